This design comes from an exercise in tuning for a short achievable clock period and few clock cycles on the open sky130 flow, not from production work. Where RTL was checked, it was by simulation tests only, not by an equivalence proof against the original. The runs stand in the order in which they began. Some may have run side by side, so a run need not build on the results above it, and the first need not be the original design. Not every run is shown, and edits may drop behaviour that the tests do not exercise. Function not checked in runs 2 and 3: the RTL went through the layout flow alone. No activity file was given, so power comes from the tool's default toggle rates.

==> design.v <==
`timescale 1ns / 1ps
`timescale 1ns / 1ps
module ALU(
    input [31:0] ReadData1,          
    input [31:0] ReadData2,          
    input [31:0] imm32,              
    input ALUSrc,                    
    input [1:0] ALUOp,               
    input [2:0] funct3,              
    input [6:0] funct7,              
    input [3:0] Ftype,               
    output reg [31:0] ALUResult,     
    output reg zero                      
    );
reg [3:0] ALUControl;
wire [31:0] operand1 = ReadData1;
wire [31:0] operand2 = (ALUSrc==1) ? imm32 : ReadData2;
wire [31:0] fadd_result, product_result;
wire [11:0] com_funct = {1'b0, funct3, 1'b0, funct7};
always @(*) begin
    case(ALUOp)
        2'b00:begin  
            ALUControl = 4'b0100;
        end
        2'b01:begin  
            if (funct3 == 3'h6 || funct3 == 3'h7)
                ALUControl = 4'b1100;
            else
                ALUControl = 4'b0110;
        end
        2'b10:begin  
            if (com_funct == 12'h0_00)
                ALUControl = 4'b0100;
            else if (com_funct == 12'h0_20)
                ALUControl = 4'b0110;
            else if (com_funct == 12'h4_00)
                ALUControl = 4'b1001;
            else if (com_funct == 12'h6_00)
                ALUControl = 4'b1000;
            else if (com_funct == 12'h7_00)
                ALUControl = 4'b0111;
            else if (com_funct == 12'h1_00)
                ALUControl = 4'b0001;
            else if (com_funct == 12'h5_00)
                ALUControl = 4'b0010;
            else if (com_funct == 12'h5_20)
                ALUControl = 4'b0011;
            else if (com_funct == 12'h2_00)
                ALUControl = 4'b1011;
            else if (com_funct == 12'h3_00)
                ALUControl = 4'b1010;
            else if (com_funct == 12'h0_01)
                ALUControl = 4'b1110; 
            else
                ALUControl = 4'b0000;
        end 
        2'b11:begin  
            if (funct3 == 3'h0)
                ALUControl = 4'b0100;
            else if (funct3 == 3'h4)
                ALUControl = 4'b1001;
            else if (funct3 == 3'h6)
                ALUControl = 4'b1000;
            else if (Ftype == 4'b0001)
                ALUControl = 4'b1101;
            else if (funct3 == 3'h7)
                ALUControl = 4'b0111;
            else if (com_funct == 12'h1_00)
                ALUControl = 4'b0001;
            else if (com_funct == 12'h5_00)
                ALUControl = 4'b0010;
            else if (com_funct == 12'h5_20)
                ALUControl = 4'b0011;
            else if (funct3 == 3'h2)
                ALUControl = 4'b1011;
            else if (funct3 == 3'h3)
                ALUControl = 4'b1010;
            else
                ALUControl = 4'b0000;
        end
    endcase
end
always @(*) begin
    case (ALUControl)
        4'b0000:              ALUResult = 0;
        4'b0001:            ALUResult = operand1 << operand2[4:0];
        4'b0010:            ALUResult = operand1 >> operand2[4:0];
        4'b0011:      ALUResult = $signed(operand1) >>> operand2[4:0];
        4'b0100:               ALUResult = $signed(operand1) + $signed(operand2);
        4'b0110:               ALUResult = $signed(operand1) - $signed(operand2);
        4'b0111:               ALUResult = operand1 & operand2;
        4'b1000:                ALUResult = operand1 | operand2;
        4'b1001:               ALUResult = operand1 ^ operand2;
        4'b1010:ALUResult = {31'b0, $unsigned(operand1) < $unsigned(operand2)};
        4'b1011:  ALUResult = {31'b0, $signed(operand1) < $signed(operand2)};
        4'b1100:      ALUResult = $unsigned(operand1) - $unsigned(operand2);
        4'b1101:              ALUResult = fadd_result;
        4'b1110:           ALUResult = product_result;
        default: 
            ALUResult = 0;
    endcase
end
always @(*) begin
    if (ALUOp == 2'b01) begin
        case (funct3)
            3'h0:          zero = (ALUResult == 0);
            3'h1:          zero = (ALUResult != 0);
            3'h4:          zero = ($signed(ALUResult) < 0);
            3'h5:          zero = ($signed(ALUResult) >= 0);
            3'h6:         zero = ($unsigned(operand1) < $unsigned(operand2));
            3'h7:         zero = ($unsigned(operand1) >= $unsigned(operand2));
            default: 
                zero = (ALUResult == 0);
        endcase
    end
    else 
        zero = (ALUResult == 0);
end
Float_Addition fadd(
    .operand1(operand1),
    .operand2(operand2),
    .addition_result(fadd_result)
);
MUL mul(
    .operand1(operand1[15:0]),
    .operand2(operand2[15:0]),
    .product_result(product_result)
);
endmodule
module Float_Addition(
    input [31:0]operand1,
    input [31:0]operand2,
    output reg [31:0]addition_result
);
wire [11:0] float1 = {operand1[7:0], 4'b0};  
wire [11:0] float2 = {operand2[7:0], 4'b0};  
reg  sign1, sign2, final_sign;       
reg  [2:0] exp1, exp2;       
reg  [15:0] m_align1, m_align2;
reg  [15:0] sum_m;        
always @(*) begin
    sign1 = float1[11];
    exp1  = float1[10:8];
    sign2 = float2[11];
    exp2  = float2[10:8];
    m_align1 = {7'b0, 1'b1, float1[7:0]};
    m_align2 = {7'b0, 1'b1, float2[7:0]};
    if (exp1 < 3) begin
        m_align1 = m_align1 >> (3 - exp1);
    end else if (exp1 > 3) begin
        m_align1 = m_align1 << (exp1 - 3);
    end
    if (exp2 < 3) begin
        m_align2 = m_align2 >> (3 - exp2);
    end else if (exp2 > 3) begin
        m_align2 = m_align2 << (exp2 - 3);
    end
    if(sign1 == sign2) begin
        sum_m = m_align1 + m_align2;
        final_sign = sign1;
    end else begin
        if(m_align1 >= m_align2) begin
            sum_m = m_align1 - m_align2;
            final_sign = sign1;
        end else begin
            sum_m = m_align2 - m_align1;
            final_sign = sign2;
        end
    end
    if (final_sign == 1) begin
        addition_result[31:24] = 8'hFF;
    end else begin
        addition_result[31:24] = 8'h00;
    end
    addition_result[23:0] = {16'b0, sum_m[15:8]};
end
endmodule
module MUL(
    input [15:0]operand1,
    input [15:0]operand2,
    output reg [31:0]product_result
);
    wire sign = operand1[15] ^ operand2[15];
    wire [16:0] abs_op1 = operand1[15] ? {1'b0, ~operand1} + 1'b1 : {1'b0, operand1};
    wire [16:0] abs_op2 = operand2[15] ? {1'b0, ~operand2} + 1'b1 : {1'b0, operand2};
    wire [31:0] unsigned_product = abs_op1 * abs_op2;
    always @(*) begin
        product_result = sign ? (~unsigned_product + 1) : unsigned_product;
    end
endmodule
`timescale 1ns / 1ps
module ImmGen(
    input [31:0] inst,
    output reg[31:0] imm32
    );
wire [6:0] opcode;
wire sign;
assign opcode = inst[6:0];
assign sign = inst[31];
always @(*) begin
    case (opcode)
        7'b0110011: imm32 = {32'b0};
        7'b0010011, 7'b0000011, 7'b1100111: imm32 = {{20{sign}},inst[31:20]};
        7'b0100011: imm32 = {{20{sign}}, inst[31:25], inst[11:7]};
        7'b1100011: imm32 = {{19{sign}}, inst[31], inst[7], inst[30:25], inst[11:8], 1'b0};
        7'b0110111, 7'b0010111: imm32 = {inst[31:12], 12'b0};
        7'b1101111: imm32 = {{12{sign}}, inst[31], inst[19:12], inst[20], inst[30:21], 1'b0};
        default:
            imm32 = 0;
    endcase
end
endmodule
`timescale 1ns / 1ps
module RegisterFile(
    input clk,
    input rstn,
    input en,
    input [4:0] raddr1,
    input [4:0] raddr2,
    input [4:0] waddr,
    input [31:0] wdata,
    input regWrite,
    output [31:0] rdata1,
    output [31:0] rdata2
    );
reg [31:0] registers [31:1];
assign rdata1 = (raddr1 == 5'd0) ? 32'b0 : registers[raddr1];
assign rdata2 = (raddr2 == 5'd0) ? 32'b0 : registers[raddr2];
integer i;
always @(posedge clk or negedge rstn) begin
    if (~rstn) begin
        for (i = 1; i < 32; i = i + 1) begin
            registers[i] <= 32'b0;
        end
    end
    else if (en && regWrite && waddr != 5'b0)
        registers[waddr] <= wdata;
end
endmodule
`timescale 1ns / 1ps
module Decoder(
    input clk,
    input rstn,
    input en,
    input [31:0] ALUResult,
    input [31:0] MemData,
    input [31:0] pc4_i,
    input [31:0] pc_i,
    input regWrite,
    input MemtoReg,
    input [31:0] inst,
    output [31:0] rdata1,
    output [31:0] rdata2,
    output [31:0] imm32
    );
wire [6:0] opcode = inst[6:0];
wire [4:0] raddr1 = inst[19:15];
wire [4:0] raddr2 = inst[24:20];
wire [4:0] rd_v = inst[11:7];
wire [2:0] funct3 = inst[14:12];
reg [31:0] wdata;
always @(*) begin
    if (opcode == 7'b1101111 || opcode == 7'b1100111)
        wdata = pc_i + 32'h4;
    else if (opcode == 7'b0110111)
        wdata = imm32;
    else if (opcode == 7'b0010111)
        wdata = pc4_i + imm32 + 32'h003FFFF8;
    else if (MemtoReg == 1) begin
            case (funct3)
            3'h0:
                wdata = {{24{MemData[7]}}, MemData[7:0]};
            3'h1:
                wdata = {{16{MemData[16]}}, MemData[15:0]};
            3'h2:
                wdata = MemData;
            3'h4:
                wdata = {24'b0, MemData[7:0]};
            3'h5:
                wdata = {16'b0, MemData[15:0]};
            default:
                wdata = 0;
            endcase
        end
    else
        wdata = ALUResult;
end
RegisterFile uRegisterFile(
    .clk(clk),
    .rstn(rstn),
    .en(en),
    .raddr1(raddr1),
    .raddr2(raddr2),
    .waddr(rd_v),
    .wdata(wdata),
    .regWrite(regWrite),
    .rdata1(rdata1),
    .rdata2(rdata2)
);
ImmGen uImmGen(
    .inst(inst),
    .imm32(imm32)
);
endmodule
`timescale 1ns / 1ps
module Controller(
    input [31:0] inst,
    input zero,
    output Branch,
    output Jump,
    output Jalr,
    output [3:0] Ftype,
    output [1:0] ALUOp,
    output ALUSrc,
    output MemRead,
    output MemWrite,
    output MemtoReg,
    output RegWrite,
    output eBreak
    );
wire [6:0] opcode = inst[6:0];
wire [11:0] imm12 = inst [31:20];
assign Branch = (opcode == 7'b1100011) && (zero == 1);
assign Jump = (opcode == 7'b1101111);
assign Jalr = (opcode == 7'b1100111);
assign Ftype = {3'b0, opcode == 7'b1010011};
assign ALUOp = {
            {(opcode != 7'b0000011) && (opcode != 7'b0100011) && (opcode != 7'b1100011)},
            {(opcode != 7'b0000011) && (opcode != 7'b0100011) && (opcode != 7'b0110011)}
        };
assign ALUSrc = (opcode == 7'b0010011) || (opcode == 7'b0000011) || (opcode == 7'b0100011) || (opcode == 7'b0110111) ||
            (opcode == 7'b0010111);
assign MemRead = opcode == 7'b0000011;
assign MemWrite = (opcode == 7'b0100011);
assign MemtoReg = (opcode == 7'b0000011);
assign RegWrite = (opcode == 7'b0110011) || (opcode == 7'b0010011) || (opcode == 7'b0000011) || (opcode == 7'b0110111) ||
            (opcode == 7'b0010111) || (opcode == 7'b1101111) || (opcode == 7'b1100111) ||  (opcode == 7'b1010011);
assign eBreak = ( (opcode == 7'b1110011) && (imm12 == 12'h1) );
endmodule
`timescale 1ns / 1ps
module IFetch(
    input clk,
    input rstn,
    input en,
    input [31:0] imm32,
    input Branch,
    input Jump,
    input Jalr,
    input [31:0] ALUResult,
    input [31:0] imem_rdata,
    output [31:0] imem_addr,
    output [31:0] inst,
    output [31:0] pc4_i,
    output [31:0] pc_i
    );
reg [31:0] PC;
wire [31:0] next_PC =   (Branch || Jump) ? PC + imm32 :
                        (Jalr) ? ALUResult :
                        PC + 32'h4;
assign pc_i = PC;
always @(posedge clk or negedge rstn) begin
    if (~rstn) begin
        PC <= 0;
        end
    else if (en) begin
        PC <= next_PC;
        end
end
assign pc4_i = PC + 32'h4;
assign imem_addr = PC;
assign inst = imem_rdata;
endmodule
`timescale 1ns / 1ps
module naive_cpu(
    input         clk,
    input         rst_n,
    output [31:0] imem_addr,
    input  [31:0] imem_rdata,
    output [31:0] dmem_addr,
    output [31:0] dmem_wdata,
    output        dmem_we,
    input  [31:0] dmem_rdata,
    output        halt
);
    wire [31:0] inst;
    wire [31:0] ReadData1, ReadData2;
    wire [31:0] ALUResult;
    wire [31:0] imm32;
    wire zero;
    wire Branch, Jump, Jalr, ALUSrc, MemRead, MemWrite, MemtoReg, RegWrite;
    wire [3:0] Ftype;
    wire eBreak;
    wire [1:0] ALUOp;
    wire [2:0] funct3;
    wire [6:0] funct7;
    wire [31:0] pc4_i;
    wire [31:0] pc_i;
    reg halted;
    always @(posedge clk or negedge rst_n) begin
        if (~rst_n)
            halted <= 1'b0;
        else if (eBreak)
            halted <= 1'b1;
    end
    wire en = ~halted & ~eBreak;
    IFetch ifetch(
        .clk(clk),
        .rstn(rst_n),
        .en(en),
        .imm32(imm32),
        .Branch(Branch),
        .Jump(Jump),
        .Jalr(Jalr),
        .ALUResult(ALUResult),
        .imem_rdata(imem_rdata),
        .imem_addr(imem_addr),
        .inst(inst),
        .pc4_i(pc4_i),
        .pc_i(pc_i)
    );
    Controller controller(
        .inst(inst),
        .zero(zero),
        .Branch(Branch),
        .Jump(Jump),
        .Jalr(Jalr),
        .Ftype(Ftype),
        .ALUOp(ALUOp),
        .ALUSrc(ALUSrc),
        .MemRead(MemRead),
        .MemWrite(MemWrite),
        .MemtoReg(MemtoReg),
        .RegWrite(RegWrite),
        .eBreak(eBreak)
    );
    ALU alu(
        .ReadData1(ReadData1),
        .ReadData2(ReadData2),
        .imm32(imm32),
        .ALUSrc(ALUSrc),
        .ALUOp(ALUOp),
        .funct3(funct3),
        .funct7(funct7),
        .Ftype(Ftype),
        .ALUResult(ALUResult),
        .zero(zero)
    );
    Decoder decoder(
        .clk(clk),
        .rstn(rst_n),
        .en(en),
        .ALUResult(ALUResult),
        .MemData(dmem_rdata),
        .pc4_i(pc4_i),
        .pc_i(pc_i),
        .regWrite(RegWrite),
        .MemtoReg(MemtoReg),
        .inst(inst),
        .rdata1(ReadData1),
        .rdata2(ReadData2),
        .imm32(imm32)
    );
    assign funct3 = inst[14:12];
    assign funct7 = inst[31:25];
    assign dmem_addr  = ALUResult;
    assign dmem_wdata = ReadData2;
    assign dmem_we    = MemWrite & en;
    assign halt       = halted;
endmodule
==> run.sh <==
#!/bin/bash
# synth_recipe.tcl (not shown) runs the flow's synth.tcl, then flattens the netlist and writes it again
# the make line also repeats each setting of config.mk as NAME=value (left out here)
make -C /OpenROAD-flow-scripts/flow DESIGN_CONFIG=/design/flow/config.mk WORK_HOME=/design/flow/orfs CLKGATE_MAP_FILE= SYNTH_SCRIPT=/design/flow/synth_recipe.tcl finish
==> config.mk <==
export PLATFORM = sky130hd
export DESIGN_NAME = naive_cpu
export DESIGN_NICKNAME = naive_cpu
export VERILOG_FILES = /design/flow/design.v
export SDC_FILE = /design/flow/constraint.sdc
export NUM_CORES = 4
export LEC_CHECK = 0
export CAP_MARGIN = 20
export CORE_MARGIN = 2
export CORE_UTILIZATION = 30
export PLACE_DENSITY = 0.5
export SETUP_SLACK_MARGIN = 4
export SLEW_MARGIN = 20
==> constraint.sdc <==
create_clock -name core_clock -period 18.0 [get_ports {clk}]
set_input_delay 3.6000 -clock core_clock [delete_from_list [all_inputs] [get_ports {clk}]]
set_output_delay 3.6000 -clock core_clock [all_outputs]
set_load 0.01 [all_outputs]
==> results of run 1 <==
## sequential cells by signal (all words and copies together), names as in the netlist
register / flops
ifetch.PC: 32
decoder.uRegisterFile.registers: 992
halted: 1
## worst register-to-register path: cells and delay by family, from the launching register on
family	cells	cell delay [ns]
and+or+nand+nor	15	3.66
adders and majority gates	7	3.35
AOI/OAI and AO/OA	8	2.21
buffers and inverters	13	1.50
DFF	1	0.48
xor gates and xnor gates	1	0.21
muxes	1	0.16
## metal layers
metal / global-route usage / share of wire
met3: 0.105 / 0.10
met2: 0.589 / 0.43
met5: 0 / 0.00025
met4: 0.288 / 0.094
met1: 0.471 / 0.37
## power breakdown
| part | switching [W] | internal, W |
|---|---|---|
| registers | 0.000174 | 0.00242 |
| clock network | 0.00113 | 0.00140 |
| logic | 0.00177 | 0.00109 |
## through the flow
step,worst slack [ns],cells,hold WS (ns),setup TNS (ns)
floorplan,2.07,10100,0.450,0
global route,0.968,14500,0.530,0
CTS,1.28,14400,0.507,0
finish,1.13,14500,0.508,0
global placement,-0.0940,13900,0.469,-0.195
detailed placement,0.0711,13900,0.485,0
## placed cells by master (no fill, tap or decap), types with 37 or more instances in the layout
cell type        synthesis  layout
a211oi_1                54      43
a21o_1                  66      62
a21oi_1                556     490
a21oi_2                  1      52
a22o_1                  47      47
a22oi_1                429     417
a31oi_1                 74      55
and2_1                  72      61
and3_1                 172     154
buf_12                   0     103
buf_4                   20     974
buf_6                   16     140
clkbuf_16                0     117
clkdlybuf4s50_1          0     119
dfrtp_1               1025    1025
fa_1                   228     205
ha_1                   340     313
inv_1                  522     478
inv_2                    5      37
mux2_2                  87      85
mux2i_1                104     100
nand2_1               1453    1392
nand2_2                  4      50
nand2b_1                63      56
nand3_1                700     689
nand4_1                208     208
nor2_1                 579     503
nor2_2                   4      39
nor2_4                   0      42
nor2b_1                 64      51
nor3_1                 168     129
nor4_1                  73      47
o211ai_1               104     104
o21ai_0               1050     997
o21ai_1                 13      49
o22ai_1                 53      53
xnor2_1                131     102
xor2_1                  59      47
## path summary, 6_finish.rpt
| kind | start | endpoint | slack, ns | cells after the start |
|---|---|---|---|---|
| min in group asynchronous | rst_n | decoder.uRegisterFile.registers[19][20]$_DFFE_PN0P_ | 2.90 | 1 |
| worst max register to register | decoder.uRegisterFile.registers[23][1]$_DFFE_PN0P_ | ifetch.PC[4]$_DFFE_PN0P_ | 6.29 | 45 |
| worst min-delay path | decoder.uRegisterFile.registers[12][11]$_DFFE_PN0P_ | decoder.uRegisterFile.registers[12][11]$_DFFE_PN0P_ | 0.51 | 2 |
| worst max-delay path | imem_rdata[23] | dmem_addr[31] | 1.13 | 46 |
| max in group asynchronous | rst_n | decoder.uRegisterFile.registers[13][2]$_DFFE_PN0P_ | 11.81 | 4 |
| worst min register to register | decoder.uRegisterFile.registers[12][11]$_DFFE_PN0P_ | decoder.uRegisterFile.registers[12][11]$_DFFE_PN0P_ | 0.51 | 2 |
## area by class of cell
cell class	instances	area (um2)	share of cell area
multi-input cells	7744	53800	0.522
diodes	26	65.1	0.000632
clock inverters	66	761	0.00738
repair buffers	1392	13200	0.128
well taps	3552	4440	0.0431
flip-flops and latches	1025	25600	0.249
inverters	534	2050	0.0199
clock buffers	138	3090	0.0300
## repair_timing
item	in CTS	in global routing
endpoints found under the setup margin	678	498
resized for setup	703	290
buffers inserted	224	81
hold buffers	0	0
pin swaps	198	158
gates cloned	19	4
## logic make-up after synthesis
| logic type | after synthesis | share of synthesized area |
|---|---|---|
| AND/OR/NAND/NOR | 3799 | 0.224 |
| AO/OA/AOI/OAI | 2945 | 0.233 |
| buffers and inverters | 1362 | 0.0682 |
| flip-flops | 1025 | 0.319 |
| adder cells (fa/ha/maj) | 568 | 0.110 |
| multiplexers | 195 | 0.0259 |
| XOR/XNOR | 191 | 0.0209 |
| other | 2 | 0.0000933 |
==> summary.md, run 1 <==
| Metric | Value |
|---|---|
| Wire length per cell | `37.8 um` |
| CP Capture Type | `output port` |
| Die H | `522 um` |
| Status | `timing/DRC/antenna clean` |
| Total track usage | `0.388` |
| Syn Area/Cell | `7.98 um2` |
| Post-route ant nets | `0` |
| Root Buffer Master | `clkbuf_16` |
| GPL Wtd Cong | `1.04` |
| Tot Pwr | `0.00798 W` |
| Clock Latency Late Sink | `0.78 ns` |
| Fin. max-slew vios | `0` |
| Worst clock skew | `0.0371 ns` |
| #FFs+latches synth | `1025` |
| Final HPWL DP | `388000 um` |
| Final min period | `16.87 ns` |
| Syn Inst Count | `10100` |
| Cell area power density | `77.5 nW/um2` |
| Highest Clock Rate | `59.3 MHz` |
| Largest net degree at the start of global routing | `146` |
| Residual DRC | `0` |
| Final Hold Fails | `0` |
| Worst slew pin tran | `1.32 ns` |
| CTS H-tree lvls | `3` |
| Post-DP Area | `92200 um2` |
| Sequential area share after synthesis | `0.319` |
| Post-synthesis cell type count | `117` |
| Share of the synthesized area in the top cell type | `0.319` |
| Data required time of the critical path | `14.40 ns` |
| Final net count | `11400` |
| Buf/Inv on CP | `15` |
| Initial Utilization | `0.301` |
| Layout cell share with drive strength beyond 1 | `0.212` |
| Leakage power | `45.3 nW` |
| CP top delay family | `adder cells` |
| Syn. warnings | `9` |
| First-pass iteration count of the detailed router | `8` |
| Top post-synthesis cells by area | `dfrtp_1, nand2_1, o21ai_0` |
| Initial antenna violation count | `34` |
| Clock tree buffer depth | `3` |
| DR iter-0 viols | `12400` |
| Worst-path maximum fanout | `16` |
| IO Port Bufs | `163` |
| Fin crit share | `0.937` |
| Crit start category | `input port` |
| Area growth syn-to-layout | `27.9%` |
| Finished Cell Area | `103000 um2` |
| Filler cells | `27500` |
| Post-layout util | `0.385` |
| # Max-Cap Violations | `0` |
| Die area | `273000 um2` |
| Final wirelength | `548000 um` |
| WS Path Type | `input port to output port` |
| HP Class | `flop to flop` |
| Peak VDD IR | `0.0000789 V` |
| Synth async-reset ratio | `1.00` |
| TritonCTS Buffers | `112` |
| Crit-path slowest cell | `or4_4` |
| CP peak stage delay | `0.60 ns` |
| Synth cell count leaders | `nand2_1, o21ai_0, dfrtp_1` |
| Via-to-Cell Ratio | `6.33` |
| DR vias | `91700` |
| Die Width | `522 um` |
| Grt total ovfl | `0` |
| Cell with the most instances on the worst path | `fa_1` |
| Most frequent cell after synthesis | `nand2_1` |
| Clock transition at the registers of the reported paths | `0.07 ns` |
| CTS tree | `yes` |
| EDFF count, synth | `0` |
| Main synth FF type | `dfrtp_1` |
| Largest area contributor in the netlist | `dfrtp_1` |
| I/O pins | `164` |
| Core ar. | `267000 um2` |
| First-pass GRT wire length | `740000 um` |
| Slew margin rel. | `0.114` |
| Cell Area, Synth | `80500 um2` |
| # setup viols final | `0` |
| Worst EP arrival | `13.27 ns` |
| Row cnt | `190` |
| Number of global-route vias before repair | `87200` |
| Sink Count | `1025` |
| RSZ-0062 raised after global routing | `true` |
Testbench counts, summed over its fixed seeds: cycles 203,025.
==> run 2: changes to the inputs <==
==> design.v (replaced) <==
`timescale 1ns / 1ps
`timescale 1ns / 1ps
module mul16_csa(
    input  [15:0] a,
    input  [15:0] b,
    output [31:0] s,
    output [31:0] c
    );
wire [31:0] r [0:15];
genvar j;
generate
    for (j = 0; j < 15; j = j + 1) begin : g_pp
        wire [15:0] row = {~(a[15] & b[j]), a[14:0] & {15{b[j]}}};
        if (j == 0)
            assign r[j] = {1'b1, 14'b0, 1'b1, row};
        else
            assign r[j] = {{(16-j){1'b0}}, row, {j{1'b0}}};
    end
endgenerate
assign r[15] = {1'b0, a[15] & b[15], ~(a[14:0] & {15{b[15]}}), 15'b0};
wire [31:0] l1_0 = ((r[0]) ^ (r[1]) ^ (r[2]));
wire [31:0] l1_1 = ((((r[0]) & (r[1])) | ((r[0]) & (r[2])) | ((r[1]) & (r[2]))) << 1);
wire [31:0] l1_2 = ((r[3]) ^ (r[4]) ^ (r[5]));
wire [31:0] l1_3 = ((((r[3]) & (r[4])) | ((r[3]) & (r[5])) | ((r[4]) & (r[5]))) << 1);
wire [31:0] l1_4 = ((r[6]) ^ (r[7]) ^ (r[8]));
wire [31:0] l1_5 = ((((r[6]) & (r[7])) | ((r[6]) & (r[8])) | ((r[7]) & (r[8]))) << 1);
wire [31:0] l1_6 = ((r[9]) ^ (r[10]) ^ (r[11]));
wire [31:0] l1_7 = ((((r[9]) & (r[10])) | ((r[9]) & (r[11])) | ((r[10]) & (r[11]))) << 1);
wire [31:0] l1_8 = ((r[12]) ^ (r[13]) ^ (r[14]));
wire [31:0] l1_9 = ((((r[12]) & (r[13])) | ((r[12]) & (r[14])) | ((r[13]) & (r[14]))) << 1);
wire [31:0] l1_10 = r[15];
wire [31:0] l2_0 = ((l1_0) ^ (l1_1) ^ (l1_2));
wire [31:0] l2_1 = ((((l1_0) & (l1_1)) | ((l1_0) & (l1_2)) | ((l1_1) & (l1_2))) << 1);
wire [31:0] l2_2 = ((l1_3) ^ (l1_4) ^ (l1_5));
wire [31:0] l2_3 = ((((l1_3) & (l1_4)) | ((l1_3) & (l1_5)) | ((l1_4) & (l1_5))) << 1);
wire [31:0] l2_4 = ((l1_6) ^ (l1_7) ^ (l1_8));
wire [31:0] l2_5 = ((((l1_6) & (l1_7)) | ((l1_6) & (l1_8)) | ((l1_7) & (l1_8))) << 1);
wire [31:0] l2_6 = l1_9;
wire [31:0] l2_7 = l1_10;
wire [31:0] l3_0 = ((l2_0) ^ (l2_1) ^ (l2_2));
wire [31:0] l3_1 = ((((l2_0) & (l2_1)) | ((l2_0) & (l2_2)) | ((l2_1) & (l2_2))) << 1);
wire [31:0] l3_2 = ((l2_3) ^ (l2_4) ^ (l2_5));
wire [31:0] l3_3 = ((((l2_3) & (l2_4)) | ((l2_3) & (l2_5)) | ((l2_4) & (l2_5))) << 1);
wire [31:0] l3_4 = l2_6;
wire [31:0] l3_5 = l2_7;
wire [31:0] l4_0 = ((l3_0) ^ (l3_1) ^ (l3_2));
wire [31:0] l4_1 = ((((l3_0) & (l3_1)) | ((l3_0) & (l3_2)) | ((l3_1) & (l3_2))) << 1);
wire [31:0] l4_2 = ((l3_3) ^ (l3_4) ^ (l3_5));
wire [31:0] l4_3 = ((((l3_3) & (l3_4)) | ((l3_3) & (l3_5)) | ((l3_4) & (l3_5))) << 1);
wire [31:0] l5_0 = ((l4_0) ^ (l4_1) ^ (l4_2));
wire [31:0] l5_1 = ((((l4_0) & (l4_1)) | ((l4_0) & (l4_2)) | ((l4_1) & (l4_2))) << 1);
wire [31:0] l5_2 = l4_3;
assign s = ((l5_0) ^ (l5_1) ^ (l5_2));
assign c = ((((l5_0) & (l5_1)) | ((l5_0) & (l5_2)) | ((l5_1) & (l5_2))) << 1);
endmodule
module fadd8(
    input  [7:0]  x1,
    input  [7:0]  x2,
    output [31:0] y
    );
function [15:0] align;
    input [7:0] x;
    reg [15:0] m;
    begin
        m = {7'b0, 1'b1, x[3:0], 4'b0};
        case (x[6:4])
            3'd0: align = m >> 3;
            3'd1: align = m >> 2;
            3'd2: align = m >> 1;
            3'd3: align = m;
            3'd4: align = m << 1;
            3'd5: align = m << 2;
            3'd6: align = m << 3;
            default: align = m << 4;
        endcase
    end
endfunction
wire [15:0] m1 = align(x1);
wire [15:0] m2 = align(x2);
wire [16:0] d12 = {1'b0, m1} - {1'b0, m2};
wire [15:0] d21 = m2 - m1;
wire [15:0] sm  = m1 + m2;
wire same = (x1[7] == x2[7]);
wire ge = ~d12[16];
wire [15:0] r = same ? sm : (ge ? d12[15:0] : d21);
wire sg = (same | ge) ? x1[7] : x2[7];
assign y = {{8{sg}}, 16'b0, r[15:8]};
endmodule
`timescale 1ns / 1ps
module naive_cpu(
    input         clk,
    input         rst_n,
    output [31:0] imem_addr,
    input  [31:0] imem_rdata,
    output [31:0] dmem_addr,
    output [31:0] dmem_wdata,
    output        dmem_we,
    input  [31:0] dmem_rdata,
    output        halt
);
    reg        halted;
    reg [31:0] pc_f;
    localparam NB = 16;
    reg [NB-1:0] bv;
    reg [29:0] btag [0:NB-1];
    reg [29:0] btgt [0:NB-1];
    reg [3:0]  rr;
    reg        u_ins, u_inv;
    reg [3:0]  u_idx;
    reg [29:0] u_tag, u_tgt;
    reg        v_d;
    reg [31:0] ir_d;
    reg [31:0] pc_d;
    reg [31:0] pc4_d;
    reg [31:0] nxt_d;
    reg        bp_d;
    reg [3:0]  bi_d;
    reg        v_e;
    reg [31:0] a_e, b_e, r2_e, p_e, t_e;
    reg [4:0]  rd_e;
    reg        we_e, ld_e, st_e, mul_e, br_e, jalr_e, ebrk_e, pred_e;
    reg [2:0]  f3_e;
    reg        sub_e;
    reg        s_add, s_and, s_or, s_xor, s_sll, s_srl, s_sra, s_slt, s_sltu, s_fadd, s_pass;
    reg        fa_m, fa_w, fb_m, fb_w, fs_m, fs_w;
    reg [31:0] nxt_e;
    reg [29:0] pc_e;
    reg        bp_e, tmis_e, jal_e;
    reg [3:0]  bi_e;
    reg        v_m;
    reg [31:0] res_m, sd_m, ms_m, mc_m;
    reg [4:0]  rd_m;
    reg        we_m, ld_m, st_m, mul_m;
    reg [2:0]  f3_m;
    reg        v_w;
    reg [31:0] wb_w;
    reg [4:0]  rd_w;
    reg        we_w;
    reg [31:0] rf [1:31];
    wire [31:0] A  = fa_m ? res_m : fa_w ? wb_w : a_e;
    wire [31:0] B  = fb_m ? res_m : fb_w ? wb_w : b_e;
    wire [31:0] R2 = fs_m ? res_m : fs_w ? wb_w : r2_e;
    wire [31:0] Bx = sub_e ? ~B : B;
    wire [32:0] sum33 = {1'b0, A} + {1'b0, Bx} + {32'b0, sub_e};
    wire [31:0] sum = sum33[31:0];
    wire        cout = sum33[32];            
    wire        eq = (A == B);
    wire        lt_s = (A[31] != B[31]) ? A[31] : sum[31];
    wire        lt_u = ~cout;
    wire [31:0] sll_r = A << B[4:0];
    wire [31:0] srl_r = A >> B[4:0];
    wire [31:0] sra_r = $signed(A) >>> B[4:0];
    wire [31:0] fadd_r;
    fadd8 u_fadd(.x1(A[7:0]), .x2(B[7:0]), .y(fadd_r));
    wire [31:0] res_e =
          ({32{s_add}}  & sum)
        | ({32{s_and}}  & (A & B))
        | ({32{s_or}}   & (A | B))
        | ({32{s_xor}}  & (A ^ B))
        | ({32{s_sll}}  & sll_r)
        | ({32{s_srl}}  & srl_r)
        | ({32{s_sra}}  & sra_r)
        | ({32{s_slt}}  & {31'b0, lt_s})
        | ({32{s_sltu}} & {31'b0, lt_u})
        | ({32{s_fadd}} & fadd_r)
        | ({32{s_pass}} & p_e);
    wire [31:0] mul_s, mul_c;
    mul16_csa u_mul(.a(A[15:0]), .b(B[15:0]), .s(mul_s), .c(mul_c));
    reg cond;
    always @(*) begin
        case (f3_e)
            3'd1:    cond = ~eq;
            3'd4:    cond = sum[31];
            3'd5:    cond = ~sum[31];
            3'd6:    cond = lt_u;
            3'd7:    cond = cout;
            default: cond = eq;
        endcase
    end
    wire [31:0] jx = A ^ B ^ ~nxt_e;
    wire [31:0] jc = {(A[30:0] & B[30:0]) | ((A[30:0] | B[30:0]) & ~nxt_e[30:0]), 1'b0};
    wire        jeq = &(jx ^ jc);
    wire taken_e    = br_e & cond;
    wire redirect_e = v_e & ((br_e & ((cond ^ pred_e) | (cond & bp_e & tmis_e)))
                           | (jal_e & bp_e & tmis_e)
                           | (jalr_e & ~(bp_e & jeq))
                           | ebrk_e);
    wire [31:0] target_e = jalr_e ? sum : ((br_e & ~cond) ? p_e : t_e);
    wire ins_e = v_e & (taken_e | jal_e | jalr_e) & (~bp_e | redirect_e);
    wire inv_e = v_e & br_e & ~cond & bp_e;
    reg [NB-1:0] hv;
    reg [29:0]   ptgt;
    reg [3:0]    pidx;
    integer k;
    always @(*) begin
        ptgt = 30'b0;
        pidx = 4'b0;
        for (k = 0; k < NB; k = k + 1) begin
            hv[k] = bv[k] & (btag[k] == pc_f[31:2]);
            ptgt = ptgt | ({30{hv[k]}} & btgt[k]);
            pidx = pidx | ({4{hv[k]}} & k[3:0]);
        end
    end
    wire        phit = |hv;
    wire [31:0] pc4_f = pc_f + 32'd4;
    wire [31:0] npc_f = phit ? {ptgt, 2'b00} : pc4_f;
    wire [6:0] op_d  = ir_d[6:0];
    wire [2:0] f3_d  = ir_d[14:12];
    wire [6:0] f7_d  = ir_d[31:25];
    wire [4:0] rs1_d = ir_d[19:15];
    wire [4:0] rs2_d = ir_d[24:20];
    wire [4:0] rd_d  = ir_d[11:7];
    wire is_r    = (op_d == 7'b0110011);
    wire is_i    = (op_d == 7'b0010011);
    wire is_l    = (op_d == 7'b0000011);
    wire is_s    = (op_d == 7'b0100011);
    wire is_b    = (op_d == 7'b1100011);
    wire is_lui  = (op_d == 7'b0110111);
    wire is_aui  = (op_d == 7'b0010111);
    wire is_jal  = (op_d == 7'b1101111);
    wire is_jalr = (op_d == 7'b1100111);
    wire is_f    = (op_d == 7'b1010011);
    wire is_ebrk = (op_d == 7'b1110011) && (ir_d[31:20] == 12'h1);
    wire use1 = is_r | is_i | is_l | is_s | is_b | is_jalr | is_f;
    wire use2 = is_r | is_s | is_b | is_jalr | is_f;
    wire wr_d = (is_r | is_i | is_l | is_lui | is_aui | is_jal | is_jalr | is_f) & (rd_d != 5'd0);
    wire imm_b = is_i | is_l | is_s;         
    wire [31:0] imm_i = {{20{ir_d[31]}}, ir_d[31:20]};
    wire [31:0] imm_s = {{20{ir_d[31]}}, ir_d[31:25], ir_d[11:7]};
    wire [31:0] imm_bb = {{19{ir_d[31]}}, ir_d[31], ir_d[7], ir_d[30:25], ir_d[11:8], 1'b0};
    wire [31:0] imm_j = {{12{ir_d[31]}}, ir_d[19:12], ir_d[20], ir_d[30:21], 1'b0};
    wire [31:0] imm_u = {ir_d[31:12], 12'b0};
    wire [31:0] tgt_d = pc_d + (is_jal ? imm_j : imm_bb);
    wire [31:0] aui_d = pc4_d + imm_u + 32'h003FFFF8;
    wire r_add  = is_r & (f3_d == 3'd0) & (f7_d == 7'h00);
    wire r_sub  = is_r & (f3_d == 3'd0) & (f7_d == 7'h20);
    wire r_mul  = is_r & (f3_d == 3'd0) & (f7_d == 7'h01);
    wire r_sll  = is_r & (f3_d == 3'd1) & (f7_d == 7'h00);
    wire r_slt  = is_r & (f3_d == 3'd2) & (f7_d == 7'h00);
    wire r_sltu = is_r & (f3_d == 3'd3) & (f7_d == 7'h00);
    wire r_xor  = is_r & (f3_d == 3'd4) & (f7_d == 7'h00);
    wire r_srl  = is_r & (f3_d == 3'd5) & (f7_d == 7'h00);
    wire r_sra  = is_r & (f3_d == 3'd5) & (f7_d == 7'h20);
    wire r_or   = is_r & (f3_d == 3'd6) & (f7_d == 7'h00);
    wire r_and  = is_r & (f3_d == 3'd7) & (f7_d == 7'h00);
    wire i_add  = is_i & (f3_d == 3'd0);
    wire i_sll  = is_i & (f3_d == 3'd1) & (f7_d == 7'h00);
    wire i_slt  = is_i & (f3_d == 3'd2);
    wire i_sltu = is_i & (f3_d == 3'd3);
    wire i_xor  = is_i & (f3_d == 3'd4);
    wire i_srl  = is_i & (f3_d == 3'd5) & (f7_d == 7'h00);
    wire i_sra  = is_i & (f3_d == 3'd5) & (f7_d == 7'h20);
    wire i_or   = is_i & (f3_d == 3'd6);
    wire i_and  = is_i & (f3_d == 3'd7);
    wire f_add  = is_f & (f3_d == 3'd0);
    wire f_xor  = is_f & (f3_d == 3'd4);
    wire f_or   = is_f & (f3_d == 3'd6);
    wire f_fadd = is_f & ~f_add & ~f_xor & ~f_or;
    wire [31:0] rf1 = (rs1_d == 5'd0) ? 32'b0 : rf[rs1_d];
    wire [31:0] rf2 = (rs2_d == 5'd0) ? 32'b0 : rf[rs2_d];
    wire byp1 = v_w & we_w & (rd_w == rs1_d);
    wire byp2 = v_w & we_w & (rd_w == rs2_d);
    wire [31:0] rv1 = byp1 ? wb_w : rf1;
    wire [31:0] rv2 = byp2 ? wb_w : rf2;
    wire m1e = v_e & we_e & (rd_e == rs1_d);
    wire m2e = v_e & we_e & (rd_e == rs2_d);
    wire m1m = v_m & we_m & (rd_m == rs1_d);
    wire m2m = v_m & we_m & (rd_m == rs2_d);
    wire stall_d = v_d & (ld_e | mul_e) & ((use1 & m1e) | (use2 & m2e));
    wire is_ctl = is_b | is_jal | is_jalr;
    wire pred_d = is_b & (bp_d | ir_d[31]);
    wire rd_seq = bp_d & ~is_ctl;            
    wire rd_tgt = ~bp_d & (is_jal | (is_b & ir_d[31]));
    wire redirect_d = v_d & ~stall_d & (rd_seq | rd_tgt);
    wire [31:0] rtgt_d = rd_seq ? pc4_d : tgt_d;
    always @(posedge clk or negedge rst_n) begin
        if (~rst_n) begin
            halted <= 1'b0;
            pc_f   <= 32'b0;
            v_d    <= 1'b0;
            v_e    <= 1'b0;
            v_m    <= 1'b0;
            v_w    <= 1'b0;
        end else begin
            if (v_e & ebrk_e)
                halted <= 1'b1;
            if (halted)
                pc_f <= pc_f;
            else if (redirect_e)
                pc_f <= target_e;
            else if (stall_d)
                pc_f <= pc_f;
            else if (redirect_d)
                pc_f <= rtgt_d;
            else
                pc_f <= npc_f;
            if (halted | redirect_e | redirect_d)
                v_d <= 1'b0;
            else if (~stall_d)
                v_d <= 1'b1;
            v_e <= v_d & ~stall_d & ~redirect_e & ~halted;
            v_m <= v_e;
            v_w <= v_m;
        end
    end
    always @(posedge clk) begin
        if (~stall_d) begin
            ir_d  <= imem_rdata;
            pc_d  <= pc_f;
            pc4_d <= pc4_f;
            nxt_d <= npc_f;
            bp_d  <= phit;
            bi_d  <= pidx;
        end
    end
    always @(posedge clk) begin
        a_e    <= rv1;
        b_e    <= imm_b ? (is_s ? imm_s : imm_i) : rv2;
        r2_e   <= rv2;
        p_e    <= is_lui ? imm_u : is_aui ? aui_d : pc4_d;
        t_e    <= tgt_d;
        rd_e   <= rd_d;
        we_e   <= wr_d;
        ld_e   <= is_l;
        st_e   <= is_s;
        mul_e  <= r_mul;
        br_e   <= is_b;
        jalr_e <= is_jalr;
        ebrk_e <= is_ebrk;
        pred_e <= pred_d;
        f3_e   <= f3_d;
        sub_e  <= r_sub | r_slt | r_sltu | i_slt | i_sltu | is_b;
        s_add  <= r_add | r_sub | i_add | f_add | is_l | is_s;
        s_and  <= r_and | i_and;
        s_or   <= r_or | i_or | f_or;
        s_xor  <= r_xor | i_xor | f_xor;
        s_sll  <= r_sll | i_sll;
        s_srl  <= r_srl | i_srl;
        s_sra  <= r_sra | i_sra;
        s_slt  <= r_slt | i_slt;
        s_sltu <= r_sltu | i_sltu;
        s_fadd <= f_fadd;
        s_pass <= is_lui | is_aui | is_jal | is_jalr;
        fa_m   <= m1e;
        fa_w   <= ~m1e & m1m;
        fb_m   <= ~imm_b & m2e;
        fb_w   <= ~imm_b & ~m2e & m2m;
        fs_m   <= m2e;
        fs_w   <= ~m2e & m2m;
        nxt_e  <= nxt_d;
        pc_e   <= pc_d[31:2];
        bp_e   <= bp_d;
        bi_e   <= bi_d;
        jal_e  <= is_jal;
        tmis_e <= (tgt_d != nxt_d);
    end
    always @(posedge clk or negedge rst_n) begin
        if (~rst_n) begin
            bv    <= {NB{1'b0}};
            rr    <= 4'b0;
            u_ins <= 1'b0;
            u_inv <= 1'b0;
        end else begin
            u_ins <= ins_e;
            u_inv <= inv_e;
            if (u_ins) begin
                bv[u_idx] <= 1'b1;
            end else if (u_inv) begin
                bv[u_idx] <= 1'b0;
            end
            if (ins_e & ~bp_e)
                rr <= rr + 4'd1;
        end
    end
    always @(posedge clk) begin
        u_idx <= bp_e ? bi_e : rr;
        u_tag <= pc_e;
        u_tgt <= target_e[31:2];
        if (u_ins) begin
            btag[u_idx] <= u_tag;
            btgt[u_idx] <= u_tgt;
        end
    end
    always @(posedge clk) begin
        res_m <= res_e;
        sd_m  <= R2;
        ms_m  <= mul_s;
        mc_m  <= mul_c;
        rd_m  <= rd_e;
        we_m  <= we_e;
        ld_m  <= ld_e;
        st_m  <= st_e;
        mul_m <= mul_e;
        f3_m  <= f3_e;
    end
    reg [31:0] ld_val;
    always @(*) begin
        case (f3_m)
            3'd0:    ld_val = {{24{dmem_rdata[7]}}, dmem_rdata[7:0]};
            3'd1:    ld_val = {{16{dmem_rdata[16]}}, dmem_rdata[15:0]};
            3'd2:    ld_val = dmem_rdata;
            3'd4:    ld_val = {24'b0, dmem_rdata[7:0]};
            3'd5:    ld_val = {16'b0, dmem_rdata[15:0]};
            default: ld_val = 32'b0;
        endcase
    end
    wire [31:0] mul_r = ms_m + mc_m;
    always @(posedge clk) begin
        wb_w <= ld_m ? ld_val : mul_m ? mul_r : res_m;
        rd_w <= rd_m;
        we_w <= we_m;
    end
    integer i;
    always @(posedge clk or negedge rst_n) begin
        if (~rst_n) begin
            for (i = 1; i < 32; i = i + 1)
                rf[i] <= 32'b0;
        end else if (v_w & we_w) begin
            rf[rd_w] <= wb_w;
        end
    end
    assign imem_addr  = pc_f;
    assign dmem_addr  = res_m;
    assign dmem_wdata = sd_m;
    assign dmem_we    = v_m & st_m;
    assign halt       = halted;
endmodule
==> flow/run.sh (new file) <==
#!/bin/bash
# Standard ORFS layout (standard.sh) with a larger setup repair
# margin so that repair_timing works on paths well below the 18 ns period.
set -euo pipefail
bash standard.sh SETUP_SLACK_MARGIN=13 finish > flow_make.log 2>&1
==> standard.sh (new file) <==
#!/bin/bash
# synth_recipe.tcl (not shown) runs the flow's synth.tcl, then flattens the netlist and writes it again
# the make line also repeats each setting of config.mk as NAME=value (left out here)
make -C /OpenROAD-flow-scripts/flow DESIGN_CONFIG=/design/flow/config.mk WORK_HOME=/design/flow/orfs CLKGATE_MAP_FILE= SYNTH_SCRIPT=/design/flow/synth_recipe.tcl "${@:-finish}"
removed: run.sh
==> run 2 against run 1 <==
  * Synthesized cell count grew 11%
  * Sequential cell count rose by 1614
  * Clock power grew 150%
  * Final cell count grew 20%
  * Critical endpoint is now imem_addr[28]
  * Total power rose by 140%
  * Via count is 15% higher
  * Die area grew 63%
  * Utilization down 2.9 points
  * Synthesized area rose by 63%
  * Global-route usage fell by 11 points
  * Sequential share of layout area up 19 points
  * First-iteration DRC count is 34% higher
  * Still clean
==> summary.md, run 2 <==
| Metric | Value |
|---|---|
| # Max-Cap Violations | `0` |
| Data required time of the critical path | `14.40 ns` |
| First-pass GRT wire length | `860000 um` |
| Final Hold Fails | `0` |
| Final wirelength | `641000 um` |
| HP Class | `flop to flop` |
| Leakage power | `62.0 nW` |
| Post-Synth XOR/XNOR Area | `0.0500` |
| Final HPWL DP | `378000 um` |
| Largest family of logic cells by synthesized area | `compound AO/OA/AOI/OAI gates` |
| Commonest non-fill, non-tap cell in the layout | `edfxtp_1` |
| Clock transition at the registers of the reported paths | `0.06 ns` |
| Die area | `444000 um2` |
| EDFF count, synth | `1091` |
| Most frequent cell after synthesis | `edfxtp_1` |
| I/O pins | `164` |
| Multi-input logic area | `59300 um2` |
| Status | `timing/DRC/antenna clean` |
| Clock Latency Late Sink | `0.98 ns` |
| Clock tree buffer depth | `4` |
| IO Port Bufs | `163` |
| Synth async-reset ratio | `0.398` |
| Post-layout util | `0.357` |
| Residual DRC | `0` |
| Final net count | `12000` |
| Via-to-Cell Ratio | `6.03` |
| Worst-path maximum fanout | `2` |
| Slew margin rel. | `0.0797` |
| Initial Utilization | `0.301` |
| Sequential area share after synthesis | `0.525` |
| Core ar. | `437000 um2` |
| Crit start category | `flop` |
| TritonCTS Buffers | `301` |
| Row cnt | `243` |
| Syn Area/Cell | `11.8 um2` |
| Die Width | `666 um` |
| Largest area contributor in the netlist | `edfxtp_1` |
| Largest net degree at the start of global routing | `86` |
| First-pass iteration count of the detailed router | `8` |
| Top post-synthesis cells by area | `edfxtp_1, dfrtp_1, mux2_2` |
| Top Registers | `rf (992), btag (480), btgt (480)` |
| Peak VDD IR | `0.000100 V` |
| Fin. max-slew vios | `0` |
| Syn. warnings | `4` |
| Layout cell share with drive strength beyond 1 | `0.236` |
| Wire length per cell | `36.7 um` |
| # setup viols final | `0` |
| CTS tree | `yes` |
| Cell Area, Synth | `131000 um2` |
| Main synth FF type | `edfxtp_1` |
| DR iter-0 viols | `16600` |
| GPL Wtd Cong | `0.981` |
| Area growth syn-to-layout | `18.6%` |
| Highest Clock Rate | `184 MHz` |
| Simple-Gate Fraction of Synth Area | `0.0773` |
| Syn Inst Count | `11200` |
| Synth Area in Adders | `0.0633` |
| Hold WS | `0.314 ns` |
| Worst clock skew | `0.0774 ns` |
| Share of the synthesized area in the top cell type | `0.249` |
| Largest register FFs | `992` |
| Number of global-route vias before repair | `99300` |
| Tot Pwr | `0.0188 W` |
| Mux share of post-synthesis cell area | `0.103` |
| Filler cells | `43000` |
| #FFs+latches synth | `2639` |
| Most frequent cells in the layout | `edfxtp_1, mux2_2, dfrtp_1` |
| WS Path Type | `flop to output port` |
| Reg area | `69200 um2` |
| Setup tns final | `0 ns` |
| Final min period | `5.43 ns` |
| Sink Count | `2639` |
| CP Capture Type | `output port` |
| Synth cell count leaders | `edfxtp_1, mux2_2, dfrtp_1` |
| RSZ-0062 raised after global routing | `true` |
| CTS H-tree lvls | `5` |
| Worst slew pin tran | `1.38 ns` |
| Worst EP arrival | `1.83 ns` |
| Die H | `666 um` |
| Root Buffer Master | `clkbuf_16` |
| Fin crit share | `0.301` |
| Grt total ovfl | `0` |
| Initial antenna violation count | `86` |
| Largest Register | `rf` |
| Post-synthesis cell type count | `109` |
| Total track usage | `0.278` |
| Post-route ant nets | `0` |
| DR vias | `105000` |
| Synth Area in Compound Gates | `0.142` |
| Cell area power density | `121 nW/um2` |
## run 2: through the flow
step / setup slack (ns) / instances / area (um2)
after floorplan: 13.00 / 11200 / 132000
after global placement: 11.17 / 16600 / 141000
after detailed placement: 11.15 / 16600 / 141000
after CTS: 12.54 / 17300 / 154000
after global routing: 12.57 / 17400 / 156000
final: 12.57 / 17400 / 156000
## run 2: path summary, 6_finish.rpt
check	startpoint	end	slack, ns	depth (start not counted)
setup / recovery	pc_f[28]$_DFFE_PN0P_	imem_addr[28]	12.57	2
hold reg to reg	pc_e[4]$_DFF_P_	u_tag[4]$_DFF_P_	0.31	0
setup reg to reg	ir_d[4]$_DFFE_PN_	tmis_e$_DFF_P_	12.96	19
hold / removal	pc_e[4]$_DFF_P_	u_tag[4]$_DFF_P_	0.31	0
max in group asynchronous	rst_n	rf[25][31]$_DFFE_PN0P_	13.33	4
min in group asynchronous	rst_n	rf[18][23]$_DFFE_PN0P_	2.67	1
## run 2: kinds of logic (layout without fill, tap and decap cells)
logic type      count (synthesis)  in the layout
buf+inv                      1344           1831
xor+xnor                      739            739
simple gates                 2135           2136
flops                        2639           2639
other cells                     0             33
compound gates               2556           2564
fa+ha+maj                     524            524
mux                          1217           1217
## run 2: worst max-delay path: stages (launching register included)
cell     delay (ns)
dfrtp_2        0.52
buf_12         0.19
buf_6          0.12
## run 2: timing repair
item	in CTS	in global routing
setup buffers	165	68
gates cloned	29	13
pin swaps	26	29
setup endpoints to repair	555	555
resized for setup	902	213
hold buffers	0	0
## run 2: area by class of cell
class	instances	share of cell area
clock inverters	133	0.00868
repair inverters	3	0.000112
diodes	33	0.000529
repair buffers	796	0.0533
well taps	5757	0.0462
multi-input cells	7180	0.380
inverters	484	0.0122
clock buffers	415	0.0548
flip-flops and latches	2639	0.444
## run 2: per-layer routing
layer / track usage / vias to the layer above / share of wire / wire length, um
li1: - / 42000 / - / -
met4: 0.166 / 48 / 0.075 / 47900
met3: 0.0811 / 2025 / 0.11 / 72000
met2: 0.419 / 7335 / 0.43 / 277000
met1: 0.352 / 53700 / 0.38 / 244000
met5: 0 / - / 0.00048 / 307
## run 2: power by group
part	total (W)	internal, W	switching (W)
logic	0.00468	0.00169	0.00298
clock network	0.00628	0.00357	0.00271
registers	0.00785	0.00705	0.000797
total	0.0188	0.0123	0.00649
==> run 3: changes to the inputs <==
--- a/design.v
+++ b/design.v
@@ -4,6 +4,8 @@
     input  [15:0] a,
     input  [15:0] b,
-    output [31:0] s,
-    output [31:0] c
+    output [31:0] r0,
+    output [31:0] r1,
+    output [31:0] r2,
+    output [31:0] r3
     );
 wire [31:0] r [0:15];
@@ -48,9 +50,8 @@
 wire [31:0] l4_2 = ((l3_3) ^ (l3_4) ^ (l3_5));
 wire [31:0] l4_3 = ((((l3_3) & (l3_4)) | ((l3_3) & (l3_5)) | ((l3_4) & (l3_5))) << 1);
-wire [31:0] l5_0 = ((l4_0) ^ (l4_1) ^ (l4_2));
-wire [31:0] l5_1 = ((((l4_0) & (l4_1)) | ((l4_0) & (l4_2)) | ((l4_1) & (l4_2))) << 1);
-wire [31:0] l5_2 = l4_3;
-assign s = ((l5_0) ^ (l5_1) ^ (l5_2));
-assign c = ((((l5_0) & (l5_1)) | ((l5_0) & (l5_2)) | ((l5_1) & (l5_2))) << 1);
+assign r0 = l4_0;
+assign r1 = l4_1;
+assign r2 = l4_2;
+assign r3 = l4_3;
 endmodule
 module fadd8(
@@ -87,4 +88,36 @@
 assign y = {{8{sg}}, 16'b0, r[15:8]};
 endmodule
+module csa32(
+    input  [31:0] x,
+    input  [31:0] y,
+    input  [31:0] z,
+    output [31:0] s,
+    output [31:0] c
+    );
+assign s = x ^ y ^ z;
+assign c = {(x[30:0] & y[30:0]) | (x[30:0] & z[30:0]) | (y[30:0] & z[30:0]), 1'b0};
+endmodule
+module ks_add32(
+    input  [31:0] a,
+    input  [31:0] b,
+    input         ci,
+    output [31:0] s,
+    output        co
+    );
+wire [31:0] p0 = a ^ b;
+wire [31:0] g0 = (a & b) | {31'b0, p0[0] & ci};
+wire [31:0] pp0 = {p0[31:1], 1'b0};
+wire [31:0] g1 = g0 | (pp0 & {g0[30:0], 1'b0});
+wire [31:0] p1 = pp0 & {pp0[30:0], 1'b0};
+wire [31:0] g2 = g1 | (p1 & {g1[29:0], 2'b0});
+wire [31:0] p2 = p1 & {p1[29:0], 2'b0};
+wire [31:0] g3 = g2 | (p2 & {g2[27:0], 4'b0});
+wire [31:0] p3 = p2 & {p2[27:0], 4'b0};
+wire [31:0] g4 = g3 | (p3 & {g3[23:0], 8'b0});
+wire [31:0] p4 = p3 & {p3[23:0], 8'b0};
+wire [31:0] g5 = g4 | (p4 & {g4[15:0], 16'b0});
+assign s  = p0 ^ {g5[30:0], ci};
+assign co = g5[31];
+endmodule
 `timescale 1ns / 1ps
 module naive_cpu(
@@ -100,36 +133,42 @@
 );
     reg        halted;
+    reg        halt_o;
     reg [31:0] pc_f;
-    localparam NB = 16;
+    reg [31:0] pc_o;                         
+    localparam NB = 8;
+    localparam IW = 3;                       
     reg [NB-1:0] bv;
-    reg [29:0] btag [0:NB-1];
+    reg [13:0] btag [0:NB-1];
     reg [29:0] btgt [0:NB-1];
-    reg [3:0]  rr;
+    reg [IW-1:0] rr;
     reg        u_ins, u_inv;
-    reg [3:0]  u_idx;
-    reg [29:0] u_tag, u_tgt;
+    reg [IW-1:0] u_idx;
+    reg [13:0] u_tag;
+    reg [29:0] u_tgt;
     reg        v_d;
     reg [31:0] ir_d;
+    reg [31:0] s1_d, s2_d;                   
     reg [31:0] pc_d;
     reg [31:0] pc4_d;
     reg [31:0] nxt_d;
     reg        bp_d;
-    reg [3:0]  bi_d;
+    reg [IW-1:0] bi_d;
     reg        v_e;
     reg [31:0] a_e, b_e, r2_e, p_e, t_e;
     reg [4:0]  rd_e;
-    reg        we_e, ld_e, st_e, mul_e, br_e, jalr_e, ebrk_e, pred_e;
+    reg        we_e, ld_e, st_e, mul_e, br_e, jal_e, jalr_e, ebrk_e, pred_e;
     reg [2:0]  f3_e;
     reg        sub_e;
     reg        s_add, s_and, s_or, s_xor, s_sll, s_srl, s_sra, s_slt, s_sltu, s_fadd, s_pass;
-    reg        fa_m, fa_w, fb_m, fb_w, fs_m, fs_w;
+    reg        fa_m, fb_m, fs_m;
     reg [31:0] nxt_e;
     reg [29:0] pc_e;
-    reg        bp_e, tmis_e, jal_e;
-    reg [3:0]  bi_e;
+    reg        bp_e, tmis_e;
+    reg [IW-1:0] bi_e;
     reg        v_m;
-    reg [31:0] res_m, sd_m, ms_m, mc_m;
+    reg [31:0] res_m, addr_m, sd_m;
+    reg [31:0] mr0_m, mr1_m, mr2_m, mr3_m;
     reg [4:0]  rd_m;
-    reg        we_m, ld_m, st_m, mul_m;
+    reg        we_m, ld_m, mul_m, we_o;
     reg [2:0]  f3_m;
     reg        v_w;
@@ -138,11 +177,10 @@
     reg        we_w;
     reg [31:0] rf [1:31];
-    wire [31:0] A  = fa_m ? res_m : fa_w ? wb_w : a_e;
-    wire [31:0] B  = fb_m ? res_m : fb_w ? wb_w : b_e;
-    wire [31:0] R2 = fs_m ? res_m : fs_w ? wb_w : r2_e;
-    wire [31:0] Bx = sub_e ? ~B : B;
-    wire [32:0] sum33 = {1'b0, A} + {1'b0, Bx} + {32'b0, sub_e};
-    wire [31:0] sum = sum33[31:0];
-    wire        cout = sum33[32];            
+    wire [31:0] A  = fa_m ? res_m : a_e;
+    wire [31:0] B  = fb_m ? res_m : b_e;
+    wire [31:0] R2 = fs_m ? res_m : r2_e;
+    wire [31:0] sum;
+    wire        cout;                        
+    ks_add32 u_add(.a(A), .b(sub_e ? ~B : B), .ci(sub_e), .s(sum), .co(cout));
     wire        eq = (A == B);
     wire        lt_s = (A[31] != B[31]) ? A[31] : sum[31];
@@ -165,6 +203,6 @@
         | ({32{s_fadd}} & fadd_r)
         | ({32{s_pass}} & p_e);
-    wire [31:0] mul_s, mul_c;
-    mul16_csa u_mul(.a(A[15:0]), .b(B[15:0]), .s(mul_s), .c(mul_c));
+    wire [31:0] mr0, mr1, mr2, mr3;
+    mul16_csa u_mul(.a(A[15:0]), .b(B[15:0]), .r0(mr0), .r1(mr1), .r2(mr2), .r3(mr3));
     reg cond;
     always @(*) begin
@@ -189,15 +227,31 @@
     wire ins_e = v_e & (taken_e | jal_e | jalr_e) & (~bp_e | redirect_e);
     wire inv_e = v_e & br_e & ~cond & bp_e;
+    reg [31:0] ld_val;
+    always @(*) begin
+        case (f3_m)
+            3'd0:    ld_val = {{24{dmem_rdata[7]}}, dmem_rdata[7:0]};
+            3'd1:    ld_val = {{16{dmem_rdata[16]}}, dmem_rdata[15:0]};
+            3'd2:    ld_val = dmem_rdata;
+            3'd4:    ld_val = {24'b0, dmem_rdata[7:0]};
+            3'd5:    ld_val = {16'b0, dmem_rdata[15:0]};
+            default: ld_val = 32'b0;
+        endcase
+    end
+    wire [31:0] m5s, m5c, m6s, m6c, mul_r;
+    csa32 u_m5(.x(mr0_m), .y(mr1_m), .z(mr2_m), .s(m5s), .c(m5c));
+    csa32 u_m6(.x(m5s), .y(m5c), .z(mr3_m), .s(m6s), .c(m6c));
+    ks_add32 u_madd(.a(m6s), .b(m6c), .ci(1'b0), .s(mul_r), .co());
+    wire [31:0] m_val = ld_m ? ld_val : mul_m ? mul_r : res_m;
     reg [NB-1:0] hv;
     reg [29:0]   ptgt;
-    reg [3:0]    pidx;
+    reg [IW-1:0] pidx;
     integer k;
     always @(*) begin
         ptgt = 30'b0;
-        pidx = 4'b0;
+        pidx = {IW{1'b0}};
         for (k = 0; k < NB; k = k + 1) begin
-            hv[k] = bv[k] & (btag[k] == pc_f[31:2]);
+            hv[k] = bv[k] & (btag[k] == pc_f[15:2]);
             ptgt = ptgt | ({30{hv[k]}} & btgt[k]);
-            pidx = pidx | ({4{hv[k]}} & k[3:0]);
+            pidx = pidx | ({IW{hv[k]}} & k[IW-1:0]);
         end
     end
@@ -205,4 +259,6 @@
     wire [31:0] pc4_f = pc_f + 32'd4;
     wire [31:0] npc_f = phit ? {ptgt, 2'b00} : pc4_f;
+    wire [31:0] s1_f = 32'b1 << imem_rdata[19:15];
+    wire [31:0] s2_f = 32'b1 << imem_rdata[24:20];
     wire [6:0] op_d  = ir_d[6:0];
     wire [2:0] f3_d  = ir_d[14:12];
@@ -231,6 +287,10 @@
     wire [31:0] imm_j = {{12{ir_d[31]}}, ir_d[19:12], ir_d[20], ir_d[30:21], 1'b0};
     wire [31:0] imm_u = {ir_d[31:12], 12'b0};
-    wire [31:0] tgt_d = pc_d + (is_jal ? imm_j : imm_bb);
+    wire [31:0] imm_t = is_jal ? imm_j : imm_bb;
+    wire [31:0] tgt_d = pc_d + imm_t;
     wire [31:0] aui_d = pc4_d + imm_u + 32'h003FFFF8;
+    wire [31:0] tx = pc_d ^ imm_t ^ ~nxt_d;
+    wire [31:0] tc = {(pc_d[30:0] & imm_t[30:0]) | ((pc_d[30:0] | imm_t[30:0]) & ~nxt_d[30:0]), 1'b0};
+    wire        tmis_d = ~&(tx ^ tc);
     wire r_add  = is_r & (f3_d == 3'd0) & (f7_d == 7'h00);
     wire r_sub  = is_r & (f3_d == 3'd0) & (f7_d == 7'h20);
@@ -257,49 +317,65 @@
     wire f_or   = is_f & (f3_d == 3'd6);
     wire f_fadd = is_f & ~f_add & ~f_xor & ~f_or;
-    wire [31:0] rf1 = (rs1_d == 5'd0) ? 32'b0 : rf[rs1_d];
-    wire [31:0] rf2 = (rs2_d == 5'd0) ? 32'b0 : rf[rs2_d];
-    wire byp1 = v_w & we_w & (rd_w == rs1_d);
-    wire byp2 = v_w & we_w & (rd_w == rs2_d);
-    wire [31:0] rv1 = byp1 ? wb_w : rf1;
-    wire [31:0] rv2 = byp2 ? wb_w : rf2;
+    reg [31:0] rf1, rf2;
+    integer n;
+    always @(*) begin
+        rf1 = 32'b0;
+        rf2 = 32'b0;
+        for (n = 1; n < 32; n = n + 1) begin
+            rf1 = rf1 | ({32{s1_d[n]}} & rf[n]);
+            rf2 = rf2 | ({32{s2_d[n]}} & rf[n]);
+        end
+    end
     wire m1e = v_e & we_e & (rd_e == rs1_d);
     wire m2e = v_e & we_e & (rd_e == rs2_d);
     wire m1m = v_m & we_m & (rd_m == rs1_d);
     wire m2m = v_m & we_m & (rd_m == rs2_d);
+    wire m1w = v_w & we_w & (rd_w == rs1_d);
+    wire m2w = v_w & we_w & (rd_w == rs2_d);
+    wire [31:0] rv1 = m1m ? m_val : m1w ? wb_w : rf1;
+    wire [31:0] rv2 = m2m ? m_val : m2w ? wb_w : rf2;
     wire stall_d = v_d & (ld_e | mul_e) & ((use1 & m1e) | (use2 & m2e));
     wire is_ctl = is_b | is_jal | is_jalr;
-    wire pred_d = is_b & (bp_d | ir_d[31]);
+    wire same_rs = (rs1_d == rs2_d);
+    wire pred_s = is_b & (same_rs ? (f3_d == 3'd0 || f3_d == 3'd2 || f3_d == 3'd3 || f3_d == 3'd5 || f3_d == 3'd7)
+                                  : (f3_d == 3'd1 || ir_d[31]));
+    wire pred_d = is_b & (bp_d | pred_s);
     wire rd_seq = bp_d & ~is_ctl;            
-    wire rd_tgt = ~bp_d & (is_jal | (is_b & ir_d[31]));
+    wire rd_tgt = ~bp_d & (is_jal | pred_s);
     wire redirect_d = v_d & ~stall_d & (rd_seq | rd_tgt);
     wire [31:0] rtgt_d = rd_seq ? pc4_d : tgt_d;
+    wire        hold_f = halted | stall_d;
+    wire [31:0] pc_n   = redirect_e ? target_e :
+                         hold_f ? pc_f :
+                         redirect_d ? rtgt_d : npc_f;
+    wire [31:0] pco_n  = redirect_e ? target_e :
+                         hold_f ? pc_o :
+                         redirect_d ? rtgt_d : npc_f;
     always @(posedge clk or negedge rst_n) begin
         if (~rst_n) begin
             halted <= 1'b0;
+            halt_o <= 1'b0;
             pc_f   <= 32'b0;
+            pc_o   <= 32'b0;
             v_d    <= 1'b0;
             v_e    <= 1'b0;
             v_m    <= 1'b0;
             v_w    <= 1'b0;
+            we_o   <= 1'b0;
         end else begin
-            if (v_e & ebrk_e)
+            if (v_e & ebrk_e) begin
                 halted <= 1'b1;
-            if (halted)
-                pc_f <= pc_f;
-            else if (redirect_e)
-                pc_f <= target_e;
-            else if (stall_d)
-                pc_f <= pc_f;
-            else if (redirect_d)
-                pc_f <= rtgt_d;
-            else
-                pc_f <= npc_f;
+                halt_o <= 1'b1;
+            end
+            pc_f <= pc_n;
+            pc_o <= pco_n;
             if (halted | redirect_e | redirect_d)
                 v_d <= 1'b0;
             else if (~stall_d)
                 v_d <= 1'b1;
-            v_e <= v_d & ~stall_d & ~redirect_e & ~halted;
-            v_m <= v_e;
-            v_w <= v_m;
+            v_e  <= v_d & ~stall_d & ~redirect_e & ~halted;
+            v_m  <= v_e;
+            v_w  <= v_m;
+            we_o <= v_e & st_e;
         end
     end
@@ -307,4 +383,6 @@
         if (~stall_d) begin
             ir_d  <= imem_rdata;
+            s1_d  <= s1_f;
+            s2_d  <= s2_f;
             pc_d  <= pc_f;
             pc4_d <= pc4_f;
@@ -326,4 +404,5 @@
         mul_e  <= r_mul;
         br_e   <= is_b;
+        jal_e  <= is_jal;
         jalr_e <= is_jalr;
         ebrk_e <= is_ebrk;
@@ -343,20 +422,16 @@
         s_pass <= is_lui | is_aui | is_jal | is_jalr;
         fa_m   <= m1e;
-        fa_w   <= ~m1e & m1m;
         fb_m   <= ~imm_b & m2e;
-        fb_w   <= ~imm_b & ~m2e & m2m;
         fs_m   <= m2e;
-        fs_w   <= ~m2e & m2m;
         nxt_e  <= nxt_d;
         pc_e   <= pc_d[31:2];
         bp_e   <= bp_d;
         bi_e   <= bi_d;
-        jal_e  <= is_jal;
-        tmis_e <= (tgt_d != nxt_d);
+        tmis_e <= tmis_d;
     end
     always @(posedge clk or negedge rst_n) begin
         if (~rst_n) begin
             bv    <= {NB{1'b0}};
-            rr    <= 4'b0;
+            rr    <= {IW{1'b0}};
             u_ins <= 1'b0;
             u_inv <= 1'b0;
@@ -370,10 +445,10 @@
             end
             if (ins_e & ~bp_e)
-                rr <= rr + 4'd1;
+                rr <= rr + 1'b1;
         end
     end
     always @(posedge clk) begin
         u_idx <= bp_e ? bi_e : rr;
-        u_tag <= pc_e;
+        u_tag <= pc_e[13:0];
         u_tgt <= target_e[31:2];
         if (u_ins) begin
@@ -383,29 +458,19 @@
     end
     always @(posedge clk) begin
-        res_m <= res_e;
-        sd_m  <= R2;
-        ms_m  <= mul_s;
-        mc_m  <= mul_c;
-        rd_m  <= rd_e;
-        we_m  <= we_e;
-        ld_m  <= ld_e;
-        st_m  <= st_e;
-        mul_m <= mul_e;
-        f3_m  <= f3_e;
-    end
-    reg [31:0] ld_val;
-    always @(*) begin
-        case (f3_m)
-            3'd0:    ld_val = {{24{dmem_rdata[7]}}, dmem_rdata[7:0]};
-            3'd1:    ld_val = {{16{dmem_rdata[16]}}, dmem_rdata[15:0]};
-            3'd2:    ld_val = dmem_rdata;
-            3'd4:    ld_val = {24'b0, dmem_rdata[7:0]};
-            3'd5:    ld_val = {16'b0, dmem_rdata[15:0]};
-            default: ld_val = 32'b0;
-        endcase
+        res_m  <= res_e;
+        addr_m <= sum;
+        sd_m   <= R2;
+        mr0_m  <= mr0;
+        mr1_m  <= mr1;
+        mr2_m  <= mr2;
+        mr3_m  <= mr3;
+        rd_m   <= rd_e;
+        we_m   <= we_e;
+        ld_m   <= ld_e;
+        mul_m  <= mul_e;
+        f3_m   <= f3_e;
     end
-    wire [31:0] mul_r = ms_m + mc_m;
     always @(posedge clk) begin
-        wb_w <= ld_m ? ld_val : mul_m ? mul_r : res_m;
+        wb_w <= m_val;
         rd_w <= rd_m;
         we_w <= we_m;
@@ -420,8 +485,8 @@
         end
     end
-    assign imem_addr  = pc_f;
-    assign dmem_addr  = res_m;
+    assign imem_addr  = pc_o;
+    assign dmem_addr  = addr_m;
     assign dmem_wdata = sd_m;
-    assign dmem_we    = v_m & st_m;
-    assign halt       = halted;
+    assign dmem_we    = we_o;
+    assign halt       = halt_o;
 endmodule
==> flow/run.sh (replaced) <==
#!/bin/bash
# Standard ORFS layout (standard.sh) with a larger setup repair
# margin so that repair_timing works on paths well below the 18 ns period.
set -euo pipefail
bash standard.sh SETUP_SLACK_MARGIN=13.5 finish > flow_make.log 2>&1
==> run 3 against run 2 <==
  * Global-route usage grew 0.36 points
  * Combinational power is 41% lower
  * Die area shrank 17%
  * Synthesized cell count down 14%
  * First-iteration DRC count is 13% lower
  * Total power shrank 26%
  * Final cell count shrank 15%
  * Largest power group unchanged
  * Highest routed layer unchanged
==> summary.md, run 3 <==
| Metric | Value |
|---|---|
| Highest Clock Rate | `192 MHz` |
| Largest net degree at the start of global routing | `105` |
| Syn Area/Cell | `11.4 um2` |
| Clock Latency Late Sink | `0.99 ns` |
| Die H | `606 um` |
| #FFs+latches synth | `2109` |
| Top Registers | `rf (992), btgt (240), btag (112)` |
| Setup tns final | `0 ns` |
| Final wirelength | `537000 um` |
| TritonCTS Buffers | `233` |
| Worst slew pin tran | `1.38 ns` |
| Row cnt | `221` |
| Synth cell count leaders | `mux2_2, dfrtp_1, nor2_1` |
| I/O pins | `164` |
| Initial Utilization | `0.301` |
| Multi-input logic area | `53700 um2` |
| Top post-synthesis cells by area | `dfrtp_1, edfxtp_1, mux2_2` |
| Sequential area share after synthesis | `0.486` |
| # Max-Cap Violations | `0` |
| # setup viols final | `0` |
| Grt total ovfl | `0` |
| Peak VDD IR | `0.0000956 V` |
| Leakage power | `55.4 nW` |
| Die area | `367000 um2` |
| RSZ-0062 raised after global routing | `true` |
| Most frequent cell after synthesis | `mux2_2` |
| Worst-path maximum fanout | `2` |
| Crit start category | `flop` |
| Via-to-Cell Ratio | `6.15` |
| EDFF count, synth | `544` |
| WS Path Type | `flop to output port` |
| Wire length per cell | `36.1 um` |
| Main synth FF type | `dfrtp_1` |
| DR iter-0 viols | `14400` |
| Post-route ant nets | `0` |
| Sink Count | `2109` |
| Data required time of the critical path | `14.40 ns` |
| Cell Area, Synth | `109000 um2` |
| Area growth syn-to-layout | `19.7%` |
| Reg area | `53000 um2` |
| Cell area power density | `107 nW/um2` |
| DR vias | `91500` |
| Slew margin rel. | `0.0791` |
| Number of global-route vias before repair | `87600` |
| Post-synthesis cell type count | `89` |
| IO Port Bufs | `163` |
| Final min period | `5.20 ns` |
| Core ar. | `362000 um2` |
| Layout cell share with drive strength beyond 1 | `0.259` |
| Filler cells | `35300` |
| CP top delay family | `flip-flops` |
| Commonest non-fill, non-tap cell in the layout | `mux2_2` |
| Status | `timing/DRC/antenna clean` |
| Fin. max-slew vios | `0` |
| Final net count | `10500` |
| Initial antenna violation count | `63` |
| Hold WS | `0.326 ns` |
| Share of the synthesized area in the top cell type | `0.240` |
| Worst EP arrival | `1.60 ns` |
| First-pass iteration count of the detailed router | `10` |
| Syn Inst Count | `9577` |
| Buf/Inv on CP | `2` |
| CTS tree | `yes` |
| GPL Wtd Cong | `1.05` |
| CTS H-tree lvls | `4` |
| Synth async-reset ratio | `0.495` |
| Residual DRC | `0` |
| Largest register FFs | `992` |
| Clock transition at the registers of the reported paths | `0.06 ns` |
| Crit-path slowest cell | `dfrtp_1` |
| First-pass GRT wire length | `726000 um` |
| Final HPWL DP | `333000 um` |
| Largest Register | `rf` |
| Cells along the critical path | `buf_12 -> buf_6` |
| Largest area contributor in the netlist | `dfrtp_1` |
| Most frequent cells in the layout | `mux2_2, dfrtp_1, nor2_1` |
| Fin crit share | `0.289` |
| Total track usage | `0.282` |
| CP peak stage delay | `0.40 ns` |
| Root Buffer Master | `clkbuf_16` |
| Hold Buf Count CTS | `0` |
| CP Capture Type | `output port` |
| HP Class | `flop to flop` |
| Die Width | `606 um` |
| Worst clock skew | `0.170 ns` |
| Final Hold Fails | `0` |
| Clock tree buffer depth | `4` |
| Syn. warnings | `4` |
run 3: changes by cell type after synthesis, sizes merged, moves of 75 or more:
cell and change:
a22oi -122, buf -75, clkbuf -86, edfxtp -547
nand4 -131, a21oi -134, xnor2 -315
run 3: routing by layer:
layer,vias to the layer above,global-route usage,share of wire
li1,35900,-,-
met1,46800,0.375,0.40
met2,6949,0.393,0.40
met3,1707,0.0934,0.13
met4,36,0.170,0.071
met5,-,0.00183,0.00057
run 3: cell type report:
cell class                 instances  area share
antenna                           45    0.000865
clock buffer                     327      0.0525
clock inverter                   109     0.00992
inverter                         511      0.0154
multi-input combinational       6264       0.413
sequential                      2109       0.407
tap                             4794      0.0461
timing repair buffer             711      0.0551
run 3: what timing repair did:
item	4_1_cts	5_1_grt
pin swaps	11	76
setup endpoints to repair	916	547
gates cloned	22	8
resized for setup	831	257
buffers inserted	145	60
run 3: worst paths after layout:
| check | startpoint | end | slack, ns | cells past startpoint |
|---|---|---|---|---|
| worst max-delay path | pc_o[14]$_DFFE_PN0P_ | imem_addr[14] | 12.80 | 2 |
| worst min register to register | pc_e[9]$_DFF_P_ | u_tag[9]$_DFF_P_ | 0.33 | 0 |
| min in group asynchronous | rst_n | rf[5][22]$_DFFE_PN0P_ | 2.51 | 1 |
| max in group asynchronous | rst_n | rf[10][30]$_DFFE_PN0P_ | 13.77 | 4 |
| worst min-delay path | pc_e[9]$_DFF_P_ | u_tag[9]$_DFF_P_ | 0.33 | 0 |
| worst max register to register | fa_m$_DFF_P_ | pc_o[8]$_DFFE_PN0P_ | 12.97 | 18 |
run 3: where the power goes:
group | switching, W | internal [W]
clock | 0.00214 | 0.00299
combinational | 0.00166 | 0.00110
sequential | 0.000660 | 0.00542
total | 0.00446 | 0.00951
run 3: worst register-to-register path, stage by stage (launching register included):
cell	delay [ns]
dfxtp_4	0.39
buf_4	0.13
buf_12	0.17
mux2i_4	0.31
buf_12	0.19
clkinvlp_4	0.18
ha_4	0.33
nand2_1	0.07
o21ai_1	0.24
a21oi_2	0.16
a2111oi_4	0.52
or4bb_1	0.25
o2111ai_4	0.13
a32o_2	0.33
or4b_4	0.58
o211ai_1	0.16
buf_4	0.17
clkbuf_16	0.19
mux2_4	0.33
run 3: cells by family after synthesis:
logic type               after synthesis  share of synthesized area
AO/OA/AOI/OAI                       2260                      0.153
XOR/XNOR                             369                     0.0297
adder cells (fa/ha/maj)              583                     0.0854
buffers and inverters               1210                     0.0422
flip-flops                          2109                      0.486
multiplexers                        1223                      0.125
AND/OR/NAND/NOR                     1823                     0.0780
run 3: per-stage QoR:
step / cells / power [W] / setup WS (ns) / util / instance area (um2)
global route: 14800 / 0.0144 / 12.78 / 0.360 / 130000
global placement: 14200 / 0.00845 / 11.08 / 0.323 / 117000
CTS: 14800 / 0.0138 / 12.76 / 0.355 / 128000
detailed placement: 14200 / 0.00848 / 10.95 / 0.324 / 117000
floorplan: 9577 / 0.00723 / 5.08 / - / 109000
finish: 14900 / 0.0140 / 12.80 / 0.360 / 130000
==> run 4: changes to the inputs <==
--- a/design.v
+++ b/design.v
@@ -120,4 +120,22 @@
 assign co = g5[31];
 endmodule
+module ks_add13(
+    input  [12:0] a,
+    input  [12:0] b,
+    output [12:0] s,
+    output        co
+    );
+wire [12:0] p0 = a ^ b;
+wire [12:0] g0 = a & b;
+wire [12:0] g1 = g0 | (p0 & {g0[11:0], 1'b0});
+wire [12:0] p1 = p0 & {p0[11:0], 1'b0};
+wire [12:0] g2 = g1 | (p1 & {g1[10:0], 2'b0});
+wire [12:0] p2 = p1 & {p1[10:0], 2'b0};
+wire [12:0] g3 = g2 | (p2 & {g2[8:0], 4'b0});
+wire [12:0] p3 = p2 & {p2[8:0], 4'b0};
+wire [12:0] g4 = g3 | (p3 & {g3[4:0], 8'b0});
+assign s  = p0 ^ {g4[11:0], 1'b0};
+assign co = g4[12];
+endmodule
 `timescale 1ns / 1ps
 module naive_cpu(
@@ -139,8 +157,9 @@
     localparam IW = 3;                       
     reg [NB-1:0] bv;
+    reg [NB-1:0] btk;                        
     reg [13:0] btag [0:NB-1];
     reg [29:0] btgt [0:NB-1];
     reg [IW-1:0] rr;
-    reg        u_ins, u_inv;
+    reg        u_ins, u_tk;
     reg [IW-1:0] u_idx;
     reg [13:0] u_tag;
@@ -152,24 +171,25 @@
     reg [31:0] pc4_d;
     reg [31:0] nxt_d;
-    reg        bp_d;
+    reg        pt_d;                         
+    reg        bh_d;                         
     reg [IW-1:0] bi_d;
     reg        v_e;
-    reg [31:0] a_e, b_e, r2_e, p_e, t_e;
+    reg [31:0] a_e, b_e, p_e, t_e;
+    reg [31:0] ea_e, sd_e;                   
+    reg        we_e;                         
     reg [4:0]  rd_e;
-    reg        we_e, ld_e, st_e, mul_e, br_e, jal_e, jalr_e, ebrk_e, pred_e;
+    reg        wr_e, ld_e, st_e, mul_e, br_e, jal_e, jalr_e, ebrk_e;
     reg [2:0]  f3_e;
     reg        sub_e;
     reg        s_add, s_and, s_or, s_xor, s_sll, s_srl, s_sra, s_slt, s_sltu, s_fadd, s_pass;
-    reg        fa_m, fb_m, fs_m;
     reg [31:0] nxt_e;
     reg [29:0] pc_e;
-    reg        bp_e, tmis_e;
+    reg        bh_e, ctl_e, tmis_e, nmis_e;
     reg [IW-1:0] bi_e;
     reg        v_m;
-    reg [31:0] res_m, addr_m, sd_m;
+    reg [31:0] res_m;
     reg [31:0] mr0_m, mr1_m, mr2_m, mr3_m;
     reg [4:0]  rd_m;
-    reg        we_m, ld_m, mul_m, we_o;
-    reg [2:0]  f3_m;
+    reg        we_m, mul_m;
     reg        v_w;
     reg [31:0] wb_w;
@@ -177,7 +197,6 @@
     reg        we_w;
     reg [31:0] rf [1:31];
-    wire [31:0] A  = fa_m ? res_m : a_e;
-    wire [31:0] B  = fb_m ? res_m : b_e;
-    wire [31:0] R2 = fs_m ? res_m : r2_e;
+    wire [31:0] A  = a_e;
+    wire [31:0] B  = b_e;
     wire [31:0] sum;
     wire        cout;                        
@@ -220,14 +239,14 @@
     wire        jeq = &(jx ^ jc);
     wire taken_e    = br_e & cond;
-    wire redirect_e = v_e & ((br_e & ((cond ^ pred_e) | (cond & bp_e & tmis_e)))
-                           | (jal_e & bp_e & tmis_e)
-                           | (jalr_e & ~(bp_e & jeq))
+    wire redirect_e = v_e & ((br_e & (cond ? tmis_e : nmis_e))
+                           | (jal_e & tmis_e)
+                           | (jalr_e & ~jeq)
+                           | (~ctl_e & nmis_e)
                            | ebrk_e);
     wire [31:0] target_e = jalr_e ? sum : ((br_e & ~cond) ? p_e : t_e);
-    wire ins_e = v_e & (taken_e | jal_e | jalr_e) & (~bp_e | redirect_e);
-    wire inv_e = v_e & br_e & ~cond & bp_e;
+    wire ins_e = v_e & ctl_e & redirect_e;
     reg [31:0] ld_val;
     always @(*) begin
-        case (f3_m)
+        case (f3_e)
             3'd0:    ld_val = {{24{dmem_rdata[7]}}, dmem_rdata[7:0]};
             3'd1:    ld_val = {{16{dmem_rdata[16]}}, dmem_rdata[15:0]};
@@ -242,21 +261,46 @@
     csa32 u_m6(.x(m5s), .y(m5c), .z(mr3_m), .s(m6s), .c(m6c));
     ks_add32 u_madd(.a(m6s), .b(m6c), .ci(1'b0), .s(mul_r), .co());
-    wire [31:0] m_val = ld_m ? ld_val : mul_m ? mul_r : res_m;
+    wire [31:0] m_val = mul_m ? mul_r : res_m;
     reg [NB-1:0] hv;
     reg [29:0]   ptgt;
     reg [IW-1:0] pidx;
+    reg          ptk;
     integer k;
     always @(*) begin
         ptgt = 30'b0;
         pidx = {IW{1'b0}};
+        ptk  = 1'b0;
         for (k = 0; k < NB; k = k + 1) begin
             hv[k] = bv[k] & (btag[k] == pc_f[15:2]);
             ptgt = ptgt | ({30{hv[k]}} & btgt[k]);
             pidx = pidx | ({IW{hv[k]}} & k[IW-1:0]);
+            ptk  = ptk | (hv[k] & btk[k]);
         end
     end
     wire        phit = |hv;
     wire [31:0] pc4_f = pc_f + 32'd4;
-    wire [31:0] npc_f = phit ? {ptgt, 2'b00} : pc4_f;
+    wire [31:0] w_f = imem_rdata;
+    wire        jal_f = (w_f[6:0] == 7'b1101111);
+    wire        br_f  = (w_f[6:0] == 7'b1100011);
+    wire [2:0]  f3_f  = w_f[14:12];
+    wire        same_f = (w_f[19:15] == w_f[24:20]);
+    wire        jfar_f = (w_f[19:13] != {7{w_f[31]}});
+    wire        sgs_f = (jal_f & ~jfar_f) | (br_f & (same_f ? (f3_f == 3'd0 || f3_f == 3'd2 || f3_f == 3'd3 || f3_f == 3'd5 || f3_f == 3'd7)
+                                                : (f3_f == 3'd1 || w_f[31])));
+    wire [12:0] immj_f = {w_f[12], w_f[20], w_f[30:21], 1'b0};
+    wire [12:0] immb_f = {w_f[31], w_f[7], w_f[30:25], w_f[11:8], 1'b0};
+    wire [12:0] loj_f, lob_f;
+    wire        cj_f, cb_f;
+    ks_add13 u_tj(.a(pc_f[12:0]), .b(immj_f), .s(loj_f), .co(cj_f));
+    ks_add13 u_tb(.a(pc_f[12:0]), .b(immb_f), .s(lob_f), .co(cb_f));
+    wire [18:0] hi_f   = pc_f[31:13];
+    wire [18:0] hip1_f = pc_f[31:13] + 19'd1;
+    wire [18:0] him1_f = pc_f[31:13] - 19'd1;
+    wire        c13_f  = jal_f ? cj_f : cb_f;
+    wire [18:0] shi_f  = w_f[31] ? (c13_f ? hi_f : him1_f) : (c13_f ? hip1_f : hi_f);
+    wire [31:0] stgt_f = {shi_f, jal_f ? loj_f : lob_f};
+    wire        pt_f  = phit ? ptk : sgs_f;
+    wire [31:0] dyn_f = (phit & ptk) ? {ptgt, 2'b00} : pc4_f;
+    wire [31:0] npc_f = (~phit & sgs_f) ? stgt_f : dyn_f;
     wire [31:0] s1_f = 32'b1 << imem_rdata[19:15];
     wire [31:0] s2_f = 32'b1 << imem_rdata[24:20];
@@ -293,4 +337,5 @@
     wire [31:0] tc = {(pc_d[30:0] & imm_t[30:0]) | ((pc_d[30:0] | imm_t[30:0]) & ~nxt_d[30:0]), 1'b0};
     wire        tmis_d = ~&(tx ^ tc);
+    wire        nmis_d = (pc4_d != nxt_d);
     wire r_add  = is_r & (f3_d == 3'd0) & (f7_d == 7'h00);
     wire r_sub  = is_r & (f3_d == 3'd0) & (f7_d == 7'h20);
@@ -327,29 +372,37 @@
         end
     end
-    wire m1e = v_e & we_e & (rd_e == rs1_d);
-    wire m2e = v_e & we_e & (rd_e == rs2_d);
+    wire m1e = v_e & wr_e & (rd_e == rs1_d);
+    wire m2e = v_e & wr_e & (rd_e == rs2_d);
     wire m1m = v_m & we_m & (rd_m == rs1_d);
     wire m2m = v_m & we_m & (rd_m == rs2_d);
     wire m1w = v_w & we_w & (rd_w == rs1_d);
     wire m2w = v_w & we_w & (rd_w == rs2_d);
-    wire [31:0] rv1 = m1m ? m_val : m1w ? wb_w : rf1;
-    wire [31:0] rv2 = m2m ? m_val : m2w ? wb_w : rf2;
-    wire stall_d = v_d & (ld_e | mul_e) & ((use1 & m1e) | (use2 & m2e));
+    wire [31:0] e_val = ld_e ? ld_val : res_e;
+    wire [31:0] ra1 = m1m ? m_val : m1w ? wb_w : rf1;
+    wire [31:0] ra2 = m2m ? m_val : m2w ? wb_w : rf2;
+    wire [31:0] rv1 = m1e ? e_val : ra1;
+    wire [31:0] rb1 = m1m ? res_m : m1w ? wb_w : rf1;     
+    wire [31:0] rv2 = m2e ? e_val : ra2;
+    wire stall_d = v_d & ((mul_e & ((use1 & m1e) | (use2 & m2e)))
+                        | ((is_l | is_s) & (m1e | (m1m & mul_m))));
+    wire [31:0] ea_d;
+    ks_add32 u_eadd(.a(rb1), .b(is_s ? imm_s : imm_i), .ci(1'b0), .s(ea_d), .co());
     wire is_ctl = is_b | is_jal | is_jalr;
-    wire same_rs = (rs1_d == rs2_d);
-    wire pred_s = is_b & (same_rs ? (f3_d == 3'd0 || f3_d == 3'd2 || f3_d == 3'd3 || f3_d == 3'd5 || f3_d == 3'd7)
-                                  : (f3_d == 3'd1 || ir_d[31]));
-    wire pred_d = is_b & (bp_d | pred_s);
-    wire rd_seq = bp_d & ~is_ctl;            
-    wire rd_tgt = ~bp_d & (is_jal | pred_s);
-    wire redirect_d = v_d & ~stall_d & (rd_seq | rd_tgt);
-    wire [31:0] rtgt_d = rd_seq ? pc4_d : tgt_d;
     wire        hold_f = halted | stall_d;
-    wire [31:0] pc_n   = redirect_e ? target_e :
-                         hold_f ? pc_f :
-                         redirect_d ? rtgt_d : npc_f;
-    wire [31:0] pco_n  = redirect_e ? target_e :
-                         hold_f ? pc_o :
-                         redirect_d ? rtgt_d : npc_f;
+    wire        rd_nb  = v_e & ((jal_e & tmis_e) | (~ctl_e & nmis_e) | ebrk_e);
+    wire        rd_t   = v_e & br_e & tmis_e;
+    wire        rd_n   = v_e & br_e & nmis_e;
+    wire        rd_j   = v_e & jalr_e & ~jeq;
+    wire [31:0] nrm_f  = hold_f ? pc_f : dyn_f;
+    wire [31:0] nrm_o  = hold_f ? pc_o : dyn_f;
+    wire [31:0] x1_f   = (rd_t | rd_nb) ? t_e : nrm_f;
+    wire [31:0] x0_f   = rd_n ? p_e : rd_nb ? t_e : nrm_f;
+    wire [31:0] x1_o   = (rd_t | rd_nb) ? t_e : nrm_o;
+    wire [31:0] x0_o   = rd_n ? p_e : rd_nb ? t_e : nrm_o;
+    wire        use_s  = ~redirect_e & ~hold_f & ~phit & sgs_f;
+    wire [31:0] rst_f  = rd_j ? sum : cond ? x1_f : x0_f;
+    wire [31:0] rst_o  = rd_j ? sum : cond ? x1_o : x0_o;
+    wire [31:0] pc_n   = use_s ? stgt_f : rst_f;
+    wire [31:0] pco_n  = use_s ? stgt_f : rst_o;
     always @(posedge clk or negedge rst_n) begin
         if (~rst_n) begin
@@ -362,5 +415,5 @@
             v_m    <= 1'b0;
             v_w    <= 1'b0;
-            we_o   <= 1'b0;
+            we_e   <= 1'b0;
         end else begin
             if (v_e & ebrk_e) begin
@@ -370,5 +423,5 @@
             pc_f <= pc_n;
             pc_o <= pco_n;
-            if (halted | redirect_e | redirect_d)
+            if (halted | redirect_e)
                 v_d <= 1'b0;
             else if (~stall_d)
@@ -377,5 +430,5 @@
             v_m  <= v_e;
             v_w  <= v_m;
-            we_o <= v_e & st_e;
+            we_e <= is_s & v_d & ~stall_d & ~redirect_e & ~halted;
         end
     end
@@ -388,5 +441,6 @@
             pc4_d <= pc4_f;
             nxt_d <= npc_f;
-            bp_d  <= phit;
+            pt_d  <= pt_f;
+            bh_d  <= phit;
             bi_d  <= pidx;
         end
@@ -395,9 +449,10 @@
         a_e    <= rv1;
         b_e    <= imm_b ? (is_s ? imm_s : imm_i) : rv2;
-        r2_e   <= rv2;
+        ea_e   <= ea_d;
+        sd_e   <= rv2;
         p_e    <= is_lui ? imm_u : is_aui ? aui_d : pc4_d;
-        t_e    <= tgt_d;
+        t_e    <= is_ctl ? tgt_d : pc4_d;
         rd_e   <= rd_d;
-        we_e   <= wr_d;
+        wr_e   <= wr_d;
         ld_e   <= is_l;
         st_e   <= is_s;
@@ -407,8 +462,7 @@
         jalr_e <= is_jalr;
         ebrk_e <= is_ebrk;
-        pred_e <= pred_d;
         f3_e   <= f3_d;
         sub_e  <= r_sub | r_slt | r_sltu | i_slt | i_sltu | is_b;
-        s_add  <= r_add | r_sub | i_add | f_add | is_l | is_s;
+        s_add  <= r_add | r_sub | i_add | f_add;
         s_and  <= r_and | i_and;
         s_or   <= r_or | i_or | f_or;
@@ -421,10 +475,9 @@
         s_fadd <= f_fadd;
         s_pass <= is_lui | is_aui | is_jal | is_jalr;
-        fa_m   <= m1e;
-        fb_m   <= ~imm_b & m2e;
-        fs_m   <= m2e;
         nxt_e  <= nxt_d;
         pc_e   <= pc_d[31:2];
-        bp_e   <= bp_d;
+        nmis_e <= nmis_d;
+        bh_e   <= bh_d;
+        ctl_e  <= is_ctl;
         bi_e   <= bi_d;
         tmis_e <= tmis_d;
@@ -435,30 +488,25 @@
             rr    <= {IW{1'b0}};
             u_ins <= 1'b0;
-            u_inv <= 1'b0;
         end else begin
             u_ins <= ins_e;
-            u_inv <= inv_e;
-            if (u_ins) begin
+            if (u_ins)
                 bv[u_idx] <= 1'b1;
-            end else if (u_inv) begin
-                bv[u_idx] <= 1'b0;
-            end
-            if (ins_e & ~bp_e)
+            if (ins_e & ~bh_e)
                 rr <= rr + 1'b1;
         end
     end
     always @(posedge clk) begin
-        u_idx <= bp_e ? bi_e : rr;
+        u_idx <= bh_e ? bi_e : rr;
         u_tag <= pc_e[13:0];
         u_tgt <= target_e[31:2];
+        u_tk  <= taken_e | jal_e | jalr_e;
         if (u_ins) begin
             btag[u_idx] <= u_tag;
             btgt[u_idx] <= u_tgt;
+            btk[u_idx]  <= u_tk;
         end
     end
     always @(posedge clk) begin
-        res_m  <= res_e;
-        addr_m <= sum;
-        sd_m   <= R2;
+        res_m  <= ld_e ? ld_val : res_e;
         mr0_m  <= mr0;
         mr1_m  <= mr1;
@@ -466,8 +514,6 @@
         mr3_m  <= mr3;
         rd_m   <= rd_e;
-        we_m   <= we_e;
-        ld_m   <= ld_e;
+        we_m   <= wr_e;
         mul_m  <= mul_e;
-        f3_m   <= f3_e;
     end
     always @(posedge clk) begin
@@ -486,7 +532,7 @@
     end
     assign imem_addr  = pc_o;
-    assign dmem_addr  = addr_m;
-    assign dmem_wdata = sd_m;
-    assign dmem_we    = we_o;
+    assign dmem_addr  = ea_e;
+    assign dmem_wdata = sd_e;
+    assign dmem_we    = we_e;
     assign halt       = halt_o;
 endmodule
==> run 4 against run 3 <==
  * Final cell count is 11% higher
  * Sequential cell count grew 1
  * First-iteration DRC count is 19% higher
  * Synthesized cell count grew 11%
  * Worst hold slack gained 0.0015 ns
  * Synthesized area rose by 6.9%
  * Setup slack lost 0.21 ns
  * Clock skew fell by 0.051 ns
  * Sequential share of layout area is 3.4 points lower
  * Utilization increased by 1.1 points
  * Largest power group unchanged
==> summary.md, run 4 <==
| Metric | Value |
|---|---|
| CP Capture Type | `flop` |
| Status | `timing/DRC/antenna clean` |
| First-pass GRT wire length | `814000 um` |
| # Max-Cap Violations | `0` |
| Setup tns final | `0 ns` |
| Root Buffer Master | `clkbuf_16` |
| Layout cell share with drive strength beyond 1 | `0.285` |
| I/O pins | `164` |
| Share of the synthesized area in the top cell type | `0.231` |
| Post-synthesis cell type count | `113` |
| Hold Buf Count CTS | `0` |
| Cell area power density | `105 nW/um2` |
| Post-route ant nets | `0` |
| Area growth syn-to-layout | `23.0%` |
| Worst clock skew | `0.119 ns` |
| #FFs+latches synth | `2110` |
| DR vias | `103000` |
| Sink Count | `2110` |
| Final HPWL DP | `380000 um` |
| Finished Cell Area | `143000 um2` |
| Largest Register | `rf` |
| Worst setup startpoint | `imem_rdata[8]` |
| Die area | `392000 um2` |
| Cell Area, Synth | `116000 um2` |
| GPL Wtd Cong | `0.994` |
| Clock transition at the registers of the reported paths | `0.07 ns` |
| Largest net degree at the start of global routing | `84` |
| CTS tree | `yes` |
| WS Path Type | `input port to flop` |
| Total track usage | `0.296` |
| Leakage power | `60.6 nW` |
| Grt total ovfl | `0` |
| Commonest non-fill, non-tap cell in the layout | `dfrtp_1` |
| Final net count | `11800` |
| Fin. max-slew vios | `0` |
| Peak VDD IR | `0.0000881 V` |
| Main synth FF type | `dfrtp_1` |
| Final min period | `5.41 ns` |
| Post-layout util | `0.371` |
| Clock Latency Late Sink | `1.02 ns` |
| Syn Inst Count | `10600` |
| Syn. warnings | `4` |
| First-pass iteration count of the detailed router | `10` |
| Crit start category | `input port` |
| Fin crit share | `0.301` |
| Post-DP Area | `125000 um2` |
| Largest register FFs | `992` |
| Min-Delay Startpoint | `pc_e[3]$_DFF_P_` |
| Final Hold Fails | `0` |
| # setup viols final | `0` |
| Worst-path maximum fanout | `4` |
| TritonCTS Buffers | `244` |
| Via-to-Cell Ratio | `6.25` |
| Data required time of the critical path | `18.82 ns` |
| Wire length per cell | `36.9 um` |
| Highest Clock Rate | `185 MHz` |
| Top Registers | `rf (992), btgt (240), btag (112)` |
| CTS H-tree lvls | `4` |
| Final wirelength | `609000 um` |
| Clock tree buffer depth | `4` |
| Row cnt | `228` |
| EDFF count, synth | `552` |
| Reg2reg start | `s1_d[27]$_SDFFCE_PN0N_` |
| Syn Area/Cell | `11.0 um2` |
| Most frequent cells in the layout | `dfrtp_1, mux2_2, nor2_1` |
| Largest area contributor in the netlist | `dfrtp_1` |
| RSZ-0062 raised after global routing | `true` |
| Top post-synthesis cells by area | `dfrtp_1, edfxtp_1, mux2_2` |
| Most frequent cell after synthesis | `dfrtp_1` |
| Core ar. | `386000 um2` |
| Slew margin rel. | `0.121` |
| IO Port Bufs | `163` |
| Initial antenna violation count | `70` |
| Worst slew pin tran | `1.31 ns` |
| Synth async-reset ratio | `0.509` |
| Die H | `626 um` |
| Sequential area share after synthesis | `0.457` |
| Die Width | `626 um` |
| DR iter-0 viols | `17200` |
| Multi-input logic area | `61600 um2` |
| Worst EP arrival | `6.23 ns` |
| Filler cells | `37700` |
| Number of global-route vias before repair | `98200` |
| Initial Utilization | `0.301` |
| Synth cell count leaders | `dfrtp_1, mux2_2, nor2_1` |
| Residual DRC | `0` |
| HP Class | `flop to flop` |
| Reg area | `53400 um2` |
## run 4: changes by cell type after synthesis, sizes merged, moves of 47 or more
cell   before   now
xor2       85   132
nand2     451   617
o21ai     303   359
mux4        0    62
a21oi     310   370
buf       152   207
a31oi      17    83
mux2     1101  1050
ha        318   369
a22oi     471   521
## run 4: cell families after synthesis
kind of cell,synth area share
compound gates,0.163
simple gates,0.0899
flops,0.457
buf+inv,0.0445
mux,0.125
fa+ha+maj,0.0859
xor+xnor,0.0343
## run 4: critical path: stages
cell	delay, ns
buf_8	0.10
ha_4	0.15
inv_2	0.05
fa_2	0.23
nor2b_4	0.05
o21ai_2	0.17
a21oi_2	0.09
o21ai_2	0.19
a31oi_4	0.13
or3_4	0.45
a2111oi_4	0.41
a41oi_2	0.12
xor2_1	0.27
nand2b_4	0.17
nand2_2	0.04
## run 4: path summary, 6_finish.rpt
check / to / depth (start not counted) / slack [ns]
setup / recovery: pc_f[31]$_DFF_PN0_ / 15 / 12.59
min in group asynchronous: bv[7]$_DFFE_PN0P_ / 1 / 2.53
setup reg to reg: ea_e[30]$_DFF_P_ / 22 / 13.09
hold / removal: u_tag[3]$_DFF_P_ / 0 / 0.33
hold reg to reg: u_tag[3]$_DFF_P_ / 0 / 0.33
max in group asynchronous: rf[20][13]$_DFFE_PN0P_ / 3 / 13.66
## run 4: stage by stage
step / worst slack, ns / hold WS [ns] / std cells / power (W)
after floorplan: 11.95 / 0.310 / 10600 / 0.00767
after detailed placement: 10.19 / 0.313 / 15500 / 0.00915
after CTS: 12.67 / 0.326 / 16300 / 0.0147
final: 12.59 / 0.327 / 16500 / 0.0150
after global placement: 10.19 / 0.315 / 15500 / 0.00913
after global routing: 12.55 / 0.340 / 16400 / 0.0154
## run 4: area by class of cell
cell class / count / share of cell area
tap: 5175 / 0.0453
multi-input combinational: 7171 / 0.431
clock buffer: 333 / 0.0487
timing repair buffer: 978 / 0.0754
sequential: 2110 / 0.374
antenna: 34 / 0.000595
inverter: 548 / 0.0152
clock inverter: 125 / 0.00994
## run 4: power by group
group	internal (W)	switching (W)
Sequential	0.00539	0.000873
Clock	0.00303	0.00225
Combinational	0.00141	0.00206
Total	0.00983	0.00519
## run 4: layer usage
metal / global-route usage / wire length (um) / vias up
li1: - / - / 40300
met1: 0.387 / 236000 / 52600
met2: 0.416 / 246000 / 7929
met3: 0.107 / 80900 / 2110
met4: 0.172 / 45300 / 45
met5: 0.00259 / 497 / -
## run 4: repair_timing
action,CTS,global route
setup buffers,275,137
pin swaps,155,183
cloned,29,22
resized for setup,1364,427
setup endpoints to repair,923,760
Testbench counts for the RTL of run 4, summed over its fixed seeds: cycles 213,115.
==> run 5: changes to the inputs <==
--- a/design.v
+++ b/design.v
@@ -168,8 +168,8 @@
     reg [31:0] ir_d;
     reg [31:0] s1_d, s2_d;                   
+    reg        h1e, h2e, h1m, h2m, h1w, h2w;
+    reg        pu1_d, pu2_d, pls_d;
     reg [31:0] pc_d;
     reg [31:0] pc4_d;
-    reg [31:0] nxt_d;
-    reg        pt_d;                         
     reg        bh_d;                         
     reg [IW-1:0] bi_d;
@@ -283,9 +283,5 @@
     wire        jal_f = (w_f[6:0] == 7'b1101111);
     wire        br_f  = (w_f[6:0] == 7'b1100011);
-    wire [2:0]  f3_f  = w_f[14:12];
-    wire        same_f = (w_f[19:15] == w_f[24:20]);
-    wire        jfar_f = (w_f[19:13] != {7{w_f[31]}});
-    wire        sgs_f = (jal_f & ~jfar_f) | (br_f & (same_f ? (f3_f == 3'd0 || f3_f == 3'd2 || f3_f == 3'd3 || f3_f == 3'd5 || f3_f == 3'd7)
-                                                : (f3_f == 3'd1 || w_f[31])));
+    wire        sgb_f = br_f & ((w_f[14:12] == 3'd1) | w_f[31]);
     wire [12:0] immj_f = {w_f[12], w_f[20], w_f[30:21], 1'b0};
     wire [12:0] immb_f = {w_f[31], w_f[7], w_f[30:25], w_f[11:8], 1'b0};
@@ -294,13 +290,5 @@
     ks_add13 u_tj(.a(pc_f[12:0]), .b(immj_f), .s(loj_f), .co(cj_f));
     ks_add13 u_tb(.a(pc_f[12:0]), .b(immb_f), .s(lob_f), .co(cb_f));
-    wire [18:0] hi_f   = pc_f[31:13];
-    wire [18:0] hip1_f = pc_f[31:13] + 19'd1;
-    wire [18:0] him1_f = pc_f[31:13] - 19'd1;
-    wire        c13_f  = jal_f ? cj_f : cb_f;
-    wire [18:0] shi_f  = w_f[31] ? (c13_f ? hi_f : him1_f) : (c13_f ? hip1_f : hi_f);
-    wire [31:0] stgt_f = {shi_f, jal_f ? loj_f : lob_f};
-    wire        pt_f  = phit ? ptk : sgs_f;
     wire [31:0] dyn_f = (phit & ptk) ? {ptgt, 2'b00} : pc4_f;
-    wire [31:0] npc_f = (~phit & sgs_f) ? stgt_f : dyn_f;
     wire [31:0] s1_f = 32'b1 << imem_rdata[19:15];
     wire [31:0] s2_f = 32'b1 << imem_rdata[24:20];
@@ -334,4 +322,5 @@
     wire [31:0] tgt_d = pc_d + imm_t;
     wire [31:0] aui_d = pc4_d + imm_u + 32'h003FFFF8;
+    wire [31:0] nxt_d = pc_f;
     wire [31:0] tx = pc_d ^ imm_t ^ ~nxt_d;
     wire [31:0] tc = {(pc_d[30:0] & imm_t[30:0]) | ((pc_d[30:0] | imm_t[30:0]) & ~nxt_d[30:0]), 1'b0};
@@ -372,10 +361,10 @@
         end
     end
-    wire m1e = v_e & wr_e & (rd_e == rs1_d);
-    wire m2e = v_e & wr_e & (rd_e == rs2_d);
-    wire m1m = v_m & we_m & (rd_m == rs1_d);
-    wire m2m = v_m & we_m & (rd_m == rs2_d);
-    wire m1w = v_w & we_w & (rd_w == rs1_d);
-    wire m2w = v_w & we_w & (rd_w == rs2_d);
+    wire m1e = h1e;
+    wire m2e = h2e;
+    wire m1m = h1m;
+    wire m2m = h2m;
+    wire m1w = h1w;
+    wire m2w = h2w;
     wire [31:0] e_val = ld_e ? ld_val : res_e;
     wire [31:0] ra1 = m1m ? m_val : m1w ? wb_w : rf1;
@@ -384,25 +373,20 @@
     wire [31:0] rb1 = m1m ? res_m : m1w ? wb_w : rf1;     
     wire [31:0] rv2 = m2e ? e_val : ra2;
-    wire stall_d = v_d & ((mul_e & ((use1 & m1e) | (use2 & m2e)))
-                        | ((is_l | is_s) & (m1e | (m1m & mul_m))));
+    wire stall_d = v_d & ((mul_e & ((pu1_d & m1e) | (pu2_d & m2e)))
+                        | (pls_d & (m1e | (m1m & mul_m))));
     wire [31:0] ea_d;
     ks_add32 u_eadd(.a(rb1), .b(is_s ? imm_s : imm_i), .ci(1'b0), .s(ea_d), .co());
     wire is_ctl = is_b | is_jal | is_jalr;
     wire        hold_f = halted | stall_d;
-    wire        rd_nb  = v_e & ((jal_e & tmis_e) | (~ctl_e & nmis_e) | ebrk_e);
-    wire        rd_t   = v_e & br_e & tmis_e;
-    wire        rd_n   = v_e & br_e & nmis_e;
-    wire        rd_j   = v_e & jalr_e & ~jeq;
     wire [31:0] nrm_f  = hold_f ? pc_f : dyn_f;
     wire [31:0] nrm_o  = hold_f ? pc_o : dyn_f;
-    wire [31:0] x1_f   = (rd_t | rd_nb) ? t_e : nrm_f;
-    wire [31:0] x0_f   = rd_n ? p_e : rd_nb ? t_e : nrm_f;
-    wire [31:0] x1_o   = (rd_t | rd_nb) ? t_e : nrm_o;
-    wire [31:0] x0_o   = rd_n ? p_e : rd_nb ? t_e : nrm_o;
-    wire        use_s  = ~redirect_e & ~hold_f & ~phit & sgs_f;
-    wire [31:0] rst_f  = rd_j ? sum : cond ? x1_f : x0_f;
-    wire [31:0] rst_o  = rd_j ? sum : cond ? x1_o : x0_o;
-    wire [31:0] pc_n   = use_s ? stgt_f : rst_f;
-    wire [31:0] pco_n  = use_s ? stgt_f : rst_o;
+    wire        use_j  = ~hold_f & ~phit & jal_f;
+    wire        use_b  = ~hold_f & ~phit & sgb_f;
+    wire        use_n  = ~use_j & ~use_b;
+    wire [12:0] slo_f  = ({13{use_j}} & loj_f) | ({13{use_b}} & lob_f);
+    wire [31:0] sel_f  = {use_n ? nrm_f[31:13] : pc_f[31:13], slo_f | ({13{use_n}} & nrm_f[12:0])};
+    wire [31:0] sel_o  = {use_n ? nrm_o[31:13] : pc_f[31:13], slo_f | ({13{use_n}} & nrm_o[12:0])};
+    wire [31:0] pc_n   = redirect_e ? target_e : sel_f;
+    wire [31:0] pco_n  = redirect_e ? target_e : sel_o;
     always @(posedge clk or negedge rst_n) begin
         if (~rst_n) begin
@@ -433,4 +417,31 @@
         end
     end
+    wire [4:0] rs1_f = imem_rdata[19:15];
+    wire [4:0] rs2_f = imem_rdata[24:20];
+    wire [6:0] op_f  = imem_rdata[6:0];
+    wire       ls_f  = (op_f == 7'b0000011) | (op_f == 7'b0100011);
+    wire       u2_f  = (op_f == 7'b0110011) | (op_f == 7'b0100011) | (op_f == 7'b1100011) |
+                       (op_f == 7'b1100111) | (op_f == 7'b1010011);
+    wire       u1_f  = u2_f | (op_f == 7'b0010011) | (op_f == 7'b0000011);
+    always @(posedge clk) begin
+        if (~stall_d) begin
+            pu1_d <= u1_f;
+            pu2_d <= u2_f;
+            pls_d <= ls_f;
+            h1e <= v_d & wr_d & (rd_d == rs1_f);
+            h2e <= v_d & wr_d & (rd_d == rs2_f);
+            h1m <= v_e & wr_e & (rd_e == rs1_f);
+            h2m <= v_e & wr_e & (rd_e == rs2_f);
+            h1w <= v_m & we_m & (rd_m == rs1_f);
+            h2w <= v_m & we_m & (rd_m == rs2_f);
+        end else begin
+            h1e <= 1'b0;
+            h2e <= 1'b0;
+            h1m <= h1e;
+            h2m <= h2e;
+            h1w <= h1m;
+            h2w <= h2m;
+        end
+    end
     always @(posedge clk) begin
         if (~stall_d) begin
@@ -440,6 +451,4 @@
             pc_d  <= pc_f;
             pc4_d <= pc4_f;
-            nxt_d <= npc_f;
-            pt_d  <= pt_f;
             bh_d  <= phit;
             bi_d  <= pidx;
--- a/config.mk
+++ b/config.mk
@@ -8,6 +8,6 @@
 export CAP_MARGIN = 20
 export CORE_MARGIN = 2
-export CORE_UTILIZATION = 30
-export PLACE_DENSITY = 0.5
+export CORE_UTILIZATION = 40
+export PLACE_DENSITY = 0.6
 export SETUP_SLACK_MARGIN = 4
 export SLEW_MARGIN = 20
==> run 5 against run 4 <==
  * Clock skew increased by 0.030 ns
  * Critical path depth fell by 14
  * Utilization increased by 10 points
  * Still clean
  * Design area shrank 7.3%
  * Global-route usage grew 6.3 points
  * Wire length is 13% lower
  * Sequential share of layout area up 2.3 points
  * Fmax is 4.2% higher
==> summary.md, run 5 <==
| Metric | Value |
|---|---|
| Highest Clock Rate | `193 MHz` |
| DR iter-0 viols | `15900` |
| Setup tns final | `0 ns` |
| Buf/Inv on CP | `1` |
| Via-to-Cell Ratio | `6.75` |
| Initial antenna violation count | `37` |
| CTS tree | `yes` |
| WS Path Type | `flop to output port` |
| Largest register FFs | `992` |
| Post-Synth XOR/XNOR Area | `0.0338` |
| Die H | `533 um` |
| Syn Inst Count | `10000` |
| Largest area contributor in the netlist | `dfrtp_1` |
| Largest Register | `rf` |
| CP Capture Type | `output port` |
| CP peak stage delay | `0.49 ns` |
| Data required time of the critical path | `14.40 ns` |
| Worst setup startpoint | `pc_o[4]$_DFF_PN0_` |
| Number of global-route vias before repair | `91600` |
| Top post-synthesis cells by area | `dfrtp_1, edfxtp_1, mux2_2` |
| RSZ-0062 raised after global routing | `true` |
| Final net count | `10900` |
| Final min period | `5.19 ns` |
| Worst slew pin tran | `1.33 ns` |
| Fin. max-slew vios | `0` |
| Synth cell count leaders | `dfrtp_1, mux2_2, a22oi_1` |
| Simple-Gate Fraction of Synth Area | `0.0808` |
| Clock tree buffer depth | `4` |
| Worst slack, placed | `10.87 ns` |
| HP Class | `flop to flop` |
| Fin crit share | `0.288` |
| Sequential area share after synthesis | `0.467` |
| Leakage power | `57.0 nW` |
| Final Hold Fails | `0` |
| Layout cell share with drive strength beyond 1 | `0.262` |
| Residual DRC | `0` |
| Commonest non-fill, non-tap cell in the layout | `dfrtp_1` |
| Area growth syn-to-layout | `18.2%` |
| Crit start category | `flop` |
| I/O pins | `164` |
| Final worst setup slack | `12.81 ns` |
| Root Buffer Master | `clkbuf_16` |
| Synth async-reset ratio | `0.515` |
| Clock Latency Late Sink | `1.00 ns` |
| Sink Count | `2087` |
| Final HPWL DP | `338000 um` |
| Wire length per cell | `37.5 um` |
| Cell Area, Synth | `112000 um2` |
| Syn. warnings | `4` |
| Syn Area/Cell | `11.2 um2` |
| TritonCTS Buffers | `226` |
| Status | `timing/DRC/antenna clean` |
| #FFs+latches synth | `2087` |
| Cell area power density | `101 nW/um2` |
| # Max-Cap Violations | `0` |
| Die area | `285000 um2` |
| Share of the synthesized area in the top cell type | `0.240` |
| Largest family of logic cells by synthesized area | `compound AO/OA/AOI/OAI gates` |
| Crit-path slowest cell | `dfrtp_2` |
| Critical Path Stages | `1` |
| Slew margin rel. | `0.107` |
| CP top delay family | `flip-flops` |
| Reg2reg start | `s1_d[23]$_SDFFCE_PN0N_` |
| Main synth FF type | `dfrtp_1` |
| First-pass iteration count of the detailed router | `10` |
| Cells along the critical path | `buf_6` |
| Largest net degree at the start of global routing | `159` |
| DR vias | `95800` |
| Final wirelength | `532000 um` |
| Total track usage | `0.359` |
| CTS H-tree lvls | `4` |
| Synth Area in Compound Gates | `0.158` |
| FF-to-FF path depth | `17` |
| Hold Buf Count CTS | `0` |
| Post-synthesis cell type count | `104` |
| # setup viols final | `0` |
| Crit Reg-Reg Endpoint | `ea_e[30]$_DFF_P_` |
| Synth Area in Adders | `0.0886` |
| Mux share of post-synthesis cell area | `0.126` |
| Worst clock skew | `0.150 ns` |
| Clock transition at the registers of the reported paths | `0.06 ns` |
| Top Registers | `rf (992), btgt (240), btag (112)` |
| Most frequent cell after synthesis | `dfrtp_1` |
| Flop2flop setup slack | `13.32 ns` |
| EDFF count, synth | `523` |
| GPL Wtd Cong | `1.02` |
| Initial Utilization | `0.402` |
| Row cnt | `194` |
| Crit path capture | `imem_addr[4]` |
| IO Port Bufs | `163` |
| Worst-path maximum fanout | `2` |
| Peak VDD IR | `0.0000969 V` |
| Grt total ovfl | `0` |
| Worst EP arrival | `1.59 ns` |
| Post-route ant nets | `0` |
| Die Width | `533 um` |
| Core ar. | `279000 um2` |
| Most frequent cells in the layout | `dfrtp_1, mux2_2, a22oi_1` |
| First-pass GRT wire length | `727000 um` |
==> run 5: cell count changes after synthesis, moves of 44 or more <==
cell      previous run  this run
a21oi_1            369       431
nand4_1            251       198
a222oi_1            64         1
a21o_1              73       132
nor2_1             655       589
o21ai_0            352       231
a31oi_1             83        33
o211ai_1           102        27
nor3_1             165       110
nand3_1            181       228
nand2_1            617       439
mux2i_1            129        85
a22oi_1            521       717
==> run 5: kinds of logic after synthesis <==
kind of cell | after synthesis
compound gates | 2467
flops | 2087
simple gates | 1901
buf+inv | 1278
mux | 1217
fa+ha+maj | 633
xor+xnor | 432
==> run 5: worst min-delay path by stage <==
| stage | start | endpoint | slack, ns | cells past startpoint |
|---|---|---|---|---|
| 5_1_grt | pc_e[3]$_DFF_P_ | u_tag[3]$_DFF_P_ | 0.33 | 0 |
| 2_1_floorplan | pc_e[0]$_DFF_P_ | u_tag[0]$_DFF_P_ | 0.31 | 0 |
| 3_3_place_gp | pc_e[9]$_DFF_P_ | u_tag[9]$_DFF_P_ | 0.31 | 0 |
| 4_1_cts | pc_e[5]$_DFF_P_ | u_tag[5]$_DFF_P_ | 0.31 | 0 |
| 3_5_place_dp | pc_e[10]$_DFF_P_ | u_tag[10]$_DFF_P_ | 0.31 | 0 |
| 6_report | pc_e[3]$_DFF_P_ | u_tag[3]$_DFF_P_ | 0.33 | 0 |
==> run 5: repair_timing <==
| action | in CTS | in global routing |
|---|---|---|
| gates resized for setup | 1144 | 271 |
| buffers inserted | 111 | 100 |
| pin swaps | 119 | 153 |
| cloned | 16 | 10 |
| setup endpoints to repair | 875 | 615 |
==> run 5: final cells by class <==
class / instances / area (um2)
antenna: 26 / 65.1
clock buffer: 338 / 6750
clock inverter: 88 / 937
fill: 25200 / 147000
inverter: 555 / 2200
multi-input combinational: 6650 / 57600
sequential: 2087 / 52600
tap: 3724 / 4660
timing repair buffer: 719 / 7640
timing repair inverter: 4 / 38.8
==> run 5: power breakdown <==
part           internal [W]  switching [W]
clock               0.00276        0.00210
sequential          0.00527       0.000597
combinational       0.00107        0.00165
total               0.00909        0.00434
==> run 5: layer usage <==
metal | vias to the layer above | global-route usage | wire length [um]
li1 | 37400 | - | -
met1 | 48200 | 0.448 | 194000
met2 | 7773 | 0.514 | 218000
met3 | 2451 | 0.131 | 72200
met4 | 38 | 0.249 | 47400
met5 | - | 0.00583 | 360
==> run 5: metrics by stage <==
| step | hold WS [ns] | util | area [um2] | power [W] | instances |
|---|---|---|---|---|---|
| 6_report | 0.326 | 0.475 | 133000 | 0.0134 | 14200 |
| 4_1_cts | 0.312 | 0.466 | 130000 | 0.0132 | 14100 |
| 3_5_place_dp | 0.312 | 0.425 | 119000 | 0.00830 | 13500 |
| 5_1_grt | 0.329 | 0.475 | 132000 | 0.0138 | 14200 |
| 3_3_place_gp | 0.312 | 0.425 | 119000 | 0.00826 | 13500 |
| 2_1_floorplan | 0.310 | - | 113000 | 0.00716 | 10000 |
Testbench counts for the RTL of run 5, summed over its fixed seeds: cycles 213,573.

==> re-timing with driven ports <==
Ports are ideal in the flow. The routed layouts listed here were re-timed in OpenROAD. Step 1: set_driving_cell puts a clkbuf_16 on clk and a buf_2 on each other input, an assumption about the parent block. Step 2 also shifts input and output timing later by t, the mid clock arrival at the registers, as if the neighbouring blocks saw the same clock. a / b / c = ideal / step 1 / step 2; a / b = the first two.
run	t (ns)	setup WS [ns]	latest minus earliest clock arrival (ns)	slew at the worst register clock pin (ns)
run 1	0.845	1.134 / 0.840 / 0.840	0.037 / 0.037	0.08 / 0.08
run 2	1.051	12.574 / 12.463 / 12.163	0.080 / 0.081	0.07 / 0.07
run 3	0.998	12.797 / 12.701 / 12.542	0.183 / 0.183	0.07 / 0.07
run 4	1.067	12.591 / 12.587 / 11.519	0.119 / 0.119	0.09 / 0.09
run 5	1.026	12.808 / 12.706 / 11.969	0.150 / 0.149	0.07 / 0.07
After both steps setup and hold are still met in every run listed. For run 4, which loses most, drivers alone change the setup slack by -0.004 ns; drivers and shift together by -1.072 ns.
